Context: an optimization exercise on an open-source flow, tuned for small area. The choices shown serve that exercise and are no tape-out recipe. At most, simulation tests tie the RTL to the original design; equivalence was not proved. Runs are listed by start time; runs that overlapped did not see each other's results, and the first one shown may already differ from the original design. Some runs may be left out. An edit can pass the tests and still lose a function that they never use. The RTL of runs 1 to 3 was laid out without a check of its function.

### flow/constraint.sdc
create_clock -name core_clock -period 40.0 [get_ports {pclk}]
set_input_delay 8.0000 -clock core_clock [delete_from_list [all_inputs] [get_ports {pclk}]]
set_output_delay 8.0000 -clock core_clock [all_outputs]
set_load 0.01 [all_outputs]
### flow/design.v
`timescale 1ns / 1ps
module ChangeHtoD(bdata, odata); 
    input [31:0]bdata;
    output [15:0]odata;
    reg [63:0] idata;
    integer i; 
    always @(*)
    begin
        idata = bdata;      
        for(i = 0; i < 32; i = i + 1)
        begin         
            if(idata[35:32] > 4'h4)
                idata[35:32] = idata[35:32] + 4'h3;
            if(idata[39:36] > 4'h4)
                idata[39:36] = idata[39:36] + 4'h3;
            if(idata[43:40] > 4'h4)
                idata[43:40] = idata[43:40] + 4'h3;
            if(idata[47:44] > 4'h4)
                idata[47:44] = idata[47:44] + 4'h3;   
            if(idata[51:48] > 4'h4)
                idata[51:48] = idata[51:48] + 4'h3; 
            if(idata[55:52] > 4'h4)
                    idata[55:52] = idata[55:52] + 4'h3; 
            if(idata[59:56] > 4'h4)
                    idata[59:56] = idata[59:56] + 4'h3; 
            if(idata[63:60] > 4'h4)
                    idata[63:60] = idata[63:60] + 4'h3; 
            idata = idata << 1;      
        end             
    end 
        assign odata = idata[47:32];
endmodule
`timescale 1ns / 1ps
module digit_pro(
    input [15:0]d,
    output reg [3:1]en
    );
    always @(*)begin
        if(d[15:12] == 4'b0)begin
            if(d[11:8] == 4'b0)begin
                if(d[7:4] == 4'b0) begin
                    en = 3'b000;
                end
                else en = 3'b001;
            end
            else en = 3'b011;
        end
        else en = 3'b111;
    end
endmodule
`timescale 1ns / 1ps
module Decoder_8(
    input [2:0] din,
    input [7:0]en,
    output reg [7:0] dout
    );
    always @(*)begin
        case(din)
        3'b000: dout = 8'b11111110;
        3'b001: if(en[1]) dout = 8'b11111101; else dout = 8'b11111111;
        3'b010: if(en[2]) dout = 8'b11111011; else dout = 8'b11111111;
        3'b011: if(en[3]) dout = 8'b11110111; else dout = 8'b11111111;
        3'b100: dout = 8'b11101111; 
        3'b101: if(en[5]) dout = 8'b11011111; else dout = 8'b11111111;
        3'b110: if(en[6]) dout = 8'b10111111; else dout = 8'b11111111;
        3'b111: if(en[7]) dout = 8'b01111111; else dout = 8'b11111111;
        endcase    
    end
endmodule
`timescale 1ns / 1ps
module Mux32_4(
    input [31:0] din,
    input [2:0] sel,
    output reg [3:0] dout
    );
    always @(*) begin
        case(sel)
        3'b000: dout = din[3:0];
        3'b001: dout = din[7:4];
        3'b010: dout = din[11:8];
        3'b011: dout = din[15:12];
        3'b100: dout = din[19:16];
        3'b101: dout = din[23:20];
        3'b110: dout = din[27:24];
        3'b111: dout = din[31:28];
        endcase
    end
endmodule
`timescale 1ns / 1ps
module Digit_Decoder(
    input  [3:0]din,
    output reg [6:0]dout
    );
    always@(*) begin
        case(din)
            4'b0000: begin dout = 7'b0000001;end 
            4'b0001: begin dout = 7'b1001111;end 
            4'b0010: begin dout = 7'b0010010;end 
            4'b0011: begin dout = 7'b0000110;end 
            4'b0100: begin dout = 7'b1001100;end 
            4'b0101: begin dout = 7'b0100100;end 
            4'b0110: begin dout = 7'b0100000;end 
            4'b0111: begin dout = 7'b0001111;end 
            4'b1000: begin dout = 7'b0000000;end 
            4'b1001: begin dout = 7'b0000100;end 
            4'b1010: begin dout = 7'b0001000;end 
            4'b1011: begin dout = 7'b1100000;end 
            4'b1100: begin dout = 7'b0110001;end 
            4'b1101: begin dout = 7'b1000010;end 
            4'b1110: begin dout = 7'b0110000;end 
            4'b1111: begin dout = 7'b0111000;end 
        endcase
    end
endmodule
`timescale 1ns / 1ps
module DIS(    
    input clk,
    input rst,
    input [63:0] din_h,
    output [7:0]an,
    output [6:0]c
    );
    reg clkd;
    reg [2:0]sel;
    wire [3:0]digit;
    wire [31:0]d;
    wire [7:0]en;
    parameter N = 1000;
    reg [30:0] cnt;
    always @(posedge clk)begin
        if(rst) begin
            cnt <= 0;
            clkd <= 0;
        end
        else begin
        if(cnt == (N - 1)) cnt <= 0;
        else cnt <= cnt + 1;
        clkd <= (cnt == (N - 1));
        end
    end
    always @(posedge clk)begin
        if(rst) sel <= 0;
        else if(clkd) sel <= sel + 1;
    end
    ChangeHtoD changera(din_h[63:32], d[31:16]);
    ChangeHtoD changerb(din_h[31:0], d[15:0]);
    digit_pro ctrla(d[31:16], en[7:5]);
    digit_pro ctrlb(d[15:0], en[3:1]);
    Decoder_8 ans(sel, en, an);
    Mux32_4 mux(d, sel, digit);
    Digit_Decoder out(digit, c);
endmodule
`timescale 1ns / 1ps
module VSD( 
    input pclk,
    input rst,
    input [11:0] pdata,
    output reg [10:0] hcount,
    output reg [9:0] vcount,
    output reg [11:0] vrgb,
    output reg hs, vs
);
    reg hen, ven;
    reg temp;
    reg [11:0] trgb;
    always @( posedge pclk ) begin
        if ( rst ) begin
            hcount <= 0;
            vcount <= 0;
        end
        else if ( hcount == 1039 ) begin
            hcount <= 0;
            if ( vcount == 665 ) vcount <= 0;
            else vcount <= vcount + 1;
        end
        else hcount <= hcount + 1;
    end
    always @( posedge pclk ) begin
        if ( rst ) hen <= 0;
        else begin
        if ( hcount == 0 ) hen <= 1;
        if ( hcount == 800 ) hen <= 0;
        end
    end
    always @( posedge pclk ) begin
        if ( rst ) ven <= 0;
        else begin
        if ( vcount == 0 ) ven <= 1;
        if ( vcount == 600 ) ven <= 0;
        end
    end
    always @( posedge pclk ) begin
        if ( rst ) hs <= 0;
        else begin
        if ( hcount == 856 ) hs <= 1;
        if ( hcount == 976 ) hs <= 0;
        end
    end
    always @( posedge pclk ) begin
        if ( rst ) vs <= 0;
        else begin
        if ( vcount == 637 ) vs <= 1;
        if ( vcount == 643 ) vs <= 0;
        end
    end
    always @(*) begin
        trgb = ( hen & ven ) ? pdata : 0; 
    end
    always @( posedge pclk ) begin
        if ( rst ) vrgb <= 0;
        else vrgb <= trgb;
    end
endmodule
`timescale 1ns / 1ps
module Info#(
    parameter HEADAX = 14,
    parameter HEADAY = 30,
    parameter BODYAX = 14,
    parameter BODYAY = 33,
    parameter HEADBX = 35,
    parameter HEADBY = 30,
    parameter BODYBX = 35,
    parameter BODYBY = 33,
    parameter HEADWID = 4,
    parameter HEADHEIGHT = 4,
    parameter BODYWID = 4,
    parameter BODYHEIGHT = 24,
    parameter POINTERX = 3,
    parameter POINTER1Y = 10,
    parameter POINTER2Y = 63,
    parameter POINTER3Y = 122,
    parameter POINTER4Y = 139,
    parameter WINNERAX = 6,
    parameter WINNERBX = 27,
    parameter WINNERY = 24,
    parameter FOODX = 9,
    parameter FOODY = 73,
    parameter TIMEX = 6,
    parameter TIMEY = 110
)(
    input [7:0] x,
    input [7:0] y,
    input [11:0] head_A, body_A,
    input [11:0] head_B, body_B,
    input [11:0] rdata,
    input [5:0] foodnum,
    input [2:0] food_time_left,
    input [3:0] state,
    input [1:0] vict,
    output reg [11:0] pdata
    );
    integer i, j;
    integer k;
    always @(*) begin
        if(x > HEADAX && x < HEADAX + HEADWID && y > HEADAY && y < HEADAY + HEADHEIGHT) pdata = head_A;
        else if(x > BODYAX && x < BODYAX + BODYWID && y > BODYAY && y < BODYAY + BODYHEIGHT) pdata = body_A;
        else if(x > HEADBX && x < HEADBX + HEADWID && y > HEADBY && y < HEADBY + HEADHEIGHT) pdata = head_B;
        else if(x > BODYBX && x < BODYBX + BODYWID && y > BODYBY && y < BODYBY + BODYHEIGHT) pdata = body_B;
        else if(x == POINTERX && y > POINTER1Y - 3 && y < POINTER1Y + 3 || 
                x == POINTERX + 1 && y > POINTER1Y - 2 && y < POINTER1Y + 2 ||
                x == POINTERX + 2 && y == POINTER1Y) begin
                    if(state[0]) pdata = 12'hFFF;
                    else pdata = 0;
                end
        else if(x == POINTERX && y > POINTER2Y - 3 && y < POINTER2Y + 3 || 
                x == POINTERX + 1 && y > POINTER2Y - 2 && y < POINTER2Y + 2 ||
                x == POINTERX + 2 && y == POINTER2Y) begin
                    if(state[1]) pdata = 12'hFFF;
                    else pdata = 0;
                end
        else if(x == POINTERX && y > POINTER3Y - 3 && y < POINTER3Y + 3 || 
                x == POINTERX + 1 && y > POINTER3Y - 2 && y < POINTER3Y + 2 ||
                x == POINTERX + 2 && y == POINTER3Y) begin
                    if(state[2]) pdata = 12'hFFF;
                    else pdata = 0;
                end
        else if(x == POINTERX && y > POINTER4Y - 3 && y < POINTER4Y + 3 || 
                x == POINTERX + 1 && y > POINTER4Y - 2 && y < POINTER4Y + 2 ||
                x == POINTERX + 2 && y == POINTER4Y) begin
                    if(state[3]) pdata = 12'hFFF;
                    else pdata = 0;
                end
        else if(x == WINNERAX && y > WINNERY - 3 && y < WINNERY + 3 ||
                x == WINNERAX + 1 && y > WINNERY - 2 && y < WINNERY + 2 ||
                x == WINNERAX + 2 && y == WINNERY)begin
                    if(vict[1]) pdata = 12'h00F;
                    else pdata = 0;
                end
        else if(x == WINNERBX && y > WINNERY - 3 && y < WINNERY + 3 ||
                x == WINNERBX + 1 && y > WINNERY - 2 && y < WINNERY + 2 ||
                x == WINNERBX + 2 && y == WINNERY)begin
                    if(vict[0]) pdata = 12'h00F;
                    else pdata = 0;
                end
        else pdata = rdata;
        for(i = 0; i < 6; i = i + 1) begin
            for(j = 0; j < 6; j = j + 1)begin
                if(x >= FOODX + 6 * j && x < FOODX + 6 * j + 3 && 
                   y >= FOODY + 6 * i && y < FOODY + 6 * i + 3)begin
                    if(i * 6 + j < 36 - foodnum) begin
                        pdata = 12'h0;
                    end
                    else begin
                        if((i * 6 + j + 1) % 4 == 0) pdata = 12'h00E;
                        else pdata = 12'h48F;
                    end
                end
            end
        end
        for(k = 0; k < 42; k = k + 6)begin  
            if(x >= TIMEX + k && x < TIMEX + k + 3 && y >= TIMEY && y < TIMEY + 3)begin
                if(k < 6 * (7 - food_time_left)) pdata = 12'h0;
                else pdata = 12'h00E;
            end
        end
    end
endmodule
`timescale 1ns / 1ps
module display(
    input pclk,
    input rst,
    input [11:0] head_A, body_A, head_B, body_B,
    input game_board_data,
    input [15:0] snake_data,
    input [2:0] food_time,
    input [5:0] food_count,
    input [3:0] state,
    input [1:0] winner,
    input [31:0] len_a, len_b,
    output [12:0] raddr1, raddr2,
    output [11:0] rgb,
    output hs, vs,
    output [7:0] an,
    output [6:0] c
);
    reg [11:0] pdata;
    wire [10:0] hcount, htemp;
    wire [9:0] vcount;
    VSD VSD(
        pclk, rst,
        pdata, hcount, vcount,
        rgb, hs, vs
    );
    assign htemp = hcount - 1;
    assign raddr1 = hcount[9:2] + { vcount[9:2], 5'b00000 } + 
        { vcount[9:2], 4'b0000 } + { vcount[9:2], 1'b0 };
    assign raddr2 = hcount[9:3] - 25 + 
        { vcount[9:3], 6'b000000 } + { vcount[9:3], 3'b000 } + 
        { vcount[9:3], 1'b0 } + vcount[9:3];
    reg [11:0] rdata;
    wire [11:0] gdata;
    always @( * ) begin
        if ( game_board_data ) rdata = 12'hFFF;
        else rdata = 12'h000;
    end
    Info Info(
        htemp[9:2], vcount[9:2],
        head_A, body_A,
        head_B, body_B,
        rdata,
        food_count, food_time, state, winner,
        gdata
    );
    always @( * ) begin
        if ( htemp < 200 ) begin
            if ( gdata == rdata ) pdata = rdata;
            else pdata = gdata;
        end
        else pdata = snake_data[15:4];
    end
    DIS LEN(pclk, rst, {len_a, len_b}, an, c);
endmodule
### flow/run.sh
#!/bin/bash
# synth_recipe.tcl (not shown) runs the flow's synth.tcl, then flattens the netlist and writes it again
# the make line also repeats each setting of config.mk as NAME=value (left out here)
make -C /OpenROAD-flow-scripts/flow DESIGN_CONFIG=/design/flow/config.mk WORK_HOME=/design/flow/orfs CLKGATE_MAP_FILE= SYNTH_SCRIPT=/design/flow/synth_recipe.tcl finish
### flow/config.mk
export PLATFORM = sky130hd
export DESIGN_NAME = display
export DESIGN_NICKNAME = display
export VERILOG_FILES = /design/flow/design.v
export SDC_FILE = /design/flow/constraint.sdc
export NUM_CORES = 4
export LEC_CHECK = 0
export CAP_MARGIN = 20
export CORE_MARGIN = 2
export CORE_UTILIZATION = 40
export PLACE_DENSITY = 0.6
export SLEW_MARGIN = 20
==> results of run 1 <==
-- state kept, by name (all words and copies together) (netlist names) --
name,cells
LEN.clkd,1
LEN.cnt,31
LEN.sel,3
VSD.hcount,11
VSD.hen,1
VSD.hs,1
VSD.vcount,10
VSD.ven,1
VSD.vrgb,12
VSD.vs,1
-- critical path, delay by kind of cell --
family	cells	cell delay [ps]
compound gates	27	7850
buf+inv	6	1670
fa+ha+maj	7	2150
mux	1	470
xor+xnor	4	1800
simple gates	19	6040
-- layer usage --
| layer | wire [um] | track usage |
|---|---|---|
| met5 | 81 | 0 |
| met1 | 67900 | 0.335 |
| met2 | 70400 | 0.405 |
| met3 | 10200 | 0.0247 |
| met4 | 2860 | 0.0586 |
-- layout make-up --
type / count / area [sq um] / share of cell area
Antenna cell: 4 / 10.0 / 0.000211
Clock inverter: 7 / 62.6 / 0.00132
Multi-Input combinational cell: 6009 / 40400 / 0.853
Inverter: 198 / 746 / 0.0157
Tap cell: 1500 / 1880 / 0.0396
Sequential cell: 72 / 1440 / 0.0304
Clock buffer: 9 / 225 / 0.00475
Timing Repair Buffer: 281 / 2600 / 0.0549
-- cells in the final DEF, fill, tap and decap left out, types with 44 or more instances in the layout --
| master | n |
|---|---|
| sky130_fd_sc_hd__and3_1 | 73 |
| sky130_fd_sc_hd__a221oi_1 | 52 |
| sky130_fd_sc_hd__xnor2_1 | 148 |
| sky130_fd_sc_hd__nand2b_1 | 55 |
| sky130_fd_sc_hd__nor2_1 | 592 |
| sky130_fd_sc_hd__or3_1 | 76 |
| sky130_fd_sc_hd__o22ai_1 | 69 |
| sky130_fd_sc_hd__a211o_1 | 45 |
| sky130_fd_sc_hd__ha_1 | 155 |
| sky130_fd_sc_hd__nand4_1 | 161 |
| sky130_fd_sc_hd__dfxtp_1 | 72 |
| sky130_fd_sc_hd__mux2_2 | 44 |
| sky130_fd_sc_hd__nor3_1 | 329 |
| sky130_fd_sc_hd__o221ai_1 | 49 |
| sky130_fd_sc_hd__clkdlybuf4s50_1 | 196 |
| sky130_fd_sc_hd__nor4_1 | 143 |
| sky130_fd_sc_hd__o21ai_0 | 375 |
| sky130_fd_sc_hd__a32oi_1 | 50 |
| sky130_fd_sc_hd__o31ai_1 | 71 |
| sky130_fd_sc_hd__o2111ai_1 | 56 |
| sky130_fd_sc_hd__o21ai_1 | 79 |
| sky130_fd_sc_hd__o211ai_1 | 141 |
| sky130_fd_sc_hd__nand2_1 | 639 |
| sky130_fd_sc_hd__o21a_1 | 52 |
| sky130_fd_sc_hd__inv_1 | 170 |
| sky130_fd_sc_hd__nand3_1 | 342 |
| sky130_fd_sc_hd__buf_4 | 83 |
| sky130_fd_sc_hd__a22oi_1 | 46 |
| sky130_fd_sc_hd__a21oi_1 | 474 |
| sky130_fd_sc_hd__a21o_1 | 56 |
| sky130_fd_sc_hd__mux2i_1 | 111 |
| sky130_fd_sc_hd__a31oi_1 | 109 |
| sky130_fd_sc_hd__a211oi_1 | 120 |
| sky130_fd_sc_hd__and2_1 | 60 |
-- through the flow --
| step | cells | setup slack, ps | hold WS (ps) | instance area [sq um] |
|---|---|---|---|---|
| floorplan | 6831 | 9000 | 418 | 45400 |
| global placement | 8057 | 4420 | 429 | 47100 |
| detailed placement | 8058 | 4150 | 439 | 47100 |
| CTS | 8074 | 4130 | 448 | 47400 |
| global route | 8080 | 2160 | 489 | 47400 |
| finish | 8080 | 3990 | 446 | 47400 |
-- cell families after synthesis --
kind of cell,after synthesis
simple gates,2834
compound gates,2614
buf+inv,750
xor+xnor,207
fa+ha+maj,181
mux,173
flops,72
-- worst paths after layout --
kind	from	endpoint	slack (ps)	depth (start not counted)
worst max-delay path	len_a[29]	c[3]	3990	64
worst min-delay path	LEN.cnt[0]	LEN.cnt[0]	450	1
worst max register to register	VSD.hcount[3]	VSD.vrgb[9]	29480	46
worst min register to register	LEN.cnt[0]	LEN.cnt[0]	450	1
==> results.txt, run 1 <==
flip-flop cell with the highest count after synthesis sky130_fd_sc_hd__dfxtp_1; share of synthesized cell area in and, or, nand and nor gates 0.318; vias per inst 6.79; root buffer selected by CTS sky130_fd_sc_hd__clkbuf_16; cell with the most instances on the worst path sky130_fd_sc_hd__ha_1; antenna viol nets, final 0; final setup violation count 0; number of CTS-inserted buffers 9; sequential area share after synthesis 0.0317; die area 0.116 sq mm; unrepaired setup endpoints after global routing no; category of the most critical setup path in2out; Netlist Area Pre-Place 0.0454 sq mm; fill cell count 11.8k; Area growth syn-to-layout 4.29%; overall via count from detail_route 54.9k; required time of the critical path 32000 ps; most used standard cells in the synthesized netlist sky130_fd_sc_hd__nand2_1 (639), sky130_fd_sc_hd__nor2_1 (592), sky130_fd_sc_hd__a21oi_1 (474), sky130_fd_sc_hd__o21ai_0 (376), sky130_fd_sc_hd__nand3_1 (342); outcome no timing/DRC/antenna violations; number of optimization iterations in the first detailed-route pass 8; initial antenna violation count 10; fraction of synthesized cell area in xor and xnor cells 0.0442; Mean Syn Cell Area 6.65 sq um; Syn. warnings 9; die extent in x 341 um; Initial Utilization 0.403; final worst path period share 0.900; crit path time final 36010 ps; Routed wire per std cell 18.7 um; Ports 201; core occupancy in the finished layout 0.421; library cell with the largest summed area after synthesis sky130_fd_sc_hd__nand2_1; height of the die 341 um; layout cell share with drive strength beyond 1 0.0777; core region area 0.113 sq mm; combinational family with the most area after synthesis compound AO/OA/AOI/OAI gates; setup fix buffers added after clock tree synthesis 0; adder-cell area share of the yosys netlist 0.0541; FF+latch count, synth 72; H-tree levels 3; Nets 6898; CTS Sinks 72; Crit Path Max Fanout 20; number of buffers inserted by port buffering 196; post-cts resize count 0; FP Rows 123; clock latency at the later pin of the worst-skew pair 380 ps; first-iteration detailed-routing DRC count 6505; clock input transition at the sequential cells of the worst setup and hold paths 60 ps; RePlAce Congestion 0.963; clock tree from TritonCTS done; Worst EP arrival 28010 ps; maximum root-to-sink buffer count 2; accumulated negative setup slack 0 ps; total half-perimeter wirelength after legalization and detailed placement 112000 um; number of distinct library cells after synthesis 171; global route total overflow 0; kind of end point of the critical path output port; number of max-cap violations 0; quantity of hold-fixing buffers added after cts 0; share of the synthesized area in the top cell type 0.0528; worst clock skew 25.7 ps; type of the tightest min-delay check reg2reg; post-synthesis net count 7158; cell types with the largest area share after synthesis sky130_fd_sc_hd__nand2_1 (5.3%), sky130_fd_sc_hd__a21oi_1 (5.2%), sky130_fd_sc_hd__nor2_1 (4.9%); gate count of the mapped netlist 6831; maximum number of pins on one net before global-route repair 32; proportion of register bits with asynchronous set or reset after synthesis 0; Post-route DRC 0; most frequent cell after synthesis sky130_fd_sc_hd__nand2_1; via count of the first global-routing pass 48.7k; Max Transition Viols Final 0; number of hold-slack violations in the final timing report 0; global-route wire length before repair 249000 um; global-route usage over all layers 0.243; peak per-stage delay on the critical path 820 ps; multiplexer area fraction after synthesis 0.0417; worst slew slack as a fraction of its limit 0.272; Routed WL 151000 um; startpoint class of the critical path primary input; number of enable-type register cells in the synthesized netlist 0; compound-cell area share of the yosys netlist 0.429; Tightest Pin Transition 1090 ps; Slowest cell on crit path sky130_fd_sc_hd__xnor2_1; FMAX 27.8 MHz
Power of run 1 is left out: the tool's default activity adds up to more than one toggle a clock period on the data nets, which glitch-free logic cannot reach.
==> run 2, diff against run 1 <==
==> flow/design.v (replaced) <==
`timescale 1ns / 1ps
module dd_step(
    input [2:0] e,
    input b,
    output [2:0] o,
    output c
);
    assign c    = e[2] | (e[1] & (e[0] | b));
    assign o[2] = (e[1] & ~e[0] & ~b) | (e[2] & b);
    assign o[1] = (~e[1] & e[0]) | (e[1] & e[0] & b) | (e[2] & ~b);
    assign o[0] = (~e[2] & ~e[1] & b) | (e[1] & e[0] & ~b) | (e[2] & ~b);
endmodule
module ChangeHtoD(
    input [31:0] bdata,
    output [15:0] odata
);
    wire [33*12-1:0] e;
    wire [33*4-1:0]  b;
    assign e[11:0] = 12'd0;
    assign b[3:0]  = 4'd0;
    genvar s, j;
    generate
        for (s = 0; s < 32; s = s + 1) begin : step
            wire [3:0] cy;
            for (j = 0; j < 4; j = j + 1) begin : dig
                dd_step u(.e(e[12*s+3*j+2:12*s+3*j]), .b(b[4*s+j]),
                          .o(e[12*(s+1)+3*j+2:12*(s+1)+3*j]), .c(cy[j]));
            end
            assign b[4*(s+1)+3:4*(s+1)] = {cy[2:0], bdata[31-s]};
        end
        for (j = 0; j < 4; j = j + 1) begin : outp
            assign odata[4*j+3:4*j] = {e[12*32+3*j+2:12*32+3*j], b[4*32+j]};
        end
    endgenerate
endmodule
`timescale 1ns / 1ps
module Digit_Decoder(
    input  [3:0]din,
    output reg [6:0]dout
    );
    always@(*) begin
        case(din)
            4'b0000: begin dout = 7'b0000001;end 
            4'b0001: begin dout = 7'b1001111;end 
            4'b0010: begin dout = 7'b0010010;end 
            4'b0011: begin dout = 7'b0000110;end 
            4'b0100: begin dout = 7'b1001100;end 
            4'b0101: begin dout = 7'b0100100;end 
            4'b0110: begin dout = 7'b0100000;end 
            4'b0111: begin dout = 7'b0001111;end 
            4'b1000: begin dout = 7'b0000000;end 
            4'b1001: begin dout = 7'b0000100;end 
            4'b1010: begin dout = 7'b0001000;end 
            4'b1011: begin dout = 7'b1100000;end 
            4'b1100: begin dout = 7'b0110001;end 
            4'b1101: begin dout = 7'b1000010;end 
            4'b1110: begin dout = 7'b0110000;end 
            4'b1111: begin dout = 7'b0111000;end 
        endcase
    end
endmodule
`timescale 1ns / 1ps
module DIS(
    input clk,
    input rst,
    input [31:0] len_a, len_b,
    output [7:0] an,
    output [6:0] c
    );
    reg clkd;
    reg [2:0] sel;
    reg [9:0] cnt;
    always @(posedge clk) begin
        if (rst) begin
            cnt <= 0;
            clkd <= 0;
        end
        else begin
            if (cnt == 999) cnt <= 0;
            else cnt <= cnt + 1;
            clkd <= (cnt == 999);
        end
    end
    always @(posedge clk) begin
        if (rst) sel <= 0;
        else if (clkd) sel <= sel + 1;
    end
    wire [31:0] len = sel[2] ? len_a : len_b;
    wire [15:0] d;
    ChangeHtoD conv(len, d);
    wire nz3 = d[15:12] != 0;
    wire nz2 = d[11:8] != 0;
    wire nz1 = d[7:4] != 0;
    reg lit;
    reg [3:0] digit;
    always @(*) begin
        case (sel[1:0])
        2'd0: begin lit = 1'b1;              digit = d[3:0];   end
        2'd1: begin lit = nz1 | nz2 | nz3;   digit = d[7:4];   end
        2'd2: begin lit = nz2 | nz3;         digit = d[11:8];  end
        default: begin lit = nz3;            digit = d[15:12]; end
        endcase
    end
    assign an = lit ? ~(8'b1 << sel) : 8'hFF;
    Digit_Decoder out(digit, c);
endmodule
`timescale 1ns / 1ps
module VSD(
    input pclk,
    input rst,
    input [11:0] pdata,
    output reg [10:0] hcount,
    output reg [9:0] vcount,
    output reg [11:0] vrgb,
    output reg hs, vs
);
    always @( posedge pclk ) begin
        if ( rst ) begin
            hcount <= 0;
            vcount <= 0;
        end
        else if ( hcount == 1039 ) begin
            hcount <= 0;
            if ( vcount == 665 ) vcount <= 0;
            else vcount <= vcount + 1;
        end
        else hcount <= hcount + 1;
    end
    always @( posedge pclk ) begin
        if ( rst ) hs <= 0;
        else begin
        if ( hcount == 856 ) hs <= 1;
        if ( hcount == 976 ) hs <= 0;
        end
    end
    always @( posedge pclk ) begin
        if ( rst ) vs <= 0;
        else begin
        if ( vcount == 637 ) vs <= 1;
        if ( vcount == 643 ) vs <= 0;
        end
    end
    wire vis = (hcount != 0) && (hcount <= 800) && (vcount <= 599);
    always @( posedge pclk ) begin
        if ( rst ) vrgb <= 0;
        else vrgb <= vis ? pdata : 12'h000;
    end
endmodule
`timescale 1ns / 1ps
module Info(
    input [7:0] h,
    input [9:0] v,
    input [11:0] head_A, body_A,
    input [11:0] head_B, body_B,
    input gbd,
    input [5:0] foodnum,
    input [2:0] food_time_left,
    input [3:0] state,
    input [1:0] vict,
    output [11:0] pdata
);
    wire [7:0] hm1 = h - 8'd1;
    wire [7:0] x = {2'b00, hm1[7:2]};
    wire [7:0] y = v[9:2];
    wire hA = x > 14 && x < 18 && y > 30 && y < 34;
    wire bA = x > 14 && x < 18 && y > 33 && y < 57;
    wire hB = x > 35 && x < 39 && y > 30 && y < 34;
    wire bB = x > 35 && x < 39 && y > 33 && y < 57;
    function tri_at(input [7:0] x, input [7:0] y, input [7:0] X, input [7:0] Y);
        tri_at = (x == X && y > Y - 3 && y < Y + 3) ||
                 (x == X + 1 && y > Y - 2 && y < Y + 2) ||
                 (x == X + 2 && y == Y);
    endfunction
    wire p0 = tri_at(x, y, 3, 10);
    wire p1 = tri_at(x, y, 3, 63);
    wire p2 = tri_at(x, y, 3, 122);
    wire p3 = tri_at(x, y, 3, 139);
    wire wA = tri_at(x, y, 6, 24);
    wire wB = tri_at(x, y, 27, 24);
    reg [2:0] fi, fj;
    reg fx, fy;
    integer k;
    always @(*) begin
        fx = 0; fj = 0;
        fy = 0; fi = 0;
        for (k = 0; k < 6; k = k + 1) begin
            if (x >= 9 + 6 * k && x < 12 + 6 * k) begin fx = 1; fj = k; end
            if (y >= 73 + 6 * k && y < 76 + 6 * k) begin fy = 1; fi = k; end
        end
    end
    wire food = fx & fy;
    wire [5:0] n = fi * 3'd6 + fj;
    wire food_black = (foodnum > 36) || ({1'b0, n} + {1'b0, foodnum} < 7'd36);
    wire food_dark = (n[1:0] == 2'b11);
    reg [2:0] tm;
    reg tx;
    always @(*) begin
        tx = 0; tm = 0;
        for (k = 0; k < 7; k = k + 1)
            if (x >= 6 + 6 * k && x < 9 + 6 * k) begin tx = 1; tm = k; end
    end
    wire tcell = tx && y >= 110 && y < 113;
    wire t_black = {1'b0, tm} + {1'b0, food_time_left} < 4'd7;
    wire white = (p0 & state[0]) | (p1 & state[1]) | (p2 & state[2]) | (p3 & state[3]);
    wire win = (wA & vict[1]) | (wB & vict[0]);
    wire other = hA | bA | hB | bB | p0 | p1 | p2 | p3 | wA | wB | food | tcell;
    wire bg = ~other & gbd;
    wire e3 = (food & ~food_black) | (tcell & ~t_black);    
    wire f0 = food & ~food_black & ~food_dark;              
    assign pdata = ({12{hA}} & head_A) | ({12{bA}} & body_A) |
                   ({12{hB}} & head_B) | ({12{bB}} & body_B) |
                   {12{white | bg}} |
                   {8'h00, {4{win}}} |
                   {8'h00, {3{e3}}, 1'b0} |
                   {1'b0, f0, 2'b00, f0, 6'b000000, f0};
endmodule
`timescale 1ns / 1ps
module display(
    input pclk,
    input rst,
    input [11:0] head_A, body_A, head_B, body_B,
    input game_board_data,
    input [15:0] snake_data,
    input [2:0] food_time,
    input [5:0] food_count,
    input [3:0] state,
    input [1:0] winner,
    input [31:0] len_a, len_b,
    output [12:0] raddr1, raddr2,
    output [11:0] rgb,
    output hs, vs,
    output [7:0] an,
    output [6:0] c
);
    wire [10:0] hcount;
    wire [9:0] vcount;
    wire [11:0] pdata;
    VSD VSD(
        .pclk(pclk), .rst(rst), .pdata(pdata),
        .hcount(hcount), .vcount(vcount),
        .vrgb(rgb), .hs(hs), .vs(vs)
    );
    assign raddr1 = hcount[9:2] + vcount[9:2] * 6'd50;
    assign raddr2 = hcount[9:3] - 13'd25 + vcount[9:3] * 7'd75;
    Info Info(
        .h(hcount[7:0]), .v(vcount),
        .head_A(head_A), .body_A(body_A),
        .head_B(head_B), .body_B(body_B),
        .gbd(game_board_data),
        .foodnum(food_count), .food_time_left(food_time),
        .state(state), .vict(winner),
        .pdata(pdata_panel)
    );
    wire [11:0] pdata_panel;
    wire panel = (hcount != 0) && (hcount <= 200);
    assign pdata = panel ? pdata_panel : snake_data[15:4];
    DIS LEN(.clk(pclk), .rst(rst), .len_a(len_a), .len_b(len_b), .an(an), .c(c));
endmodule
--- a/flow/config.mk
+++ b/flow/config.mk
@@ -6,7 +6,8 @@
 export NUM_CORES = 4
 export LEC_CHECK = 0
+export ABC_AREA = 1
 export CAP_MARGIN = 20
 export CORE_MARGIN = 2
-export CORE_UTILIZATION = 40
-export PLACE_DENSITY = 0.6
+export CORE_UTILIZATION = 75
+export PLACE_DENSITY = 0.85
 export SLEW_MARGIN = 20
==> run 2 against run 1 <==
The flow now stops in global placement (3_3_place_gp); area after synthesis is 66% lower; synthesized cell count decreased by 59%.
==> results.txt, run 2 <==
outcome did not finish; FF+latch count, synth 49 (-32%); cell types with the largest area share after synthesis sky130_fd_sc_hd__nand2_1 (22%), sky130_fd_sc_hd__ha_1 (9.7%), sky130_fd_sc_hd__nand3_1 (9.6%); flip-flop cell with the highest count after synthesis sky130_fd_sc_hd__dfxtp_1; Mean Syn Cell Area 5.41 sq um (-19%); number of buffers inserted by port buffering 196 (unchanged); gate count of the mapped netlist 2825 (-59%); Syn. warnings 4 (-5); most used standard cells in the synthesized netlist sky130_fd_sc_hd__nand2_1 (898), sky130_fd_sc_hd__inv_1 (367), sky130_fd_sc_hd__nand3_1 (293), sky130_fd_sc_hd__nor2_1 (273), sky130_fd_sc_hd__a21oi_1 (139); height of the die 147 um (-57%); Initial Utilization 0.760 (+0.357); most frequent cell after synthesis sky130_fd_sc_hd__nand2_1; number of distinct library cells after synthesis 63 (-63%); Netlist Area Pre-Place 0.0153 sq mm (-66%); FP Rows 52 (-58%); library cell with the largest summed area after synthesis sky130_fd_sc_hd__nand2_1; sequential area share after synthesis 0.0642 (+0.0325); Ports 201 (unchanged); stopping stage global placement (3_3_place_gp); proportion of register bits with asynchronous set or reset after synthesis 0 (unchanged); post-synthesis net count 3113 (-57%); number of enable-type register cells in the synthesized netlist 0 (unchanged); die extent in x 147 um (-57%); share of the synthesized area in the top cell type 0.221 (+0.168); first logged error message [ERROR GPL-0301] Utilization 101.751 % exceeds 100%.
run 2: changes by cell type after synthesis, sizes merged, moves of 297 or more:
cell	change
nor3	-328
nor2	-346
a21oi	-328
buf	-297
nand2	+356
o21ai	-319
run 2: kinds of logic after synthesis:
group	after synthesis	share of synthesized area
buf+inv	424	0.107
fa+ha+maj	142	0.128
xor+xnor	51	0.0292
flops	49	0.0642
simple gates	1779	0.520
compound gates	380	0.152
==> run 3, diff against run 2 <==
--- a/flow/config.mk
+++ b/flow/config.mk
@@ -9,5 +9,5 @@
 export CAP_MARGIN = 20
 export CORE_MARGIN = 2
-export CORE_UTILIZATION = 75
-export PLACE_DENSITY = 0.85
+export CORE_UTILIZATION = 55
+export PLACE_DENSITY = 0.75
 export SLEW_MARGIN = 20
==> run 3 against run 2 <==
Synthesized cell count stayed put; area after synthesis stayed put; now clean on timing, DRC and antenna.
==> results.txt, run 3 <==
outcome no timing/DRC/antenna violations; capture instance of the worst register-to-register path VSD.vrgb[7]; maximum number of pins on one net before global-route repair 37; antenna viol nets, final 0; overall via count from detail_route 18.5k; Mean Syn Cell Area 5.41 sq um (unchanged); core occupancy in the finished layout 0.646; Post-route DRC 0; global route total overflow 0; share of the synthesized area in the top cell type 0.221 (unchanged); Tightest Pin Transition 974 ps; library cell with the largest summed area after synthesis sky130_fd_sc_hd__nand2_1; final setup violation count 0; most common cell after layout, fill and taps aside sky130_fd_sc_hd__nand2_1; type of the tightest min-delay check reg2reg; height of the die 171 um (+16%); kind of end point of the critical path output port; root buffer selected by CTS sky130_fd_sc_hd__clkbuf_16; layout cell share with drive strength beyond 1 0.0889; Slowest cell on crit path sky130_fd_sc_hd__clkdlybuf4s50_1; global-route wire length before repair 71700 um; worst clock skew 8.04 ps; Initial Utilization 0.555 (-0.206); die area 0.0291 sq mm; most used standard cells in the synthesized netlist sky130_fd_sc_hd__nand2_1 (898), sky130_fd_sc_hd__inv_1 (367), sky130_fd_sc_hd__nand3_1 (293), sky130_fd_sc_hd__nor2_1 (273), sky130_fd_sc_hd__a21oi_1 (139); proportion of register bits with asynchronous set or reset after synthesis 0 (unchanged); Worst EP arrival 18380 ps; instance area after placement 0.0176 sq mm; setup slack on the worst flop-to-flop path 34290 ps; FP Rows 61 (+17%); post-synthesis net count 3113 (unchanged); register cell area after layout 982 sq um; total half-perimeter wirelength after legalization and detailed placement 35900 um; number of max-cap violations 0; gate count of the mapped netlist 2825 (unchanged); cell area after layout 0.0178 sq mm; Nets 3300; required time of the critical path 32000 ps; CTS Sinks 49; Ports 201 (unchanged); number of CTS-inserted buffers 5; commonest non-fill, non-tap cells in the layout sky130_fd_sc_hd__nand2_1 (898), sky130_fd_sc_hd__inv_1 (367), sky130_fd_sc_hd__nand3_1 (293); die extent in x 171 um (+16%); RePlAce Congestion 0.949; hold wc startpoint VSD.hcount[0]; number of distinct library cells after synthesis 63 (unchanged); number of buffers inserted by port buffering 196 (unchanged); H-tree levels 2; quantity of hold-fixing buffers added after cts 0; Crit Path Max Fanout 7; Routed wire per std cell 12.6 um; register name with the most flops VSD.vrgb; post-cts resize count 0; delay-heaviest family, CP simple AND/OR/NAND/NOR gates; global-route usage over all layers 0.287; number of enable-type register cells in the synthesized netlist 0 (unchanged); setup fix buffers added after clock tree synthesis 0; Area growth syn-to-layout 16.4%; max reg flops 12; peak per-stage delay on the critical path 480 ps; cell types with the largest area share after synthesis sky130_fd_sc_hd__nand2_1 (22%), sky130_fd_sc_hd__ha_1 (9.7%), sky130_fd_sc_hd__nand3_1 (9.6%); accumulated negative setup slack 0 ps; WHS Path Cells 1; fill cell count 2674; largest registers VSD.vrgb x12, VSD.hcount x11; endpoint of the worst hold path VSD.hcount[0]; FMAX 37.9 MHz; unrepaired setup endpoints after global routing no; clock tree from TritonCTS done; vias per inst 5.46; maximum root-to-sink buffer count 2; most frequent cell after synthesis sky130_fd_sc_hd__nand2_1; number of optimization iterations in the first detailed-route pass 6; via count of the first global-routing pass 16.6k; crit path time final 26380 ps; worst slew slack as a fraction of its limit 0.343; clock input transition at the sequential cells of the worst setup and hold paths 70 ps; initial antenna violation count 0; Syn. warnings 4 (unchanged); Netlist Area Pre-Place 0.0153 sq mm (unchanged); cell depth of the worst flop-to-flop path 22; Routed WL 42900 um; Max Transition Viols Final 0; final antenna diode count 0; area taken by multi-input logic gates 0.0127 sq mm; final worst path period share 0.660; sequential area share after synthesis 0.0642 (unchanged); number of hold-slack violations in the final timing report 0; clock latency at the later pin of the worst-skew pair 300 ps; cell with the most instances on the worst path sky130_fd_sc_hd__nand2_1; origin of the critical flop-to-flop path VSD.vcount[9]; category of the most critical setup path in2out; first-iteration detailed-routing DRC count 1278; flip-flop cell with the highest count after synthesis sky130_fd_sc_hd__dfxtp_1; FF+latch count, synth 49 (unchanged); startpoint class of the critical path primary input; combined buffer and inverter count along the critical path 8; core region area 0.0276 sq mm
run 3: cell counts after synthesis:
Identical to the previous run, type by type.
run 3: cell families (layout without fill, tap and decap cells):
logic type	after synthesis	after routing	synth area share
fa+ha+maj	142	142	0.128
buf+inv	424	612	0.107
compound gates	380	380	0.152
simple gates	1779	1779	0.520
flops	49	49	0.0642
xor+xnor	51	51	0.0292
run 3: metal layers:
metal  up-vias  GRT usage  routed length (um)
li1       9633          -                   -
met1      8266      0.367               19500
met2       549      0.516               20100
met3        68     0.0280                2470
met4         0     0.0710                 816
met5         -          0                   0
run 3: how the worst max path moves through the flow:
| stage | cells past startpoint | slack (ps) | start | to |
|---|---|---|---|---|
| after global routing | 88 | 12200 | len_a[29] | c[0] |
| after detailed placement | 86 | 13790 | len_a[31] | c[0] |
| after floorplan | 92 | 16160 | len_a[29] | c[0] |
| after CTS | 82 | 13760 | len_a[31] | c[0] |
| final | 78 | 13620 | len_a[31] | c[0] |
| after global placement | 82 | 14160 | len_a[29] | c[0] |
run 3: area by class of cell:
class,instances,area share
tap,378,0.0266
timing repair buffer,200,0.112
clock buffer,5,0.00703
multi-input combinational,2352,0.712
inverter,404,0.0857
sequential,49,0.0552
clock inverter,3,0.00120
run 3: per-stage QoR:
| step | instances | setup slack (ps) | hold WS [ps] |
|---|---|---|---|
| 6_report | 3391 | 13620 | 446 |
| 5_1_grt | 3391 | 12200 | 474 |
| 4_1_cts | 3391 | 13760 | 450 |
| 3_5_place_dp | 3383 | 13790 | 440 |
| 3_3_place_gp | 3383 | 14160 | 430 |
| 2_1_floorplan | 2825 | 16160 | 417 |
Power of run 3 is left out for the same reason.
## Run 4: large edit since run 3, in outline
flow/design.v: 258 -> 14423 lines; modules unchanged: 0
  display: edited, 41 -> 14422 lines, shown in part
  removed: dd_step, ChangeHtoD, Digit_Decoder, DIS, VSD, Info
  code outside the modules changed too, not shown
==> module display, changes in run 4, first 56 of 14462 lines <==
@@ -1,41 +1,14422 @@
-module display(
-    input pclk,
-    input rst,
-    input [11:0] head_A, body_A, head_B, body_B,
-    input game_board_data,
-    input [15:0] snake_data,
-    input [2:0] food_time,
-    input [5:0] food_count,
-    input [3:0] state,
-    input [1:0] winner,
-    input [31:0] len_a, len_b,
-    output [12:0] raddr1, raddr2,
-    output [11:0] rgb,
-    output hs, vs,
-    output [7:0] an,
-    output [6:0] c
+module display(pclk, rst, head_A, body_A, head_B, body_B, game_board_data, snake_data, food_time, food_count, state, winner, len_a, len_b, raddr1, raddr2, rgb, hs, vs, an, c
 );
-    wire [10:0] hcount;
-    wire [9:0] vcount;
-    wire [11:0] pdata;
-    VSD VSD(
-        .pclk(pclk), .rst(rst), .pdata(pdata),
-        .hcount(hcount), .vcount(vcount),
-        .vrgb(rgb), .hs(hs), .vs(vs)
-    );
-    assign raddr1 = hcount[9:2] + vcount[9:2] * 6'd50;
-    assign raddr2 = hcount[9:3] - 13'd25 + vcount[9:3] * 7'd75;
-    Info Info(
-        .h(hcount[7:0]), .v(vcount),
-        .head_A(head_A), .body_A(body_A),
-        .head_B(head_B), .body_B(body_B),
-        .gbd(game_board_data),
-        .foodnum(food_count), .food_time_left(food_time),
-        .state(state), .vict(winner),
-        .pdata(pdata_panel)
-    );
-    wire [11:0] pdata_panel;
-    wire panel = (hcount != 0) && (hcount <= 200);
-    assign pdata = panel ? pdata_panel : snake_data[15:4];
-    DIS LEN(.clk(pclk), .rst(rst), .len_a(len_a), .len_b(len_b), .an(an), .c(c));
+  input pclk;
+  wire pclk;
+  input rst;
+  wire rst;
+  input [11:0] head_A;
+  wire [11:0] head_A;
+  input [11:0] body_A;
+  wire [11:0] body_A;
+  input [11:0] head_B;
+  wire [11:0] head_B;
+  input [11:0] body_B;
+  wire [11:0] body_B;
+  input game_board_data;
+  wire game_board_data;
==> run 4 against run 3 <==
Critical path depth is 84 higher; utilization up 2.8 points; sequential share of layout area is 1.4 points higher; clock skew shrank 1.8 ps; via count down 31%; critical endpoint is now c[3]; largest cell class unchanged.
==> results.txt, run 4 <==
outcome no timing/DRC/antenna violations; FMAX 27.5 MHz (-27%); quantity of hold-fixing buffers added after cts 0 (unchanged); peak per-stage delay on the critical path 530 ps (+50 ps); layout cell share with drive strength beyond 1 0.121 (+0.0321); initial antenna violation count 0 (unchanged); share of the synthesized area in the top cell type 0.152 (-0.0687); sequential area share after synthesis 0.0828 (+0.0187); instance area after placement 0.0140 sq mm (-20%); Worst EP arrival 28390 ps (+10010 ps); maximum number of pins on one net before global-route repair 29 (-22%); Slowest cell on crit path sky130_fd_sc_hd__clkdlybuf4s50_1; global route total overflow 0 (unchanged); Crit Path Max Fanout 6 (-1); flip-flop cell with the highest count after synthesis sky130_fd_sc_hd__dfxtp_1; type of the tightest min-delay check reg2reg; number of distinct library cells after synthesis 64 (+1.6%); number of enable-type register cells in the synthesized netlist 0 (unchanged); Worst Slack Setup Final 3610 ps (-10000 ps); total half-perimeter wirelength after legalization and detailed placement 26700 um (-26%); maximum root-to-sink buffer count 2 (unchanged); cell with the most instances on the worst path sky130_fd_sc_hd__nand2_1; global-route wire length before repair 52200 um (-27%); proportion of register bits with asynchronous set or reset after synthesis 0 (unchanged); number of max-cap violations 0 (unchanged); kind of end point of the critical path output port; Syn. warnings 1 (-3); cell types with the largest area share after synthesis sky130_fd_sc_hd__nand2_1 (15%), sky130_fd_sc_hd__inv_1 (11%), sky130_fd_sc_hd__ha_1 (11%); WHS Path Cells 1 (unchanged); cell area after layout 0.0142 sq mm (-20%); CTS Sinks 49 (unchanged); largest registers rgb x12, g_LEN_cnt x10, g_Info_v x9; final setup violation count 0 (unchanged); core region area 0.0211 sq mm (-23%); register name with the most flops rgb; commonest non-fill, non-tap cells in the layout sky130_fd_sc_hd__nand2_1 (479), sky130_fd_sc_hd__inv_1 (357), sky130_fd_sc_hd__clkdlybuf4s50_1 (196); Nets 2444 (-26%); startpoint class of the critical path primary input; most frequent cell after synthesis sky130_fd_sc_hd__nand2_1; accumulated negative setup slack 0 ps (unchanged); clock input transition at the sequential cells of the worst setup and hold paths 60 ps (about the same); setup slack at placement 3600 ps (-10190 ps); global-route usage over all layers 0.273 (-0.0144); final worst path period share 0.910 (+0.250); clock tree from TritonCTS done; worst clock skew 6.29 ps (-1.76 ps); number of buffers inserted by port buffering 196 (unchanged); H-tree levels 2 (unchanged); Tightest Pin Transition 865 ps (-109 ps); category of the most critical setup path in2out; number of optimization iterations in the first detailed-route pass 5 (-1); most used standard cells in the synthesized netlist sky130_fd_sc_hd__nand2_1 (479), sky130_fd_sc_hd__inv_1 (357), sky130_fd_sc_hd__nor2_1 (156), sky130_fd_sc_hd__nand3_1 (107), sky130_fd_sc_hd__ha_1 (104); FP Rows 53 (-13%); die extent in x 151 um (-12%); FF+latch count, synth 49 (unchanged); Max Transition Viols Final 0 (unchanged); most common cell after layout, fill and taps aside sky130_fd_sc_hd__nand2_1; final antenna diode count 0 (unchanged); number of hold-slack violations in the final timing report 0 (unchanged); RePlAce Congestion 0.952 (+0.28%); Initial Utilization 0.562 (+0.00684); cell depth of the worst flop-to-flop path 35 (+59%); worst slew slack as a fraction of its limit 0.421 (+0.0786); overall via count from detail_route 12.8k (-31%); required time of the critical path 32000 ps (about the same); gate count of the mapped netlist 1989 (-30%); Mean Syn Cell Area 5.95 sq um (+10%); root buffer selected by CTS sky130_fd_sc_hd__clkbuf_16; max reg flops 12 (unchanged); Routed WL 31400 um (-27%); Post-route DRC 0 (unchanged); via count of the first global-routing pass 12.1k (-27%); clock latency at the later pin of the worst-skew pair 290 ps (about the same); vias per inst 5.25 (-3.9%); post-synthesis net count 2262 (-27%); number of CTS-inserted buffers 5 (unchanged); unrepaired setup endpoints after global routing no; Routed wire per std cell 12.8 um (+1.6%); post-cts resize count 0 (unchanged); library cell with the largest summed area after synthesis sky130_fd_sc_hd__nand2_1; Area growth syn-to-layout 19.9%; height of the die 151 um (-12%); Netlist Area Pre-Place 0.0118 sq mm (-23%); setup fix buffers added after clock tree synthesis 0 (unchanged); die area 0.0227 sq mm (-22%); crit path time final 36390 ps (+10000 ps); antenna viol nets, final 0 (unchanged); Ports 201 (unchanged); first-iteration detailed-routing DRC count 594 (-54%)
[run 4: changes by cell type after synthesis, moves of 11 or more]
| cell | before | now |
|---|---|---|
| sky130_fd_sc_hd__a21oi_1 | 139 | 46 |
| sky130_fd_sc_hd__ha_1 | 119 | 104 |
| sky130_fd_sc_hd__inv_2 | 28 | 60 |
| sky130_fd_sc_hd__nand2_1 | 898 | 479 |
| sky130_fd_sc_hd__nand2_2 | 109 | 70 |
| sky130_fd_sc_hd__nand3_1 | 293 | 107 |
| sky130_fd_sc_hd__nand4_1 | 103 | 38 |
| sky130_fd_sc_hd__nor2_1 | 273 | 156 |
| sky130_fd_sc_hd__o211ai_1 | 6 | 17 |
| sky130_fd_sc_hd__o211ai_2 | 0 | 15 |
| sky130_fd_sc_hd__o21ai_0 | 91 | 76 |
| sky130_fd_sc_hd__o21ai_1 | 29 | 40 |
| sky130_fd_sc_hd__o22ai_1 | 6 | 25 |
| sky130_fd_sc_hd__or2_1 | 3 | 15 |
[run 4: final cells by class]
type	count	area (sq um)
multi-input combinational	1495	9140
fill	1974	6890
timing repair buffer	197	1970
inverter	423	1590
sequential	49	982
tap	275	344
clock buffer	6	129
clock inverter	2	38.8
[run 4: per-stage QoR]
step | instances | hold WS [ps] | util
floorplan | 1989 | 399 | -
global placement | 2439 | 409 | 0.665
detailed placement | 2439 | 420 | 0.665
CTS | 2447 | 429 | 0.673
global route | 2447 | 451 | 0.673
finish | 2447 | 424 | 0.673
[run 4: cell families after synthesis]
family / count (synthesis) / synth area share
flip-flops: 49 / 0.0828
multiplexers: 6 / 0.00507
buffers and inverters: 445 / 0.145
adder cells (fa/ha/maj): 128 / 0.150
XOR/XNOR: 63 / 0.0498
AND/OR/NAND/NOR: 975 / 0.385
AO/OA/AOI/OAI: 323 / 0.183
[run 4: routing by layer]
| layer | track usage | share of wire | wire length, um |
|---|---|---|---|
| met5 | 0 | 0 | 0 |
| met4 | 0.0472 | 0.013 | 421 |
| met3 | 0.0276 | 0.047 | 1480 |
| met2 | 0.486 | 0.48 | 15100 |
| met1 | 0.360 | 0.46 | 14400 |
[run 4: final timing paths]
kind / start / endpoint / slack (ps)
worst max-delay path: len_a[30] / c[3] / 3610
worst min register to register: g_LEN_cnt[0] / g_LEN_cnt[0] / 420
worst max register to register: g_Info_h_reg_0_ / rgb[0] / 34190
worst min-delay path: g_LEN_cnt[0] / g_LEN_cnt[0] / 420
[run 4: worst max-delay path, delay by kind of cell]
family / cells / cell delay [ps]
AO/OA/AOI/OAI: 17 / 3120
adder cells (fa/ha/maj): 18 / 5250
buffers and inverters: 32 / 2890
AND/OR/NAND/NOR: 95 / 9150
Power of run 4 is left out for the same reason.
==> run 5, diff against run 4 <==
==> flow/flow/run.sh (new file) <==
#!/bin/bash
# Own layout flow: the standard synthesis, then the combinational logic
# between the (unchanged) registers is re-mapped for area with ABC (dch +
# amap), then the standard layout from floorplan on, with the port
# buffers made from the smallest buffer cell. Each tool's output goes to a
# log file of its own in this folder.
set -euo pipefail
RES=orfs/results/${FLOW_PLATFORM}/display/base
LOGS=orfs/logs/${FLOW_PLATFORM}/display/base
YOSYS=$(command -v yosys || echo "$FLOW_HOME/../tools/install/yosys/bin/yosys")

bash standard.sh synth > std_synth.log 2>&1

cp $RES/1_2_yosys.v std_1_2_yosys.v
grep -o -- "-dont_use [A-Za-z0-9_]*" $LOGS/1_2_yosys.log | sort -u | tr '\n' ' ' > dont_use.txt
LIB=$FLOW_HOME/platforms/${FLOW_PLATFORM}/lib/sky130_fd_sc_hd__tt_025C_1v80.lib \
IN=std_1_2_yosys.v OUT=resynth.v ABCS=flow/amap.abc \
  "$YOSYS" -c flow/resynth.tcl > resynth.log 2>&1
cp resynth.v $RES/1_2_yosys.v
rm -f $RES/1_synth.odb $RES/1_synth.sdc

bash standard.sh "BUFFER_PORTS_ARGS=-buffer_cell sky130_fd_sc_hd__buf_1" finish > std_finish.log 2>&1
test -f out/final.def
==> flow/flow/amap.abc (new file) <==
strash
dch -f
amap
topo
==> flow/flow/resynth.tcl (new file) <==
# Re-map the combinational logic of the standard synthesis's netlist. The
# registers (and tie cells) are kept as they are, with their names.
set lib $::env(LIB)
yosys read_liberty -ignore_miss_func $lib
yosys read_verilog $::env(IN)
yosys hierarchy -top $::env(FLOW_TOP)
yosys setattr -mod -set keep_hierarchy 1 sky130_fd_sc_hd__df* sky130_fd_sc_hd__sdf* sky130_fd_sc_hd__ed* sky130_fd_sc_hd__dl* sky130_fd_sc_hd__conb_1
yosys flatten
yosys opt_clean -purge
yosys tee -o resynth_before.txt stat
set du [string trim [read [open dont_use.txt]]]
yosys abc -script $::env(ABCS) -liberty $lib {*}$du
yosys opt_clean -purge
yosys hilomap -singleton -hicell sky130_fd_sc_hd__conb_1 HI -locell sky130_fd_sc_hd__conb_1 LO
yosys insbuf -buf sky130_fd_sc_hd__buf_4 A X
yosys blackbox sky130_fd_sc_hd__*
yosys read_liberty -lib $lib
yosys tee -o resynth_stat.txt stat -liberty $lib
yosys check -assert -mapped
yosys write_verilog -noattr -nohex -nodec $::env(OUT)
==> flow/standard.sh (new file) <==
#!/bin/bash
# synth_recipe.tcl (not shown) runs the flow's synth.tcl, then flattens the netlist and writes it again
# the make line also repeats each setting of config.mk as NAME=value (left out here)
make -C /OpenROAD-flow-scripts/flow DESIGN_CONFIG=/design/flow/config.mk WORK_HOME=/design/flow/orfs CLKGATE_MAP_FILE= SYNTH_SCRIPT=/design/flow/synth_recipe.tcl "${@:-finish}"
removed: flow/run.sh
==> run 5 against run 4 <==
Still clean on timing, DRC and antenna; count of clock-buffer cells in the layout decreased by 1; routed wire length decreased by 7.4%; global-route usage increased by 3.4 points; sequential share of layout area increased by 2.1 points; cell area decreased by 24%; non-clock buffer count increased by 49; utilization increased by 0.30 points; fmax decreased by 2.6%; hold slack improved by 23 ps; synthesized cell count decreased by 15%; worst setup slack got worse by 980 ps; area after synthesis decreased by 23%; critical path type unchanged; largest cell class unchanged; highest routed layer unchanged.
==> results.txt, run 5 <==
global-route wire length before repair 47400 um (-9.1%); number of CTS-inserted buffers 5 (unchanged); post-synthesis net count 1838 (-19%); antenna viol nets, final 0 (unchanged); cell with the most instances on the worst path sky130_fd_sc_hd__nor2_1; initial antenna violation count 0 (unchanged); gate count of the mapped netlist 1692 (-15%); startpoint class of the critical path primary input; area taken by multi-input logic gates 0.00746 sq mm (-18%); register cell area after layout 981 sq um (-0.13%); maximum root-to-sink buffer count 2 (unchanged); Max Transition Viols Final 0 (unchanged); fill cell count 1569 (-21%); global route total overflow 0 (unchanged); Worst EP arrival 29370 ps (+980 ps); Nets 2090 (-14%); commonest non-fill, non-tap cells in the layout sky130_fd_sc_hd__nor2_1 (391), sky130_fd_sc_hd__clkinv_1 (222), sky130_fd_sc_hd__nand2_1 (200); Netlist Area Pre-Place 0.00908 sq mm (-23%); outcome no timing/DRC/antenna violations; Routed WL 29100 um (-7.4%); worst slew slack as a fraction of its limit 0.278 (-0.144); core occupancy in the finished layout 0.676 (+0.00305); final antenna diode count 0 (unchanged); number of optimization iterations in the first detailed-route pass 8 (+3); Final Instance Count excl. Fillers 2161 (-12%); setup slack on the worst flop-to-flop path 33200 ps (-990 ps); RePlAce Congestion 0.989 (+3.9%); root buffer selected by CTS sky130_fd_sc_hd__clkbuf_16; cell depth of the worst flop-to-flop path 27 (-23%); peak per-stage delay on the critical path 360 ps (-170 ps); number of buffers inserted by port buffering 196 (unchanged); max reg flops 12 (unchanged); endpoint of the worst hold path g_LEN_cnt[0]; category of the most critical setup path in2out; number of hold-slack violations in the final timing report 0 (unchanged); layout cell share with drive strength beyond 1 0.0566 (-0.0645); final setup violation count 0 (unchanged); post-placement cell count 2148 (-12%); clock latency at the later pin of the worst-skew pair 290 ps (about the same); Tightest Pin Transition 1080 ps (+219 ps); FMAX 26.8 MHz (-2.6%); required time of the critical path 32000 ps (about the same); Crit Path Max Fanout 7 (+1); number of max-cap violations 0 (unchanged); crit path time final 37370 ps (+984 ps); clock input transition at the sequential cells of the worst setup and hold paths 70 ps (about the same); total half-perimeter wirelength after legalization and detailed placement 23300 um (-13%); Mean Syn Cell Area 5.36 sq um (-9.9%); worst clock skew 6.08 ps (-0.208 ps); largest registers rgb x12, g_LEN_cnt x10, g_Info_v x9; maximum number of pins on one net before global-route repair 37 (+28%); H-tree levels 2 (unchanged); vias per inst 5.93 (+13%); kind of end point of the critical path output port; die extent in x 132 um (-12%); Area growth syn-to-layout 19.2%; Initial Utilization 0.567 (+0.00566); origin of the critical flop-to-flop path g_Info_h_reg_3_; CTS Sinks 49 (unchanged); via count of the first global-routing pass 11.0k (-9.0%); Routed wire per std cell 13.5 um (+4.8%); overall via count from detail_route 12.8k (-0.30%); FP Rows 46 (-13%); height of the die 132 um (-12%); Slowest cell on crit path sky130_fd_sc_hd__a211oi_2; WHS Path Cells 1 (unchanged); capture instance of the worst register-to-register path rgb[1]; register name with the most flops rgb; type of the tightest min-delay check reg2reg; Syn. warnings 1 (unchanged); global-route usage over all layers 0.307 (+0.0341); first-iteration detailed-routing DRC count 871 (+47%); die area 0.0175 sq mm (-23%); most common cell after layout, fill and taps aside sky130_fd_sc_hd__nor2_1; clock tree from TritonCTS done; hold wc startpoint g_LEN_cnt[0]; Post-route DRC 0 (unchanged); quantity of hold-fixing buffers added after cts 0 (unchanged); core region area 0.0160 sq mm (-24%); Ports 201 (unchanged); final worst path period share 0.934 (+0.0246)
run 5: cell type report:
cell class,instances,area share
Clock buffer,5,0.0116
Clock inverter,3,0.00162
Inverter,227,0.0788
Multi-Input combinational cell,1415,0.690
Sequential cell,49,0.0907
Tap cell,216,0.0250
Timing Repair Buffer,246,0.103
run 5: routing by layer:
layer | track usage | up-vias | share of wire
met5 | 0 | - | 0
met4 | 0.104 | 0 | 0.038
met3 | 0.0307 | 98 | 0.060
met2 | 0.547 | 483 | 0.47
met1 | 0.385 | 5603 | 0.43
li1 | - | 6623 | -
run 5: timing repair:
action	4_1_cts	5_1_grt
setup buffers	0	5
resized for setup	0	83
setup endpoints to repair	0	14
endpoints found under the hold margin	0	0
run 5: stage by stage:
stage | hold slack (ps) | setup slack, ps | area, sq um | setup TNS (ps)
5_1_grt | 481 | -347 | 10800 | -2150
6_report | 446 | 2630 | 10800 | 0
4_1_cts | 447 | 119 | 10600 | 0
3_3_place_gp | 422 | 1050 | 10400 | 0
2_1_floorplan | 409 | 2220 | 9080 | 0
3_5_place_dp | 438 | 289 | 10400 | 0
run 5: worst max path at each step:
| stage | cells after the start | startpoint | to |
|---|---|---|---|
| 2_1_floorplan | 143 | len_b[30] | c[3] |
| 5_1_grt | 141 | len_b[31] | c[0] |
| 3_5_place_dp | 144 | len_b[29] | c[3] |
| 6_report | 143 | len_b[31] | c[3] |
| 4_1_cts | 146 | len_b[29] | c[0] |
| 3_3_place_gp | 143 | len_b[31] | c[3] |
run 5: critical path, delay by kind of cell:
family,cells,cell delay (ps)
AND/OR/NAND/NOR,51,6360
buffers and inverters,37,4430
AO/OA/AOI/OAI,55,10530
Power of run 5 is left out for the same reason.
==> run 6, diff against run 5 <==
--- a/flow/config.mk
+++ b/flow/config.mk
@@ -10,4 +10,5 @@
 export CORE_MARGIN = 2
 export CORE_UTILIZATION = 55
+export GPL_TIMING_DRIVEN = 0
 export PLACE_DENSITY = 0.75
 export SLEW_MARGIN = 20
==> run 6 against run 5 <==
Still clean; count of clock-buffer cells in the layout rose by 2; non-clock buffer count fell by 40; worst setup slack got worse by 170 ps; utilization fell by 0.67 points; synthesized cell count did not move; area after synthesis did not move; routed wire length fell by 0.35%; via count fell by 1.6%; register-to-register slack improved by 80 ps; cell area fell by 0.99%; first-iteration DRC count rose by 8.8%; critical path type unchanged.
==> results.txt, run 6 <==
H-tree levels 2 (unchanged); Critical Path Start len_b[30]; max reg flops 12 (unchanged); via count of the first global-routing pass 10.7k (-2.5%); delay-heaviest family, CP compound AO/OA/AOI/OAI gates; height of the die 132 um (unchanged); gate count of the mapped netlist 1692 (unchanged); required time of the critical path 32000 ps (about the same); Ports 201 (unchanged); crit path time final 37540 ps (+174 ps); number of CTS-inserted buffers 5 (unchanged); Max Transition Viols Final 0 (unchanged); global route total overflow 0 (unchanged); FMAX 26.6 MHz (-0.46%); cell with the most instances on the worst path sky130_fd_sc_hd__clkinv_1; core region area 0.0160 sq mm (unchanged); CTS Sinks 49 (unchanged); Slowest cell on crit path sky130_fd_sc_hd__a21boi_2; startpoint class of the critical path primary input; most common cell after layout, fill and taps aside sky130_fd_sc_hd__nor2_1; global-route wire length before repair 46700 um (-1.6%); number of optimization iterations in the first detailed-route pass 10 (+2); quantity of hold-fixing buffers added after cts 0 (unchanged); worst clock skew 7.37 ps (+1.29 ps); largest registers rgb x12, g_LEN_cnt x10, g_Info_v x9; Routed WL 29000 um (-0.35%); antenna viol nets, final 0 (unchanged); die area 0.0175 sq mm (unchanged); total half-perimeter wirelength after legalization and detailed placement 22600 um (-2.9%); final antenna diode count 0 (unchanged); Crit Path Max Fanout 7 (unchanged); Initial Utilization 0.567 (unchanged); maximum number of pins on one net before global-route repair 39 (+5.4%); origin of the critical flop-to-flop path g_Info_h_reg_3_; hold wc startpoint g_Info_h_reg_0_; final worst path period share 0.939 (+0.00434); layout cell share with drive strength beyond 1 0.0514 (-0.00511); global-route usage over all layers 0.302 (-0.00461); clock latency at the later pin of the worst-skew pair 300 ps (about the same); peak per-stage delay on the critical path 300 ps (-60 ps); first-iteration detailed-routing DRC count 948 (+8.8%); Worst EP arrival 29540 ps (+170 ps); number of hold-slack violations in the final timing report 0 (unchanged); Syn. warnings 1 (unchanged); Hold WS 451 ps (+5.13 ps); initial antenna violation count 0 (unchanged); type of the tightest min-delay check reg2reg; worst slew slack as a fraction of its limit 0.256 (-0.0213); maximum root-to-sink buffer count 2 (unchanged); commonest non-fill, non-tap cells in the layout sky130_fd_sc_hd__nor2_1 (386), sky130_fd_sc_hd__clkinv_1 (219), sky130_fd_sc_hd__nand2_1 (200); combined buffer and inverter count along the critical path 35 (-5.4%); Post-route DRC 0 (unchanged); root buffer selected by CTS sky130_fd_sc_hd__clkbuf_16; Netlist Area Pre-Place 0.00908 sq mm (unchanged); overall via count from detail_route 12.6k (-1.6%); kind of end point of the critical path output port; final setup violation count 0 (unchanged); Routed wire per std cell 13.7 um (+1.5%); Nets 2050 (-1.9%); Tightest Pin Transition 1120 ps (+32.0 ps); die extent in x 132 um (unchanged); Area growth syn-to-layout 18.0%; number of buffers inserted by port buffering 196 (unchanged); category of the most critical setup path in2out; number of max-cap violations 0 (unchanged); RePlAce Congestion 1.02 (+3.2%); vias per inst 5.94 (+0.23%); Mean Syn Cell Area 5.36 sq um (unchanged); FP Rows 46 (unchanged); register name with the most flops rgb; clock tree from TritonCTS done; post-synthesis net count 1838 (unchanged); outcome no timing/DRC/antenna violations; clock input transition at the sequential cells of the worst setup and hold paths 70 ps (about the same)
[run 6: changes by cell type in the layout (fill, tap and decap cells not counted), sizes merged]
cell	previous run	this run
clkbuf	5	7
buf	246	206
inv	5	8
clkinv	224	219
bufinv	0	1
clkinvlp	1	0
[run 6: worst register-to-register path, cell delays in order (launching register included)]
cell and delay, ps:
sky130_fd_sc_hd__dfxtp_1 540, sky130_fd_sc_hd__clkinv_1 290, sky130_fd_sc_hd__o21ai_0 410, sky130_fd_sc_hd__clkinv_1 230
sky130_fd_sc_hd__nor2b_1 280, sky130_fd_sc_hd__nor2_1 160, sky130_fd_sc_hd__nand2_1 160, sky130_fd_sc_hd__o21ai_0 160
sky130_fd_sc_hd__nor2_1 350, sky130_fd_sc_hd__nand3_1 210, sky130_fd_sc_hd__nand3_1 160, sky130_fd_sc_hd__a211oi_1 80
sky130_fd_sc_hd__or3_1 430, sky130_fd_sc_hd__nor3_1 270, sky130_fd_sc_hd__nand3_1 170, sky130_fd_sc_hd__o22ai_1 330
sky130_fd_sc_hd__nand2_1 110, sky130_fd_sc_hd__o21ai_0 160, sky130_fd_sc_hd__nand2_1 90, sky130_fd_sc_hd__a31oi_1 220
sky130_fd_sc_hd__nand3_1 120, sky130_fd_sc_hd__nand3_1 100, sky130_fd_sc_hd__o211ai_1 100, sky130_fd_sc_hd__a221oi_1 380
sky130_fd_sc_hd__nor3_1 110, sky130_fd_sc_hd__or4_1 480, sky130_fd_sc_hd__a2111oi_0 350, sky130_fd_sc_hd__nor3_1 110
[run 6: what timing repair did]
action / CTS / global route
pin swaps: 0 / 9
gates cloned: 0 / 0
endpoints found under the setup margin: 14 / 14
gates resized for setup: 24 / 95
setup buffers: 1 / 8
[run 6: path summary, 6_finish.rpt]
path / end / slack [ps] / depth (start not counted)
setup reg to reg: rgb[1] / 33280 / 27
hold / removal: g_Info_h_reg_0_ / 450 / 1
hold reg to reg: g_Info_h_reg_0_ / 450 / 1
setup / recovery: c[0] / 2460 / 149
[run 6: metrics by stage]
| stage | TNS, ps | setup WS [ps] | util | area [sq um] | cells |
|---|---|---|---|---|---|
| final | 0 | 2460 | 0.669 | 10700 | 2121 |
| after global routing | -1850 | -299 | 0.669 | 10700 | 2121 |
| after CTS | 0 | 0.870 | 0.646 | 10300 | 2113 |
| after detailed placement | -26510 | -2230 | 0.631 | 10100 | 2104 |
| after global placement | -13580 | -1270 | 0.630 | 10100 | 2104 |
| after floorplan | 0 | 2220 | - | 9080 | 1692 |
[run 6: final cells by class]
cell class | instances | area (sq um)
clock inverters | 1 | 30.0
flip-flops and latches | 49 | 982
fillers | 1575 | 5290
well taps | 216 | 270
inverters | 227 | 852
multi-input cells | 1415 | 7620
repair buffers | 205 | 803
clock buffers | 7 | 143
plain buffers | 1 | 7.51
[run 6: metal layers]
layer / wire length [um] / track usage
met3: 1910 / 0.0326
met1: 12800 / 0.391
met4: 863 / 0.0824
met2: 13400 / 0.532
met5: 0 / 0
Power of run 6 is left out for the same reason.
--- run 7: outline of the changes from run 6 ---
flow/design.v: 14423 -> 12687 lines; modules unchanged: 0
  display: edited, 14422 -> 12686 lines, shown in part
==> module display, changes in run 7, first 100 of 14529 lines <==
@@ -32,5 +32,5 @@
   wire [12:0] raddr1;
   output [12:0] raddr2;
-  wire [12:0] raddr2;
+  reg [12:0] raddr2;
   output [11:0] rgb;
   reg [11:0] rgb;
@@ -1362,7 +1362,7 @@
   wire _01317_;
   wire _01318_;
-  wire _01319_;
-  wire _01320_;
-  wire _01321_;
+  wire [2:0] _01319_;
+  wire [9:0] _01320_;
+  wire [10:0] _01321_;
   wire _01322_;
   wire _01323_;
@@ -1558,7 +1558,7 @@
   wire _01513_;
   wire _01514_;
-  wire [2:0] _01515_;
-  wire [9:0] _01516_;
-  wire [10:0] _01517_;
+  wire _01515_;
+  wire _01516_;
+  wire _01517_;
   wire _01518_;
   wire _01519_;
@@ -6224,885 +6224,4 @@
   wire _06179_;
   wire _06180_;
-  wire _06181_;
-  wire _06182_;
-  wire _06183_;
-  wire _06184_;
-  wire _06185_;
-  wire _06186_;
-  wire _06187_;
-  wire _06188_;
-  wire _06189_;
-  wire _06190_;
-  wire _06191_;
-  wire _06192_;
-  wire _06193_;
-  wire _06194_;
-  wire _06195_;
-  wire _06196_;
-  wire _06197_;
-  wire _06198_;
-  wire _06199_;
-  wire _06200_;
-  wire _06201_;
-  wire _06202_;
-  wire _06203_;
-  wire _06204_;
-  wire _06205_;
-  wire _06206_;
-  wire _06207_;
-  wire _06208_;
-  wire _06209_;
-  wire _06210_;
-  wire _06211_;
-  wire _06212_;
-  wire _06213_;
-  wire _06214_;
-  wire _06215_;
-  wire _06216_;
-  wire _06217_;
-  wire _06218_;
-  wire _06219_;
-  wire _06220_;
-  wire _06221_;
-  wire _06222_;
-  wire _06223_;
-  wire _06224_;
-  wire _06225_;
-  wire _06226_;
-  wire _06227_;
-  wire _06228_;
-  wire _06229_;
-  wire _06230_;
-  wire _06231_;
-  wire _06232_;
-  wire _06233_;
-  wire _06234_;
-  wire _06235_;
-  wire _06236_;
-  wire _06237_;
-  wire _06238_;
-  wire _06239_;
-  wire _06240_;
-  wire _06241_;
-  wire _06242_;
-  wire _06243_;
-  wire _06244_;
-  wire _06245_;
-  wire _06246_;
-  wire _06247_;
-  wire _06248_;
--- a/flow/flow/run.sh
+++ b/flow/flow/run.sh
@@ -3,5 +3,6 @@
 # between the (unchanged) registers is re-mapped for area with ABC (dch +
 # amap), then the standard layout from floorplan on, with the port
-# buffers made from the smallest buffer cell. Each tool's output goes to a
+# buffers made from the smallest buffer cell and a clock tree of small
+# clock buffers. Each tool's output goes to a
 # log file of its own in this folder.
 set -euo pipefail
@@ -20,4 +21,5 @@
 rm -f $RES/1_synth.odb $RES/1_synth.sdc
 
-bash standard.sh "BUFFER_PORTS_ARGS=-buffer_cell sky130_fd_sc_hd__buf_1" finish > std_finish.log 2>&1
+CTS="-sink_clustering_enable -repair_clock_nets -root_buf sky130_fd_sc_hd__clkbuf_4 -buf_list sky130_fd_sc_hd__clkbuf_4 -dont_use_dummy_load"
+bash standard.sh "BUFFER_PORTS_ARGS=-buffer_cell sky130_fd_sc_hd__buf_1" "CTS_ARGS=$CTS" finish > std_finish.log 2>&1
 test -f out/final.def
==> flow/flow/amap.abc (replaced) <==
strash
dch -f
amap
strash
dch -f
amap
topo
==> run 7 against run 6 <==
Critical endpoint is now c[3]; sequential cell count increased by 13; die area down 3.1%; worst setup slack better by 4400 ps; still clean; critical path depth shrank 52; non-clock buffer count grew 7; sequential share of layout area rose by 3.4 points; global-route usage shrank 1.1 points; hold slack worse by 12 ps; via count shrank 8.6%; count of clock-buffer cells in the layout rose by 2; routed wire length shrank 10%.
==> results.txt, run 7 <==
antenna viol nets, final 0 (unchanged); Post-route DRC 0 (unchanged); hold wc startpoint g_LEN_cnt[0]; Ports 201 (unchanged); CTS Sinks 62 (+27%); clock tree from TritonCTS done; height of the die 130 um (-1.6%); register name with the most flops raddr2; global-route wire length before repair 41600 um (-11%); quantity of hold-fixing buffers added after cts 0 (unchanged); Area growth syn-to-layout 12.6%; final worst path period share 0.828 (-0.110); setup fix buffers added after clock tree synthesis 0 (-1); post-cts resize count 0 (-100%); maximum number of pins on one net before global-route repair 39 (unchanged); RePlAce Congestion 0.937 (-8.2%); total half-perimeter wirelength after legalization and detailed placement 21000 um (-7.2%); Slowest cell on crit path sky130_fd_sc_hd__a211oi_1; number of hold-slack violations in the final timing report 0 (unchanged); commonest non-fill, non-tap cells in the layout sky130_fd_sc_hd__nor2_1 (385), sky130_fd_sc_hd__buf_1 (195), sky130_fd_sc_hd__clkinv_1 (188); startpoint class of the critical path primary input; fill cell count 1649 (+4.7%); FMAX 30.2 MHz (+13%); maximum root-to-sink buffer count 2 (unchanged); worst clock skew 37.5 ps (+30.2 ps); layout cell share with drive strength beyond 1 0.0173 (-0.0341); max reg flops 13 (+1); clock input transition at the sequential cells of the worst setup and hold paths 90 ps (+20 ps); unrepaired setup endpoints after global routing no; Mean Syn Cell Area 5.55 sq um (+3.5%); type of the tightest min-delay check reg2reg; largest registers raddr2 x13, rgb x12; Routed WL 26000 um (-10%); Nets 1938 (-5.5%); gate count of the mapped netlist 1582 (-6.5%); final antenna diode count 0 (unchanged); global-route usage over all layers 0.291 (-0.0113); Netlist Area Pre-Place 0.00879 sq mm (-3.2%); number of buffers inserted by port buffering 196 (unchanged); Worst EP arrival 25140 ps (-4400 ps); peak per-stage delay on the critical path 580 ps (+280 ps); Critical Path Start len_b[31]; core region area 0.0158 sq mm (-1.4%); Crit Path Max Fanout 6 (-1); post-synthesis net count 1728 (-6.0%); Initial Utilization 0.557 (-0.0100); vias per inst 5.74 (-3.4%); category of the most critical setup path in2out; H-tree levels 3 (+1); number of CTS-inserted buffers 9 (+4); origin of the critical flop-to-flop path g_Info_v[6]; Routed wire per std cell 13.0 um (-5.2%); kind of end point of the critical path output port; via count of the first global-routing pass 9686 (-9.8%); number of optimization iterations in the first detailed-route pass 6 (-4); final setup violation count 0 (unchanged); die extent in x 130 um (-1.6%); delay-heaviest family, CP compound AO/OA/AOI/OAI gates; most common cell after layout, fill and taps aside sky130_fd_sc_hd__nor2_1; initial antenna violation count 0 (unchanged); combined buffer and inverter count along the critical path 13 (-63%); Tightest Pin Transition 1090 ps (-26.1 ps); Syn. warnings 1 (unchanged); overall via count from detail_route 11.5k (-8.6%); worst slew slack as a fraction of its limit 0.266 (+0.00970); die area 0.0170 sq mm (-3.1%); root buffer selected by CTS sky130_fd_sc_hd__clkbuf_4; global route total overflow 0 (unchanged); number of max-cap violations 0 (unchanged); Max Transition Viols Final 0 (unchanged); first-iteration detailed-routing DRC count 824 (-13%); accumulated negative setup slack 0 ps (unchanged); cell with the most instances on the worst path sky130_fd_sc_hd__nor2_1; crit path time final 33140 ps (-4400 ps); required time of the critical path 32000 ps (about the same); outcome no timing/DRC/antenna violations; FP Rows 46 (unchanged); clock latency at the later pin of the worst-skew pair 430 ps (+130 ps)
run 7: path summary, 6_finish.rpt:
path	to	slack [ps]	cells after the start
worst max-delay path	c[3]	6860	97
worst min-delay path	g_LEN_cnt[0]	440	1
worst min register to register	g_LEN_cnt[0]	440	1
worst max register to register	rgb[7]	33660	30
run 7: layer usage:
| layer | track usage | up-vias | wire (um) | share of wire |
|---|---|---|---|---|
| met5 | 0 | - | 0 | 0 |
| met4 | 0.0882 | 0 | 501 | 0.019 |
| met3 | 0.0448 | 50 | 1500 | 0.058 |
| met2 | 0.493 | 306 | 11900 | 0.46 |
| met1 | 0.383 | 5017 | 12100 | 0.46 |
| li1 | - | 6137 | - | - |
run 7: stage by stage:
stage	setup WS (ps)	hold WS (ps)	cells	utilization	instance area [sq um]
4_1_cts	6940	440	2006	0.627	9890
2_1_floorplan	9670	409	1582	-	8790
6_report	6860	439	2006	0.627	9890
3_3_place_gp	7520	420	1994	0.621	9790
5_1_grt	4480	453	2006	0.627	9890
3_5_place_dp	6990	428	1997	0.623	9820
run 7: cell type report:
cell class | instances | area [sq um] | share of cell area
Timing Repair Buffer | 199 | 754 | 0.0763
Clock buffer | 9 | 67.6 | 0.00683
Inverter | 189 | 709 | 0.0717
Tap cell | 216 | 270 | 0.0273
Buffer | 14 | 105 | 0.0106
Multi-Input combinational cell | 1317 | 6740 | 0.682
Sequential cell | 62 | 1240 | 0.126
Power of run 7 is left out for the same reason.
## Run 8: large edit since run 7, in outline
flow/design.v: 12687 -> 13876 lines; modules unchanged: 0
  display: edited, 12686 -> 13875 lines, shown in part
==> module display, changes in run 8, first 102 of 13877 lines <==
@@ -1362,7 +1362,7 @@
   wire _01317_;
   wire _01318_;
-  wire [2:0] _01319_;
-  wire [9:0] _01320_;
-  wire [10:0] _01321_;
+  wire _01319_;
+  wire _01320_;
+  wire _01321_;
   wire _01322_;
   wire _01323_;
@@ -1398,6 +1398,6 @@
   wire _01353_;
   wire _01354_;
-  wire _01355_;
-  wire _01356_;
+  wire [2:0] _01355_;
+  wire [10:0] _01356_;
   wire _01357_;
   wire _01358_;
@@ -6224,8 +6224,608 @@
   wire _06179_;
   wire _06180_;
+  wire _06181_;
+  wire _06182_;
+  wire _06183_;
+  wire _06184_;
+  wire _06185_;
+  wire _06186_;
+  wire _06187_;
+  wire _06188_;
+  wire _06189_;
+  wire _06190_;
+  wire _06191_;
+  wire _06192_;
+  wire _06193_;
+  wire _06194_;
+  wire _06195_;
+  wire _06196_;
+  wire _06197_;
+  wire _06198_;
+  wire _06199_;
+  wire _06200_;
+  wire _06201_;
+  wire _06202_;
+  wire _06203_;
+  wire _06204_;
+  wire _06205_;
+  wire _06206_;
+  wire _06207_;
+  wire _06208_;
+  wire _06209_;
+  wire _06210_;
+  wire _06211_;
+  wire _06212_;
+  wire _06213_;
+  wire _06214_;
+  wire _06215_;
+  wire _06216_;
+  wire _06217_;
+  wire _06218_;
+  wire _06219_;
+  wire _06220_;
+  wire _06221_;
+  wire _06222_;
+  wire _06223_;
+  wire _06224_;
+  wire _06225_;
+  wire _06226_;
+  wire _06227_;
+  wire _06228_;
+  wire _06229_;
+  wire _06230_;
+  wire _06231_;
+  wire _06232_;
+  wire _06233_;
+  wire _06234_;
+  wire _06235_;
+  wire _06236_;
+  wire _06237_;
+  wire _06238_;
+  wire _06239_;
+  wire _06240_;
+  wire _06241_;
+  wire _06242_;
+  wire _06243_;
+  wire _06244_;
+  wire _06245_;
+  wire _06246_;
+  wire _06247_;
+  wire _06248_;
+  wire _06249_;
+  wire _06250_;
+  wire _06251_;
+  wire _06252_;
+  wire _06253_;
+  wire _06254_;
+  wire _06255_;
+  wire _06256_;
+  wire _06257_;
+  wire _06258_;
+  wire _06259_;
--- a/flow/flow/run.sh
+++ b/flow/flow/run.sh
@@ -21,5 +21,5 @@
 rm -f $RES/1_synth.odb $RES/1_synth.sdc
 
-CTS="-sink_clustering_enable -repair_clock_nets -root_buf sky130_fd_sc_hd__clkbuf_4 -buf_list sky130_fd_sc_hd__clkbuf_4 -dont_use_dummy_load"
+CTS="-sink_clustering_enable -repair_clock_nets -root_buf sky130_fd_sc_hd__clkbuf_8 -buf_list {sky130_fd_sc_hd__clkbuf_4 sky130_fd_sc_hd__clkbuf_8} -dont_use_dummy_load"
 bash standard.sh "BUFFER_PORTS_ARGS=-buffer_cell sky130_fd_sc_hd__buf_1" "CTS_ARGS=$CTS" finish > std_finish.log 2>&1
 test -f out/final.def
--- a/flow/flow/resynth.tcl
+++ b/flow/flow/resynth.tcl
@@ -7,4 +7,5 @@
 yosys setattr -mod -set keep_hierarchy 1 sky130_fd_sc_hd__df* sky130_fd_sc_hd__sdf* sky130_fd_sc_hd__ed* sky130_fd_sc_hd__dl* sky130_fd_sc_hd__conb_1
 yosys flatten
+yosys rename -hide w:*.*
 yosys opt_clean -purge
 yosys tee -o resynth_before.txt stat
==> run 8 against run 7 <==
Cell area fell by 1.9%; routed wire length fell by 2.9%; hold slack worse by 27 ps; sequential share of layout area barely moved; clock skew shrank 16 ps; synthesized cell count down 2.8%.
==> results.txt, run 8 <==
outcome no timing/DRC/antenna violations; gate count of the mapped netlist 1537 (-2.8%); endpoint of the worst hold path g_LEN_cnt[8]; commonest non-fill, non-tap cells in the layout sky130_fd_sc_hd__nor2_1 (354), sky130_fd_sc_hd__clkinv_1 (199), sky130_fd_sc_hd__buf_1 (196); initial antenna violation count 0 (unchanged); cell area after layout 0.00970 sq mm (-1.9%); total half-perimeter wirelength after legalization and detailed placement 20600 um (-1.9%); Worst EP arrival 25310 ps (+170 ps); FP Rows 45 (-2.2%); type of the tightest min-delay check reg2reg; largest registers raddr2 x13, rgb x12; area taken by multi-input logic gates 0.00660 sq mm (-2.1%); Post-route DRC 0 (unchanged); Crit path depth 112 (+15%); Ports 201 (unchanged); FMAX 30.0 MHz (-0.50%); root buffer selected by CTS sky130_fd_sc_hd__clkbuf_8; Syn. warnings 1 (unchanged); final worst path period share 0.833 (+0.00415); Routed wire per std cell 13.1 um (+0.77%); accumulated negative setup slack 0 ps (unchanged); register cell area after layout 0.00122 sq mm (-1.6%); clock latency at the later pin of the worst-skew pair 350 ps (-80 ps); crit path time final 33310 ps (+166 ps); number of max-cap violations 0 (unchanged); first-iteration detailed-routing DRC count 766 (-7.0%); hold wc startpoint g_LEN_cnt[7]; Area growth syn-to-layout 13.2%; instance area after placement 0.00958 sq mm (-2.5%); setup fix buffers added after clock tree synthesis 0 (unchanged); H-tree levels 3 (unchanged); global-route wire length before repair 41600 um (-0.20%); Routed WL 25200 um (-2.9%); unrepaired setup endpoints after global routing no; die area 0.0166 sq mm (-2.4%); capture instance of the worst register-to-register path rgb[7]; vias per inst 5.92 (+3.3%); delay-heaviest family, CP compound AO/OA/AOI/OAI gates; maximum number of pins on one net before global-route repair 39 (unchanged); setup slack on the worst flop-to-flop path 33750 ps (+90 ps); post-cts resize count 0 (unchanged); clock tree from TritonCTS done; Mean Syn Cell Area 5.58 sq um (+0.42%); final antenna diode count 0 (unchanged); maximum root-to-sink buffer count 2 (unchanged); worst slew slack as a fraction of its limit 0.358 (+0.0917); layout cell share with drive strength beyond 1 0.0109 (-0.00643); fill cell count 1579 (-4.2%); combined buffer and inverter count along the critical path 20 (+7); required time of the critical path 32000 ps (about the same); die extent in x 129 um (-1.2%); Netlist Area Pre-Place 0.00857 sq mm (-2.4%); number of buffers inserted by port buffering 196 (unchanged); global-route usage over all layers 0.292 (+0.00104); Initial Utilization 0.564 (+0.00675); clock input transition at the sequential cells of the worst setup and hold paths 70 ps (-20 ps); cell depth of the worst flop-to-flop path 29 (-3.3%); final setup violation count 0 (unchanged); number of hold-slack violations in the final timing report 0 (unchanged); Crit Path Max Fanout 5 (-1); Slowest cell on crit path sky130_fd_sc_hd__a211oi_1; kind of end point of the critical path output port; register name with the most flops raddr2; height of the die 129 um (-1.2%); overall via count from detail_route 11.5k (-0.50%); RePlAce Congestion 1.02 (+8.6%); cell with the most instances on the worst path sky130_fd_sc_hd__nor2_1; Max Transition Viols Final 0 (unchanged); origin of the critical flop-to-flop path g_Info_v[4]; global route total overflow 0 (unchanged); peak per-stage delay on the critical path 460 ps (-120 ps); post-synthesis net count 1683 (-2.6%); Nets 1893 (-2.3%); worst clock skew 21.3 ps (-16.2 ps); WHS Path Cells 2 (+1); most common cell after layout, fill and taps aside sky130_fd_sc_hd__nor2_1; startpoint class of the critical path primary input; Tightest Pin Transition 963 ps (-126 ps); CTS Sinks 61 (-1.6%); category of the most critical setup path in2out; max reg flops 13 (unchanged); antenna viol nets, final 0 (unchanged); core region area 0.0152 sq mm (-3.6%); number of optimization iterations in the first detailed-route pass 8 (+2); number of CTS-inserted buffers 9 (unchanged); quantity of hold-fixing buffers added after cts 0 (unchanged); via count of the first global-routing pass 9795 (+1.1%)
## run 8: changes by cell type in the layout (fill, tap and decap cells not counted), moves of 11 or more
cell,before,now
sky130_fd_sc_hd__a21oi_1,136,121
sky130_fd_sc_hd__buf_4,15,3
sky130_fd_sc_hd__clkinv_1,188,199
sky130_fd_sc_hd__nand3_1,19,8
sky130_fd_sc_hd__nor2_1,385,354
sky130_fd_sc_hd__nor3_1,70,57
sky130_fd_sc_hd__o22ai_1,52,71
## run 8: worst max path at each step
stage | slack, ps | start | endpoint
3_3_place_gp | 7380 | len_a[31] | c[0]
4_1_cts | 6730 | len_a[31] | c[3]
3_5_place_dp | 6850 | len_a[31] | c[3]
6_report | 6690 | len_a[31] | c[3]
2_1_floorplan | 9110 | len_a[31] | c[3]
5_1_grt | 3900 | len_a[31] | c[0]
## run 8: layout make-up
cell class	instances	share of cell area
inverters	200	0.0774
multi-input cells	1274	0.680
clock buffers	9	0.0128
plain buffers	2	0.00155
repair buffers	199	0.0776
well taps	188	0.0242
flip-flops and latches	61	0.126
## run 8: per-stage QoR
stage / setup slack, ps / hold slack [ps] / instances / util
6_report: 6690 / 413 / 1933 / 0.638
5_1_grt: 3900 / 450 / 1933 / 0.638
4_1_cts: 6730 / 411 / 1933 / 0.638
3_5_place_dp: 6850 / 412 / 1924 / 0.630
3_3_place_gp: 7380 / 411 / 1921 / 0.628
2_1_floorplan: 9110 / 403 / 1537 / -
## run 8: metal layers
layer,vias to the layer above,GRT usage,part of all wire
met3,57,0.0358,0.058
met4,0,0.0793,0.022
met5,-,0,0
met1,5042,0.379,0.45
met2,365,0.510,0.47
li1,5988,-,-
## run 8: worst reg2reg max path, delay by kind of cell, from the launching register on
family / cells / cell delay [ps]
AOI/OAI and AO/OA: 13 / 3360
and+or+nand+nor: 12 / 1550
buffers and inverters: 4 / 650
DFF: 1 / 560
Power of run 8 is left out for the same reason.
--- run 9: outline of the changes from run 8 ---
flow/design.v: 13876 -> 13087 lines; modules unchanged: 0
  display: edited, 13875 -> 13086 lines, shown in part
==> module display as of run 9, first 92 of 13086 lines <==
module display(pclk, rst, head_A, body_A, head_B, body_B, game_board_data, snake_data, food_time, food_count, state, winner, len_a, len_b, raddr1, raddr2, rgb, hs, vs, an, c
);
  input pclk;
  wire pclk;
  input rst;
  wire rst;
  input [11:0] head_A;
  wire [11:0] head_A;
  input [11:0] body_A;
  wire [11:0] body_A;
  input [11:0] head_B;
  wire [11:0] head_B;
  input [11:0] body_B;
  wire [11:0] body_B;
  input game_board_data;
  wire game_board_data;
  input [15:0] snake_data;
  wire [15:0] snake_data;
  input [2:0] food_time;
  wire [2:0] food_time;
  input [5:0] food_count;
  wire [5:0] food_count;
  input [3:0] state;
  wire [3:0] state;
  input [1:0] winner;
  wire [1:0] winner;
  input [31:0] len_a;
  wire [31:0] len_a;
  input [31:0] len_b;
  wire [31:0] len_b;
  output [12:0] raddr1;
  wire [12:0] raddr1;
  output [12:0] raddr2;
  reg [12:0] raddr2;
  output [11:0] rgb;
  reg [11:0] rgb;
  output hs;
  reg hs;
  output vs;
  reg vs;
  output [7:0] an;
  wire [7:0] an;
  output [6:0] c;
  wire [6:0] c;
  wire _00000_;
  wire _00001_;
  wire _00002_;
  wire _00003_;
  wire _00004_;
  wire _00005_;
  wire _00006_;
  wire _00007_;
  wire _00008_;
  wire _00009_;
  wire _00010_;
  wire _00011_;
  wire _00012_;
  wire _00013_;
  wire _00014_;
  wire _00015_;
  wire _00016_;
  wire _00017_;
  wire _00018_;
  wire _00019_;
  wire _00020_;
  wire _00021_;
  wire _00022_;
  wire _00023_;
  wire _00024_;
  wire _00025_;
  wire _00026_;
  wire _00027_;
  wire _00028_;
  wire _00029_;
  wire _00030_;
  wire _00031_;
  wire _00032_;
  wire _00033_;
  wire _00034_;
  wire _00035_;
  wire _00036_;
  wire _00037_;
  wire _00038_;
  wire _00039_;
  wire _00040_;
  wire _00041_;
  wire _00042_;
  wire _00043_;
  wire _00044_;
  wire _00045_;
  wire _00046_;
  wire _00047_;
--- a/flow/flow/run.sh
+++ b/flow/flow/run.sh
@@ -21,5 +21,5 @@
 rm -f $RES/1_synth.odb $RES/1_synth.sdc
 
-CTS="-sink_clustering_enable -repair_clock_nets -root_buf sky130_fd_sc_hd__clkbuf_8 -buf_list {sky130_fd_sc_hd__clkbuf_4 sky130_fd_sc_hd__clkbuf_8} -dont_use_dummy_load"
+CTS="-sink_clustering_enable -repair_clock_nets -root_buf sky130_fd_sc_hd__clkbuf_8 -buf_list sky130_fd_sc_hd__clkbuf_4 -dont_use_dummy_load"
 bash standard.sh "BUFFER_PORTS_ARGS=-buffer_cell sky130_fd_sc_hd__buf_1" "CTS_ARGS=$CTS" finish > std_finish.log 2>&1
 test -f out/final.def
==> run 9 against run 8 <==
Synthesized cell count decreased by 3.7%; routed wire length fell by 1.3%; utilization down 0.79 points; die area is 2.5% lower; hold slack improved by 19 ps; first-iteration DRC count is 19% higher; worst setup slack worse by 1200 ps; critical endpoint is now c[0]; global-route usage up 0.20 points; critical path depth decreased by 18; area after synthesis is 2.6% lower; still clean on timing, DRC and antenna; sequential share of layout area up 0.30 points; clock skew decreased by 2.4 ps.
==> results.txt, run 9 <==
global route total overflow 0 (unchanged); Netlist Area Pre-Place 0.00835 sq mm (-2.6%); accumulated negative setup slack 0 ps (unchanged); number of buffers inserted by port buffering 196 (unchanged); via count of the first global-routing pass 9208 (-6.0%); clock latency at the later pin of the worst-skew pair 350 ps (about the same); total half-perimeter wirelength after legalization and detailed placement 20000 um (-2.9%); setup slack on the worst flop-to-flop path 34140 ps (+390 ps); vias per inst 5.94 (+0.25%); Worst EP arrival 26490 ps (+1180 ps); most common cell after layout, fill and taps aside sky130_fd_sc_hd__nor2_1; Routed wire per std cell 13.3 um (+1.8%); antenna viol nets, final 0 (unchanged); max reg flops 13 (unchanged); root buffer selected by CTS sky130_fd_sc_hd__clkbuf_8; Ports 201 (unchanged); quantity of hold-fixing buffers added after cts 0 (unchanged); clock input transition at the sequential cells of the worst setup and hold paths 70 ps (about the same); fill cell count 1509 (-4.4%); maximum number of pins on one net before global-route repair 40 (+2.6%); Crit path depth 94 (-16%); gate count of the mapped netlist 1480 (-3.7%); maximum root-to-sink buffer count 2 (unchanged); worst clock skew 19.0 ps (-2.35 ps); layout cell share with drive strength beyond 1 0.0101 (-0.000811); Tightest Pin Transition 962 ps (-1.57 ps); setup fix buffers added after clock tree synthesis 0 (unchanged); post-placement cell count 1866 (-3.0%); Initial Utilization 0.556 (-0.00840); WHS Path Cells 2 (unchanged); FMAX 29.0 MHz (-3.4%); worst slew slack as a fraction of its limit 0.357 (-0.00132); hold wc startpoint g_LEN_cnt[7]; cell with the most instances on the worst path sky130_fd_sc_hd__nor2_1; number of CTS-inserted buffers 9 (unchanged); largest registers raddr2 x13, rgb x12; delay-heaviest family, CP simple AND/OR/NAND/NOR gates; crit path time final 34490 ps (+1180 ps); number of hold-slack violations in the final timing report 0 (unchanged); initial antenna violation count 0 (unchanged); Mean Syn Cell Area 5.64 sq um (+1.2%); die extent in x 127 um (-1.3%); Routed WL 24900 um (-1.3%); Post-route DRC 0 (unchanged); final worst path period share 0.862 (+0.0295); cell depth of the worst flop-to-flop path 22 (-24%); first-iteration detailed-routing DRC count 915 (+19%); register name with the most flops raddr2; overall via count from detail_route 11.1k (-2.8%); kind of end point of the critical path output port; number of optimization iterations in the first detailed-route pass 6 (-2); Max Transition Viols Final 0 (unchanged); Area growth syn-to-layout 13.5%; type of the tightest min-delay check reg2reg; capture instance of the worst register-to-register path rgb[0]; FP Rows 45 (unchanged); H-tree levels 3 (unchanged); post-cts resize count 0 (unchanged); CTS Sinks 61 (unchanged); Syn. warnings 1 (unchanged); Nets 1835 (-3.1%); global-route usage over all layers 0.294 (+0.00202); die area 0.0162 sq mm (-2.5%); Slowest cell on crit path sky130_fd_sc_hd__a2111oi_0; startpoint class of the critical path primary input; final antenna diode count 0 (unchanged); global-route wire length before repair 40400 um (-2.8%); category of the most critical setup path in2out; combined buffer and inverter count along the critical path 14 (-30%); unrepaired setup endpoints after global routing no; commonest non-fill, non-tap cells in the layout sky130_fd_sc_hd__nor2_1 (367), sky130_fd_sc_hd__buf_1 (195), sky130_fd_sc_hd__clkinv_1 (180); number of max-cap violations 0 (unchanged); height of the die 127 um (-1.3%); core region area 0.0150 sq mm (-1.1%); RePlAce Congestion 0.974 (-4.3%); post-synthesis net count 1626 (-3.4%); peak per-stage delay on the critical path 630 ps (+170 ps); Crit Path Max Fanout 5 (unchanged); clock tree from TritonCTS done; outcome no timing/DRC/antenna violations; Final Instance Count excl. Fillers 1875 (-3.0%); origin of the critical flop-to-flop path g_Info_v[3]; required time of the critical path 32000 ps (about the same); final setup violation count 0 (unchanged); endpoint of the worst hold path g_LEN_cnt[8]
run 9: worst reg2reg max path, cell delays in order (launching register included):
cell and delay (ps):
sky130_fd_sc_hd__dfxtp_1 500, sky130_fd_sc_hd__clkinv_1 420, sky130_fd_sc_hd__nor2_1 310, sky130_fd_sc_hd__clkinv_1 160, sky130_fd_sc_hd__o21ai_0 350, sky130_fd_sc_hd__nor3_1 150
sky130_fd_sc_hd__nor2_1 110, sky130_fd_sc_hd__nand2_1 90, sky130_fd_sc_hd__a22oi_1 320, sky130_fd_sc_hd__clkinv_1 110, sky130_fd_sc_hd__o22ai_1 330, sky130_fd_sc_hd__nand2_1 110
sky130_fd_sc_hd__o21ai_0 120, sky130_fd_sc_hd__nor2_1 80, sky130_fd_sc_hd__nor2_1 150, sky130_fd_sc_hd__nand2_1 130, sky130_fd_sc_hd__nor4_1 440, sky130_fd_sc_hd__nor4_1 100
sky130_fd_sc_hd__nor3_1 510, sky130_fd_sc_hd__clkinv_1 270, sky130_fd_sc_hd__or2_0 340, sky130_fd_sc_hd__a2111oi_0 500, sky130_fd_sc_hd__nor3_1 120
run 9: area by class of cell:
class,instances,area (sq um),share of cell area
Timing Repair Buffer,198,752,0.0794
Multi-Input combinational cell,1237,6450,0.681
Clock buffer,9,124,0.0131
Sequential cell,61,1220,0.129
Tap cell,188,235,0.0248
Inverter,181,679,0.0717
Buffer,1,7.51,0.000792
run 9: worst max-delay path by stage:
stage	start	to	slack, ps
finish	len_b[31]	c[0]	5510
global route	len_b[31]	c[1]	3140
CTS	len_b[31]	c[0]	5870
detailed placement	len_b[31]	c[0]	5930
global placement	len_b[31]	c[0]	6700
floorplan	len_b[31]	c[1]	8820
run 9: per-stage QoR:
stage	cell area, sq um	hold slack, ps	util	setup WS [ps]
finish	9480	432	0.630	5510
global route	9480	446	0.630	3140
CTS	9470	432	0.630	5870
detailed placement	9350	420	0.622	5930
global placement	9320	428	0.620	6700
floorplan	8350	403	-	8820
run 9: routing by layer:
layer	global-route usage	routed length, um
met1	0.403	11700
met2	0.484	11100
met3	0.0398	1570
met4	0.0866	570
met5	0	0
Power of run 9 is left out for the same reason.
==> run 10, diff against run 9 <==
--- a/flow/flow/run.sh
+++ b/flow/flow/run.sh
@@ -2,5 +2,5 @@
 # Own layout flow: the standard synthesis, then the combinational logic
 # between the (unchanged) registers is re-mapped for area with ABC (dch +
-# amap), then the standard layout from floorplan on, with the port
+# amap, a few variants, keeping the smallest), then the standard layout from floorplan on, with the port
 # buffers made from the smallest buffer cell and a clock tree of small
 # clock buffers. Each tool's output goes to a
@@ -15,8 +15,18 @@
 cp $RES/1_2_yosys.v std_1_2_yosys.v
 grep -o -- "-dont_use [A-Za-z0-9_]*" $LOGS/1_2_yosys.log | sort -u | tr '\n' ' ' > dont_use.txt
-LIB=$FLOW_HOME/platforms/${FLOW_PLATFORM}/lib/sky130_fd_sc_hd__tt_025C_1v80.lib \
-IN=std_1_2_yosys.v OUT=resynth.v ABCS=flow/amap.abc \
-  "$YOSYS" -c flow/resynth.tcl > resynth.log 2>&1
-cp resynth.v $RES/1_2_yosys.v
+# a few area mapping scripts; keep the smallest result
+LIB=$FLOW_HOME/platforms/${FLOW_PLATFORM}/lib/sky130_fd_sc_hd__tt_025C_1v80.lib
+best=""; best_area=""
+for m in map1 map2 map3 map4; do
+  LIB=$LIB IN=std_1_2_yosys.v OUT=resynth_$m.v ABCS=flow/$m.abc STAT=resynth_stat_$m.txt \
+    "$YOSYS" -c flow/resynth.tcl > resynth_$m.log 2>&1
+  a=$(awk '/Chip area/ {print $NF}' resynth_stat_$m.txt)
+  echo "$m $a" >> resynth_areas.txt
+  if [[ -z "$best" ]] || awk -v a="$a" -v b="$best_area" 'BEGIN {exit !(a < b)}'; then
+    best=$m; best_area=$a
+  fi
+done
+echo "chosen $best $best_area" >> resynth_areas.txt
+cp resynth_$best.v $RES/1_2_yosys.v
 rm -f $RES/1_synth.odb $RES/1_synth.sdc
 
==> flow/flow/map1.abc (new file) <==
strash
dch -f
amap
strash
dch -f
amap
topo
==> flow/flow/map2.abc (new file) <==
strash
dch -f
amap
strash
dch -f
map -a
strash
dch -f
amap
topo
==> flow/flow/map3.abc (new file) <==
strash
dch -f
amap
strash
dch -f
amap
strash
dch -f
amap
topo
==> flow/flow/map4.abc (new file) <==
strash
dch -f
amap
topo
--- a/flow/flow/resynth.tcl
+++ b/flow/flow/resynth.tcl
@@ -17,5 +17,5 @@
 yosys blackbox sky130_fd_sc_hd__*
 yosys read_liberty -lib $lib
-yosys tee -o resynth_stat.txt stat -liberty $lib
+yosys tee -o $::env(STAT) stat -liberty $lib
 yosys check -assert -mapped
 yosys write_verilog -noattr -nohex -nodec $::env(OUT)
removed: flow/flow/amap.abc
==> run 10 against run 9 <==
Count of clock-buffer cells in the layout unchanged; synthesized cell count down 0.95%; sequential cell count unchanged; worst setup slack better by 350 ps; area after synthesis down 0.39%; global-route usage up 2.0 points; cell area down 0.44%; utilization up 1.4 points; die area down 0.38%; sequential share of layout area up 0.056 points; routed wire length up 4.4%; critical endpoint is now c[1].
==> results.txt, run 10 <==
initial antenna violation count 0 (unchanged); Post-route DRC 0 (unchanged); number of max-cap violations 0 (unchanged); RePlAce Congestion 0.968 (-0.62%); global route total overflow 0 (unchanged); most common cell after layout, fill and taps aside sky130_fd_sc_hd__nor2_1; instance area after placement 0.00931 sq mm (-0.43%); number of CTS-inserted buffers 9 (unchanged); gate count of the mapped netlist 1466 (-0.95%); Max Transition Viols Final 0 (unchanged); die area 0.0161 sq mm (-0.38%); post-placement cell count 1848 (-0.96%); setup fix buffers added after clock tree synthesis 0 (unchanged); Critical Path Start len_a[31]; maximum root-to-sink buffer count 2 (unchanged); maximum number of pins on one net before global-route repair 39 (-2.5%); CTS Sinks 61 (unchanged); cell area after layout 0.00943 sq mm (-0.44%); post-cts resize count 0 (unchanged); post-synthesis net count 1612 (-0.86%); startpoint class of the critical path primary input; number of optimization iterations in the first detailed-route pass 7 (+1); final worst path period share 0.853 (-0.00882); Netlist Area Pre-Place 0.00832 sq mm (-0.39%); Routed wire per std cell 14.0 um (+5.4%); Crit Path Max Fanout 4 (-1); Worst Slack Setup Final 5870 ps (+353 ps); outcome no timing/DRC/antenna violations; unrepaired setup endpoints after global routing no; quantity of hold-fixing buffers added after cts 0 (unchanged); FP Rows 44 (-2.2%); FMAX 29.3 MHz (+1.0%); first-iteration detailed-routing DRC count 800 (-13%); height of the die 127 um (-0.19%); Mean Syn Cell Area 5.67 sq um (+0.56%); worst slew slack as a fraction of its limit 0.273 (-0.0838); clock latency at the later pin of the worst-skew pair 360 ps (about the same); global-route wire length before repair 43300 um (+7.1%); Final Instance Count excl. Fillers 1857 (-0.96%); required time of the critical path 32000 ps (about the same); final setup violation count 0 (unchanged); Nets 1821 (-0.76%); clock input transition at the sequential cells of the worst setup and hold paths 70 ps (about the same); Slowest cell on crit path sky130_fd_sc_hd__a2111oi_0; kind of end point of the critical path output port; setup slack at placement 6200 ps (+273 ps); die extent in x 127 um (-0.19%); antenna viol nets, final 0 (unchanged); via count of the first global-routing pass 9782 (+6.2%); layout cell share with drive strength beyond 1 0.00956 (-0.000513); Syn. warnings 1 (unchanged); Tightest Pin Transition 1090 ps (+129 ps); cell with the most instances on the worst path sky130_fd_sc_hd__nor2_1; crit path time final 34130 ps (-353 ps); accumulated negative setup slack 0 ps (unchanged); global-route usage over all layers 0.314 (+0.0196); max reg flops 13 (unchanged); total half-perimeter wirelength after legalization and detailed placement 20800 um (+3.9%); final antenna diode count 0 (unchanged); commonest non-fill, non-tap cells in the layout sky130_fd_sc_hd__nor2_1 (370), sky130_fd_sc_hd__buf_1 (196), sky130_fd_sc_hd__clkinv_1 (162); overall via count from detail_route 11.2k (+0.38%); vias per inst 6.02 (+1.4%); Ports 201 (unchanged); worst clock skew 16.6 ps (-2.34 ps); origin of the critical flop-to-flop path g_Info_v[3]; number of buffers inserted by port buffering 196 (unchanged); root buffer selected by CTS sky130_fd_sc_hd__clkbuf_8; Initial Utilization 0.568 (+0.0125); peak per-stage delay on the critical path 780 ps (+150 ps); Routed WL 26000 um (+4.4%); category of the most critical setup path in2out; largest registers raddr2 x13, rgb x12; Worst EP arrival 26130 ps (-360 ps); number of hold-slack violations in the final timing report 0 (unchanged); H-tree levels 3 (unchanged); Area growth syn-to-layout 13.4% (about the same); type of the tightest min-delay check reg2reg; hold wc startpoint g_LEN_cnt[3]; core region area 0.0146 sq mm (-2.6%); register name with the most flops raddr2; clock tree from TritonCTS done
-- run 10: worst max-delay path: cells and delay by family --
| family | cells | cell delay, ps |
|---|---|---|
| compound gates | 28 | 6840 |
| buf+inv | 15 | 1560 |
| simple gates | 65 | 9710 |
-- run 10: cell type report --
class | instances | area (sq um)
Multi-Input combinational cell | 1241 | 6490
Fill cell | 1445 | 5210
Sequential cell | 61 | 1220
Timing Repair Buffer | 198 | 748
Inverter | 163 | 612
Tap cell | 184 | 230
Clock buffer | 9 | 124
Buffer | 1 | 7.51
-- run 10: metal layers --
metal | vias to the layer above | global-route usage | wire length, um
met2 | 412 | 0.526 | 11600
met5 | - | 0 | 0
met1 | 4938 | 0.419 | 12000
met4 | 0 | 0.0944 | 586
li1 | 5772 | - | -
met3 | 56 | 0.0452 | 1800
-- run 10: final timing paths --
check                 end  slack, ps  depth (start not counted)
max reg2reg        rgb[0]      34360                         20
min          g_LEN_cnt[4]        410                          2
max                  c[1]       5870                        108
min reg2reg  g_LEN_cnt[4]        410                          2
-- run 10: per-stage QoR --
step	util	hold WS [ps]
CTS	0.644	415
floorplan	-	403
global route	0.644	447
detailed placement	0.636	416
finish	0.644	411
global placement	0.634	418
Power of run 10 is left out for the same reason.
## Run 11: large edit since run 10, in outline
flow/design.v: 13087 -> 13085 lines; modules unchanged: 0
  display: edited, 13086 -> 13084 lines, shown in part
==> module display, changes in run 11, first 60 of 6628 lines <==
@@ -5675,5 +5675,5 @@
   wire _05630_;
   wire _05631_;
-  wire _05632_;
+  wire [2:0] _05632_;
   wire _05633_;
   wire _05634_;
@@ -5681,5 +5681,5 @@
   wire _05636_;
   wire _05637_;
-  wire [2:0] _05638_;
+  wire _05638_;
   wire _05639_;
   wire _05640_;
@@ -6403,7 +6403,6 @@
   wire _06358_;
   wire _06359_;
-  wire _06360_;
+  wire [10:0] _06360_;
   wire [10:0] _06361_;
-  wire [10:0] _06362_;
   wire [7:0] g_Info_h ;
   reg [9:0] g_Info_v ;
@@ -6516,5 +6515,5 @@
   assign _00586_ = _00582_ | _00583_;
   assign _00587_ = _00586_ | _00584_;
-  assign _05638_[2] = _00587_ | _00585_;
+  assign _05632_[2] = _00587_ | _00585_;
   assign _00574_ = ~g_LEN_sel [2];
   assign _00575_ = ~_00014_;
@@ -6659,5 +6658,5 @@
   assign _00675_ = _00014_ | _00035_;
   assign an[6] = _00675_ | _00037_;
-  assign _05638_[1] = _00676_ & _00677_;
+  assign _05632_[1] = _00676_ & _00677_;
   assign _00676_ = ~_00019_;
   assign _00677_ = ~_00030_;
@@ -7192,5 +7191,5 @@
   assign _01078_ = _01074_ & _01075_;
   assign _01079_ = _01076_ & _01077_;
-  assign _06362_[2] = _01078_ | _01079_;
+  assign _06361_[2] = _01078_ | _01079_;
   assign _01074_ = ~_00110_;
   assign _01075_ = ~_00112_;
@@ -7242,5 +7241,5 @@
   assign _01116_ = _01112_ & _01113_;
   assign _01117_ = _01114_ & _01115_;
-  assign _06362_[6] = _01116_ | _01117_;
+  assign _06361_[6] = _01116_ | _01117_;
   assign _01112_ = ~_00105_;
   assign _01113_ = ~_00174_;
@@ -7252,5 +7251,5 @@
   assign _01120_ = g_Info_h [7] & _00175_;
   assign _01121_ = _00174_ & _00175_;
-  assign _06362_[7] = _01120_ | _01121_;
+  assign _06361_[7] = _01120_ | _01121_;
   assign _00176_ = ~g_VSD_hcount [8];
   assign _00177_ = _01122_ & _01123_;
@@ -7259,5 +7258,5 @@
   assign _01128_ = _01124_ & _01125_;
==> run 11 against run 10 <==
Still clean; clock skew up 4.6 ps; sequential share of layout area up 0.064 points; cell area down 0.49%; non-clock buffer count unchanged; routed wire length down 4.3%; via count down 0.64%; global-route usage down 1.9 points; critical path type unchanged; highest routed layer unchanged.
==> results.txt, run 11 <==
Tightest Pin Transition 993 ps (-98.3 ps); register name with the most flops raddr2; post-cts resize count 0 (unchanged); final worst path period share 0.843 (-0.0101); startpoint class of the critical path primary input; clock tree from TritonCTS done; crit path time final 33730 ps (-403 ps); number of hold-slack violations in the final timing report 0 (unchanged); hold wc startpoint g_LEN_cnt[7]; kind of end point of the critical path output port; Area growth syn-to-layout 13.4% (about the same); CTS Sinks 61 (unchanged); post-synthesis net count 1607 (-0.31%); initial antenna violation count 0 (unchanged); Routed WL 24900 um (-4.3%); die area 0.0160 sq mm (-0.48%); cell with the most instances on the worst path sky130_fd_sc_hd__nor2_1; commonest non-fill, non-tap cells in the layout sky130_fd_sc_hd__nor2_1 (334), sky130_fd_sc_hd__buf_1 (196), sky130_fd_sc_hd__nand2_1 (186); antenna viol nets, final 0 (unchanged); worst slew slack as a fraction of its limit 0.338 (+0.0655); outcome no timing/DRC/antenna violations; height of the die 127 um (-0.24%); Nets 1816 (-0.27%); setup fix buffers added after clock tree synthesis 0 (unchanged); Post-route DRC 0 (unchanged); H-tree levels 3 (unchanged); global-route wire length before repair 40600 um (-6.2%); via count of the first global-routing pass 9377 (-4.1%); Syn. warnings 1 (unchanged); clock latency at the later pin of the worst-skew pair 350 ps (about the same); Critical Path Start len_b[31]; met1 GRT Util 0.398 (-0.0211); Crit Path Max Fanout 4 (unchanged); worst clock skew 21.3 ps (+4.63 ps); maximum number of pins on one net before global-route repair 39 (unchanged); Final Instance Count excl. Fillers 1852 (-0.27%); met2 track demand over resource 0.491 (-0.0350); global-route usage over all layers 0.294 (-0.0193); Slowest cell on crit path sky130_fd_sc_hd__a2111oi_1; Ports 201 (unchanged); Routed wire per std cell 13.4 um (-4.0%); layout cell share with drive strength beyond 1 0.00899 (-0.000571); number of CTS-inserted buffers 9 (unchanged); Mean Syn Cell Area 5.67 sq um (-0.16%); FP Rows 44 (unchanged); required time of the critical path 32000 ps (about the same); first-iteration detailed-routing DRC count 842 (+5.3%); number of max-cap violations 0 (unchanged); overall via count from detail_route 11.1k (-0.64%); total half-perimeter wirelength after legalization and detailed placement 20200 um (-2.9%); accumulated negative setup slack 0 ps (unchanged); Netlist Area Pre-Place 0.00828 sq mm (-0.50%); FMAX 29.6 MHz (+1.2%); Worst EP arrival 25730 ps (-400 ps); type of the tightest min-delay check reg2reg; met3 global-route usage 0.0464 (+0.00117); Max Transition Viols Final 0 (unchanged); vias per inst 6.00 (-0.37%); core region area 0.0146 sq mm (unchanged); maximum root-to-sink buffer count 2 (unchanged); final setup violation count 0 (unchanged); number of optimization iterations in the first detailed-route pass 6 (-1); Most Used Layer, Global Route met2; quantity of hold-fixing buffers added after cts 0 (unchanged); final antenna diode count 0 (unchanged); RePlAce Congestion 0.985 (+1.8%); unrepaired setup endpoints after global routing no; clock input transition at the sequential cells of the worst setup and hold paths 50 ps (-20 ps); most common cell after layout, fill and taps aside sky130_fd_sc_hd__nor2_1; global route total overflow 0 (unchanged); die extent in x 127 um (-0.24%); gate count of the mapped netlist 1461 (-0.34%); category of the most critical setup path in2out; number of buffers inserted by port buffering 196 (unchanged); largest registers raddr2 x13, rgb x12; max reg flops 13 (unchanged); root buffer selected by CTS sky130_fd_sc_hd__clkbuf_8; peak per-stage delay on the critical path 600 ps (-180 ps); Initial Utilization 0.565 (-0.00282); origin of the critical flop-to-flop path g_Info_h_reg_6_; post-placement cell count 1842 (-0.32%)
[run 11: per-stage QoR]
step | instance area (sq um) | hold slack (ps) | setup WS, ps | util
3_3_place_gp | 9240 | 420 | 6760 | 0.631
2_1_floorplan | 8280 | 403 | 8500 | -
3_5_place_dp | 9260 | 429 | 6260 | 0.632
5_1_grt | 9390 | 459 | 3430 | 0.641
6_report | 9390 | 440 | 6270 | 0.641
4_1_cts | 9380 | 443 | 6180 | 0.641
[run 11: per-layer routing]
layer / up-vias / part of all wire
met5: - / 0
met3: 44 / 0.065
li1: 5775 / -
met4: 0 / 0.017
met1: 4896 / 0.46
met2: 392 / 0.46
[run 11: critical path, delay by kind of cell]
family | cells | cell delay [ps]
AO/OA/AOI/OAI | 31 | 8370
buffers and inverters | 22 | 2700
AND/OR/NAND/NOR | 49 | 6640
[run 11: layout make-up]
type                            instances  area [sq um]
Buffer                                  1          7.51
Clock buffer                            9           124
Fill cell                            1446          5260
Inverter                              177           666
Multi-Input combinational cell       1222          6390
Sequential cell                        61          1220
Tap cell                              184           230
Timing Repair Buffer                  198           746
[run 11: path summary, 6_finish.rpt]
| check | depth (start not counted) | to | slack (ps) |
|---|---|---|---|
| hold / removal | 2 | g_LEN_cnt[8] | 440 |
| setup / recovery | 102 | c[1] | 6270 |
| hold reg to reg | 2 | g_LEN_cnt[8] | 440 |
| setup reg to reg | 18 | rgb[3] | 33640 |
Power of run 11 is left out for the same reason.
==> run 12, diff against run 11 <==
--- a/flow/flow/run.sh
+++ b/flow/flow/run.sh
@@ -31,5 +31,5 @@
 rm -f $RES/1_synth.odb $RES/1_synth.sdc
 
-CTS="-sink_clustering_enable -repair_clock_nets -root_buf sky130_fd_sc_hd__clkbuf_8 -buf_list sky130_fd_sc_hd__clkbuf_4 -dont_use_dummy_load"
+CTS="-sink_clustering_enable -repair_clock_nets -root_buf sky130_fd_sc_hd__clkbuf_4 -buf_list sky130_fd_sc_hd__clkbuf_4 -dont_use_dummy_load"
 bash standard.sh "BUFFER_PORTS_ARGS=-buffer_cell sky130_fd_sc_hd__buf_1" "CTS_ARGS=$CTS" finish > std_finish.log 2>&1
 test -f out/final.def
--- a/flow/config.mk
+++ b/flow/config.mk
@@ -9,6 +9,6 @@
 export CAP_MARGIN = 20
 export CORE_MARGIN = 2
-export CORE_UTILIZATION = 55
+export CORE_UTILIZATION = 65
 export GPL_TIMING_DRIVEN = 0
-export PLACE_DENSITY = 0.75
+export PLACE_DENSITY = 0.8
 export SLEW_MARGIN = 20
==> run 12 against run 11 <==
Fmax is 0.73% lower; largest cell class unchanged; global-route usage rose by 4.1 points; register-to-register slack gained 240 ps; non-clock buffer count is 1 lower; critical path type unchanged; utilization grew 10 points.
==> results.txt, run 12 <==
outcome no timing/DRC/antenna violations; Routed wire per std cell 12.9 um (-3.8%); cell with the most instances on the worst path sky130_fd_sc_hd__nor2_1; core region area 0.0125 sq mm (-15%); register cell area after layout 0.00122 sq mm (unchanged); post-placement cell count 1830 (-0.65%); maximum root-to-sink buffer count 2 (unchanged); Routed WL 23800 um (-4.4%); Nets 1815 (-0.055%); post-synthesis net count 1607 (unchanged); Max Transition Viols Final 0 (unchanged); commonest non-fill, non-tap cells in the layout sky130_fd_sc_hd__nor2_1 (334), sky130_fd_sc_hd__buf_1 (196), sky130_fd_sc_hd__nand2_1 (186); RePlAce Congestion 1.04 (+5.4%); number of optimization iterations in the first detailed-route pass 6 (unchanged); vias per inst 6.10 (+1.8%); most common cell after layout, fill and taps aside sky130_fd_sc_hd__nor2_1; CTS Sinks 61 (unchanged); clock input transition at the sequential cells of the worst setup and hold paths 100 ps (+50 ps); Final Instance Count excl. Fillers 1840 (-0.65%); startpoint class of the critical path primary input; clock latency at the later pin of the worst-skew pair 430 ps (+80 ps); core occupancy in the finished layout 0.744 (+0.103); clock tree from TritonCTS done; fill cell count 1147 (-21%); final worst path period share 0.849 (+0.00624); Crit Path Max Fanout 4 (unchanged); Slowest cell on crit path sky130_fd_sc_hd__a2111oi_1; post-cts resize count 0 (unchanged); number of buffers inserted by port buffering 196 (unchanged); die extent in x 117 um (-7.8%); global-route usage over all layers 0.335 (+0.0413); worst slew slack as a fraction of its limit 0.287 (-0.0513); number of max-cap violations 0 (unchanged); type of the tightest min-delay check reg2reg; maximum number of pins on one net before global-route repair 39 (unchanged); Initial Utilization 0.661 (+0.0961); initial antenna violation count 0 (unchanged); max reg flops 13 (unchanged); largest registers raddr2 x13, rgb x12; quantity of hold-fixing buffers added after cts 0 (unchanged); overall via count from detail_route 11.2k (+1.1%); peak per-stage delay on the critical path 740 ps (+140 ps); layout cell share with drive strength beyond 1 0.00840 (-0.000594); via count of the first global-routing pass 9435 (+0.62%); FMAX 29.4 MHz (-0.73%); H-tree levels 3 (unchanged); Syn. warnings 1 (unchanged); kind of end point of the critical path output port; required time of the critical path 32000 ps (about the same); Post-route DRC 0 (unchanged); height of the die 117 um (-7.8%); number of CTS-inserted buffers 9 (unchanged); first-iteration detailed-routing DRC count 746 (-11%); Ports 201 (unchanged); global-route wire length before repair 38600 um (-4.9%); Area growth syn-to-layout 12.5%; gate count of the mapped netlist 1461 (unchanged); instance area after placement 0.00924 sq mm (-0.18%); Worst EP arrival 25980 ps (+250 ps); Netlist Area Pre-Place 0.00828 sq mm (unchanged); area taken by multi-input logic gates 0.00639 sq mm (unchanged); worst clock skew 23.6 ps (+2.37 ps); die area 0.0137 sq mm (-15%); register name with the most flops raddr2; final setup violation count 0 (unchanged); total half-perimeter wirelength after legalization and detailed placement 19200 um (-4.7%); root buffer selected by CTS sky130_fd_sc_hd__clkbuf_4; global route total overflow 0 (unchanged); Mean Syn Cell Area 5.67 sq um (unchanged); Tightest Pin Transition 1070 ps (+76.9 ps); setup fix buffers added after clock tree synthesis 0 (unchanged); antenna viol nets, final 0 (unchanged); number of hold-slack violations in the final timing report 0 (unchanged); category of the most critical setup path in2out; accumulated negative setup slack 0 ps (unchanged); crit path time final 33980 ps (+250 ps); unrepaired setup endpoints after global routing no; FP Rows 41 (-6.8%); cell area after layout 0.00931 sq mm (-0.80%)
run 12: area by class of cell:
| cell class | instances | share of cell area |
|---|---|---|
| repair buffers | 197 | 0.0795 |
| diodes | 1 | 0.000269 |
| inverters | 177 | 0.0713 |
| well taps | 172 | 0.0231 |
| multi-input cells | 1222 | 0.686 |
| clock buffers | 9 | 0.00726 |
| flip-flops and latches | 61 | 0.131 |
| plain buffers | 1 | 0.000806 |
run 12: final timing paths:
| check | start | endpoint | slack, ps | depth (start not counted) |
|---|---|---|---|---|
| worst max-delay path | len_b[31] | c[1] | 6020 | 100 |
| worst min-delay path | g_LEN_cnt[7] | g_LEN_cnt[8] | 420 | 2 |
| worst max register to register | g_Info_h_reg_6_ | rgb[3] | 33880 | 18 |
| worst min register to register | g_LEN_cnt[7] | g_LEN_cnt[8] | 420 | 2 |
run 12: layer usage:
metal,up-vias,part of all wire,track usage
li1,5766,-,-
met1,4980,0.43,0.412
met2,415,0.47,0.590
met3,72,0.073,0.0566
met4,0,0.027,0.125
met5,-,0,0
run 12: through the flow:
stage / hold slack (ps) / setup slack [ps]
floorplan: 403 / 8500
global placement: 419 / 6950
detailed placement: 430 / 6110
CTS: 424 / 6070
global route: 418 / 3440
finish: 417 / 6020
run 12: critical path: cells and delay by family:
family | cells | cell delay, ps
compound gates | 28 | 7970
buf+inv | 22 | 2660
simple gates | 50 | 7300
Power of run 12 is left out for the same reason.

[port drivers added, routing unchanged]
The flow's constraints put no driver on any port. The routed layouts listed below were extracted and timed again, unchanged, in two steps. Step 1 (the two cells are an assumption about what drives the block):
set clk [get_ports {pclk}]
set_driving_cell -lib_cell sky130_fd_sc_hd__clkbuf_16 $clk
set_driving_cell -lib_cell sky130_fd_sc_hd__buf_2 [delete_from_list [all_inputs] $clk]
Step 2 also shifts input and output timing later by t, the mid clock arrival at the registers, as if the neighbouring blocks saw the same clock. Three values: ideal ports, drivers, drivers and shift; two values: the first two.
run | shift t [ns] | setup WS [ns] | worst setup path at the end | latest minus earliest clock arrival (ns) | cell pins on the clock port's net
run 1 | 0.423 | 3.989 / 3.967 / 3.967 | input to output | 0.026 / 0.026 | 1
run 3 | 0.339 | 13.616 / 13.593 / 13.593 | input to output | 0.009 / 0.009 | 1
run 4 | 0.330 | 3.613 / 3.593 / 3.593 | input to output | 0.007 / 0.007 | 1
run 5 | 0.318 | 2.630 / 2.604 / 2.604 | input to output | 0.007 / 0.006 | 1
run 6 | 0.330 | 2.456 / 2.436 / 2.436 | input to output | 0.008 / 0.007 | 1
run 7 | 0.445 | 6.861 / 6.839 / 6.839 | input to output | 0.037 / 0.038 | 1
run 8 | 0.362 | 6.695 / 6.675 / 6.675 | input to output | 0.022 / 0.022 | 1
run 9 | 0.376 | 5.514 / 5.492 / 5.492 | input to output | 0.019 / 0.020 | 1
run 10 | 0.383 | 5.867 / 5.843 / 5.843 | input to output | 0.018 / 0.017 | 1
run 11 | 0.376 | 6.270 / 6.250 / 6.250 | input to output | 0.022 / 0.022 | 1
run 12 | 0.444 | 6.020 / 6.001 / 6.001 | input to output | 0.024 / 0.024 | 1
After both steps setup and hold are still met in every run listed. The setup slack of run 5, which loses most, moves by -0.026 ns with the drivers and by -0.026 ns with both steps.
